What follows belongs to an exercise in optimizing a design on an open flow for small area, a short achievable clock period and few clock cycles per item; a production flow would make more cautious choices. RTL that was checked went through simulation tests only; none was proved equivalent to the original. Order is by start time. A run may have started before the one above it ended, and the first run may already hold edits. The series may have gaps, and a smaller design here may also do less where the tests do not look. No functional check of the RTL was part of runs 3, 4, 7 to 9 and 11 to 13. Power figures rest on the tool's default switching activity, not on a simulated workload.

<file path="design/flow/design.v">
module w_machine (
    input wire clk,
    input wire load,
    input wire [511:0] block,
    output wire [31:0] w);
reg [511:0] state;
assign w = state[511:480];
wire [31:0] w_im3 = state[95:64];
wire [31:0] w_im8 = state[255:224];
wire [31:0] w_im14 = state[447:416];
wire [31:0] w_im16 = state[511:480];
wire [31:0] w_temp = w_im3 ^ w_im8 ^ w_im14 ^ w_im16;
wire [31:0] w_next = {w_temp[30:0], w_temp[31]};
always @(posedge clk)
begin
    if (load)
        state <= block;
    else begin
        state <= {state[479:0], w_next};
    end
end
endmodule
module sha1_round (
    input wire [159:0] context_in,
    input wire [31:0] w,
    input wire [31:0] k,
    input wire [31:0] f,
    output wire [159:0] context_out,
    output wire [31:0] f_next_20,
    output wire [31:0] f_next_40,
    output wire [31:0] f_next_60,
    output wire [31:0] f_next_80);
wire [31:0] a_in = context_in[159:128];
wire [31:0] b_in = context_in[127:96];
wire [31:0] c_in = context_in[95:64];
wire [31:0] d_in = context_in[63:32];
wire [31:0] e_in = context_in[31:0];
wire [31:0] a_out = {a_in[26:0], a_in[31:27]} + f + e_in + k + w;
wire [31:0] b_out = a_in;
wire [31:0] c_out = {b_in[1:0],b_in[31:2]};
wire [31:0] d_out = c_in;
wire [31:0] e_out = d_in;
assign f_next_20 = ((b_out & c_out) | (~b_out & d_out));
assign f_next_40 = (b_out ^ c_out ^ d_out);
assign f_next_60 = ((b_out & c_out) | (b_out & d_out) | (c_out & d_out));
assign f_next_80 = (b_out ^ c_out ^ d_out);
assign context_out = {a_out, b_out, c_out, d_out, e_out};
endmodule
module sha1_block (
    input wire clk,
    input wire start,
    input wire [159:0] context_in,
    input wire [511:0] block,
    output wire done,
    output wire [159:0] context_out);
reg [6:0] round;
reg [159:0] ctx;
wire [159:0] context_next;
assign done = round == 80;
wire [31:0] h0 = context_in[159:128];
wire [31:0] h1 = context_in[127:96];
wire [31:0] h2 = context_in[95:64];
wire [31:0] h3 = context_in[63:32];
wire [31:0] h4 = context_in[31:0];
wire [31:0] a = ctx[159:128];
wire [31:0] b = ctx[127:96];
wire [31:0] c = ctx[95:64];
wire [31:0] d = ctx[63:32];
wire [31:0] e = ctx[31:0];
wire [31:0] w;
wire [31:0] k = (round <= 19) ? 32'h5A827999 :
                (round <= 39) ? 32'h6ED9EBA1 :
                (round <= 59) ? 32'h8F1BBCDC :
                                32'hCA62C1D6;
reg [31:0] f;
wire [31:0] f_zero = ((h1 & h2) | (~h1 & h3));
wire [31:0] f_next_20;
wire [31:0] f_next_40;
wire [31:0] f_next_60;
wire [31:0] f_next_80;
assign context_out = {h0+a, h1+b, h2+c, h3+d, h4+e};
w_machine w_machine (.clk(clk), .load(start), .block(block), .w(w));
sha1_round sha1_round (
    .context_in(ctx),
    .w(w), .k(k), .f(f),
    .context_out(context_next),
    .f_next_20(f_next_20),
    .f_next_40(f_next_40),
    .f_next_60(f_next_60),
    .f_next_80(f_next_80));
always @(posedge clk)
begin
    if (start) begin
        round <= 0;
        ctx <= context_in;
        f <= f_zero;
    end else begin
        round <= (round + 1) % 128;
        ctx <= context_next;
        if (round+1 <= 19)  
            f <= f_next_20;
        else if (round+1 <= 39)
            f <= f_next_40;
        else if (round+1 <= 59)
            f <= f_next_60;
        else
            f <= f_next_80;
    end
end
endmodule
</file>
<file path="design/flow/run.sh">
#!/bin/bash
# synth_recipe.tcl (not shown) runs the flow's synth.tcl, then flattens the netlist and writes it again
# the make line also repeats each setting of config.mk as NAME=value (left out here)
make -C /OpenROAD-flow-scripts/flow DESIGN_CONFIG=/design/flow/config.mk WORK_HOME=/design/flow/orfs CLKGATE_MAP_FILE= SYNTH_SCRIPT=/design/flow/synth_recipe.tcl finish
</file>
<file path="design/flow/config.mk">
export PLATFORM = sky130hd
export DESIGN_NAME = sha1_block
export DESIGN_NICKNAME = sha1_block
export VERILOG_FILES = /design/flow/design.v
export SDC_FILE = /design/flow/constraint.sdc
export NUM_CORES = 4
export LEC_CHECK = 0
export CAP_MARGIN = 20
export CORE_MARGIN = 2
export CORE_UTILIZATION = 40
export PLACE_DENSITY = 0.6
export SLEW_MARGIN = 20
</file>
<file path="design/flow/constraint.sdc">
create_clock -name core_clock -period 10.0 [get_ports {clk}]
set_input_delay 2.0000 -clock core_clock [delete_from_list [all_inputs] [get_ports {clk}]]
set_output_delay 2.0000 -clock core_clock [all_outputs]
set_load 0.01 [all_outputs]
</file>
==> run_results.csv, run 1 <==
group,metric,value,unit
routing,drt_iter0_drc,1888,
clock_network,cts-buffers-inserted,82,
sta,setup_viol,0,
placement,place_hpwl,107000,um
floorplanning,fp-row-count,111,
cells_and_area,final_common_cell,"clkdlybuf4s50_1",
floorplanning,initial_core_util,0.403,
placement,portBuffers,834,
global_route,grt_pass1_vias,28700,
routing,finalWirelength,129000,um
critical_path,cp_slowest_stage_delay,580,ps
critical_path,worst_ep_required_time,8000,ps
sta,clock.fmax,124,MHz
sta,finalCritPeriodShare,0.805,
critical_path,worstPathCellList,"clkdlybuf4s50_1, ha_1, inv_1, fa_1, nor2b_1, o2111ai_1, a21oi_2, o21ai_0, o21a_1, o21ai_0, a21o_1, a21oi_1, xnor2_1, clkdlybuf4s50_1",
global_route,antenna_found_initial,50,
routing,drtPass1Iterations,5,
cells_and_area,area_growth_syn_to_layout,33.4,%
critical_path,cp_slowest_cell,"clkdlybuf4s50_1",
power_and_ir_drop,power_density,304,nW/um^2
clock_network,cts_root_buf,"clkbuf_16",
sta,tightest_slew,895,ps
power_and_ir_drop,power_leakage,21.1,nW
critical_path,worstSetupStartpointType,"primary input",
sta,slew_violations,0,
critical_path,setup.worst_path.end_class,"output port",
run_status,status,"timing/DRC/antenna clean",
placement,place_ws,1980,ps
synth,ys_seq_area_frac,0.385,
critical_path,crit_type,"primary input to output port",
clock_network,htreeDepth,3,
global_route,grt_util_all_layers,0.267,
clock_network,post_cts_buffers,0,
synth,synth_area_per_cell,10.6,um^2
floorplanning,boundaryPins,835,
synth,synth_area,36900,um^2
sta,layout_setup_ws,1950,ps
routing,routedWlPerCell,23.2,um
clock_network,clk-insertion-delay-late,650,ps
cells_and_area,multi_input_area,21200,um^2
routing,drc_errors,0,
floorplanning,die_x,308,um
critical_path,worstPathArrival,6050,ps
clock_network,cts_buffer_depth,3,
sta,hold_viol,0,
clock_network,cts_tree,"done",
routing,vias,28400,
synth,yosysUniqueCellTypes,64,
flow_run,drv_cap,0,
cells_and_area,num-fill-cells,8261,
hold_path,min_path_type,"flop to flop",
cells_and_area,drive_above_1_share,0.176,
sta,slew_headroom,0.403,
synth,synthCells,3490,
clock_network,post_cts_resized,0,
floorplanning,dieArea,94800,um^2
routing,vias_per_cell,5.10,
global_route,grt_pass1_wl,187000,um
synth,synth_flop_cell,"dfxtp_1",
synth,synthArstFlopShare,0,
global_route,overflow,0,
floorplanning,design.core.area,91500,um^2
sta,setup_tns,0,ps
sta,fin_hold_ws,441,ps
sta,min_period,8050,ps
critical_path,critPathMaxFanout,3,
sta,rsz0062_at_grt,"no",
routing,ant_nets,0,
global_route,grt_max_degree,163,
synth,ys_warn_count,2,
synth,synth_seq_cells,711,
synth,synth_edf_count,0,
cells_and_area,ff_latch_area,14200,um^2
cells_and_area,nets,5296,
cells_and_area,finalNonFillerCells,5567,
sta,skew,39.2,ps
clock_network,clk_pin_slew,60,ps
clock_network,cts_sinks,711,
cells_and_area,utilization,0.538,
floorplanning,die_h,308,um
cells_and_area,mostFrequentLayoutCells,"clkdlybuf4s50_1 (833), dfxtp_1 (711), mux2_2 (581)",
clock_network,cts_hold_buf,0,
power_and_ir_drop,ir_worst_vdd,0.183,mV
placement,gp_congestion,0.935,
placement,place_inst,5406,
## worst max-delay path: cells and delay by family
kind,cells,cell delay [ps]
AOI/OAI and AO/OA,7,1820
buffers and inverters,3,1200
adders and majority gates,2,700
and+or+nand+nor,1,190
xor gates and xnor gates,1,150
## flip-flops by register name, summed over array words and instances, names as in the netlist
signal	flops
w_machine.state	512
ctx	160
f	32
round	7
## through the flow
step | area, um^2 | power (W)
2_1_floorplan | 36900 | 0.00899
3_3_place_gp | 46400 | 0.0119
3_5_place_dp | 46400 | 0.0119
4_1_cts | 49200 | 0.0151
5_1_grt | 49200 | 0.0162
6_report | 49300 | 0.0150
## cells by family after synthesis
kind of cell,count (synthesis),share of synthesized area
AO/OA/AOI/OAI,638,0.109
XOR/XNOR,268,0.0636
adder cells (fa/ha/maj),318,0.133
buffers and inverters,379,0.0399
flip-flops,711,0.385
multiplexers,710,0.212
AND/OR/NAND/NOR,466,0.0568
## final cells by class
type                            instances  share of cell area
Tap cell                             1186              0.0301
Clock buffer                          123              0.0491
Sequential cell                       711               0.289
Multi-Input combinational cell       2400               0.431
Clock inverter                         23             0.00742
Inverter                              262              0.0200
Timing Repair Buffer                  847               0.172
Antenna cell                           15            0.000762
## path summary, 6_finish.rpt
check | startpoint | endpoint | slack (ps) | cells after the start
setup / recovery | context_in[32] | context_out[52] | 1950 | 14
hold reg to reg | w_machine.state[375] | w_machine.state[407] | 440 | 1
hold / removal | w_machine.state[375] | w_machine.state[407] | 440 | 1
setup reg to reg | ctx[157] | ctx[158] | 4520 | 17
## Yosys cell counts, drive strengths merged (14+ instances only)
cell type / number / share of area
nor2: 128 / 0.013
xnor2: 217 / 0.051
a21oi: 211 / 0.030
nand4: 18 / 0.0030
xor2: 51 / 0.012
mux2i: 129 / 0.035
mux2: 581 / 0.18
dfxtp: 711 / 0.39
o21bai: 21 / 0.0047
clkbuf: 102 / 0.010
inv: 262 / 0.027
nor3: 25 / 0.0034
a21o: 85 / 0.017
o21ai: 179 / 0.025
nand2b: 25 / 0.0042
fa: 123 / 0.067
ha: 195 / 0.066
nand3: 41 / 0.0056
nand2: 180 / 0.018
o21a: 29 / 0.0059
a211oi: 22 / 0.0045
and3: 14 / 0.0025
## report_power, final
group          internal [W]  switching, W  total (W)
Combinational       0.00380       0.00436    0.00816
Sequential          0.00331      0.000417    0.00373
Clock               0.00183       0.00126    0.00309
Total               0.00895       0.00604     0.0150
## metal layers
| metal | routed length (um) | share of wire | global-route usage |
|---|---|---|---|
| met1 | 55300 | 0.43 | 0.337 |
| met2 | 60900 | 0.47 | 0.445 |
| met3 | 9810 | 0.076 | 0.0761 |
| met4 | 2930 | 0.023 | 0.0721 |
| met5 | 293 | 0.0023 | 0 |
Testbench counts, summed over its fixed seeds: cycles 31,104, items 384.
==> inputs of run 2 (changes only) <==
==> design/flow/design.v (replaced) <==
module w_machine (
    input wire clk,
    input wire start,
    input wire [5:0] cnt,
    input wire [511:0] block,
    output wire [63:0] w2);
reg [511:0] win;     
wire [31:0] w0  = win[511:480];
wire [31:0] w1  = win[479:448];
wire [31:0] w2_ = win[447:416];
wire [31:0] w3  = win[415:384];
wire [31:0] w8  = win[255:224];
wire [31:0] w9  = win[223:192];
wire [31:0] w13 = win[95:64];
wire [31:0] w14 = win[63:32];
wire [31:0] xa = w13 ^ w8 ^ w2_ ^ w0;
wire [31:0] xb = w14 ^ w9 ^ w3 ^ w1;
wire [63:0] expanded = {xa[30:0], xa[31], xb[30:0], xb[31]};
wire [2:0] sel = start ? 3'd0 : cnt[2:0];
wire from_block = start || (cnt[5:3] == 3'd0);
reg [63:0] blk2;
always @(*) begin
    case (sel)
        3'd0: blk2 = block[511:448];
        3'd1: blk2 = block[447:384];
        3'd2: blk2 = block[383:320];
        3'd3: blk2 = block[319:256];
        3'd4: blk2 = block[255:192];
        3'd5: blk2 = block[191:128];
        3'd6: blk2 = block[127:64];
        default: blk2 = block[63:0];
    endcase
end
assign w2 = from_block ? blk2 : expanded;
always @(posedge clk)
    win <= {win[447:0], w2};
endmodule
module sha1_round (
    input wire [31:0] a,
    input wire [31:0] b,
    input wire [31:0] c,
    input wire [31:0] d,
    input wire [31:0] x,
    input wire [31:0] y,
    input wire f_ch,
    input wire f_maj,
    input wire [31:0] h0,
    output wire [31:0] t1,
    output wire [31:0] t2);
function [31:0] f_sel(input ch, input maj, input [31:0] p, input [31:0] q, input [31:0] r);
    f_sel = ch  ? ((p & q) | (~p & r)) :
            maj ? ((p & q) | (p & r) | (q & r)) :
                  (p ^ q ^ r);
endfunction
wire [31:0] b30 = {b[1:0], b[31:2]};
assign t1 = {a[26:0], a[31:27]} + f_sel(f_ch, f_maj, b, c, d) + x;
wire [31:0] z = f_sel(f_ch, f_maj, a, b30, c) + y + h0;
assign t2 = {t1[26:0], t1[31:27]} + z;
endmodule
module sha1_block (
    input wire clk,
    input wire start,
    input wire [159:0] context_in,
    input wire [511:0] block,
    output wire done,
    output wire [159:0] context_out);
wire [31:0] h0 = context_in[159:128];
wire [31:0] h1 = context_in[127:96];
wire [31:0] h2 = context_in[95:64];
wire [31:0] h3 = context_in[63:32];
wire [31:0] h4 = context_in[31:0];
reg [5:0] cnt;
reg [31:0] a, b, c, d, e;
reg [31:0] x, y;        
reg f_ch, f_maj;        
wire last = (cnt == 6'd40);
assign done = (cnt == 6'd41);
assign context_out = {a, b, c, d, e};
wire [63:0] w2;
w_machine w_machine (
    .clk(clk), .start(start), .cnt(cnt), .block(block), .w2(w2));
wire [1:0] kidx = start ? 2'd0 :
                  (cnt <= 6'd9)  ? 2'd0 :
                  (cnt <= 6'd19) ? 2'd1 :
                  (cnt <= 6'd29) ? 2'd2 : 2'd3;
wire [31:0] k = (kidx == 2'd0) ? 32'h5A827999 :
                (kidx == 2'd1) ? 32'h6ED9EBA1 :
                (kidx == 2'd2) ? 32'h8F1BBCDC : 32'hCA62C1D6;
wire [31:0] t1, t2;
sha1_round sha1_round (
    .a(a), .b(b), .c(c), .d(d), .x(x), .y(y),
    .f_ch(f_ch), .f_maj(f_maj),
    .h0(last ? h0 : 32'd0),
    .t1(t1), .t2(t2));
wire [31:0] hg1 = last ? h1 : 32'd0;
wire [31:0] hg2 = last ? h2 : 32'd0;
wire [31:0] hg3 = last ? h3 : 32'd0;
wire [31:0] hg4 = last ? h4 : 32'd0;
wire [31:0] x_src = start ? h4 : c;
wire [31:0] y_src = start ? h3 : {b[1:0], b[31:2]};
always @(posedge clk) begin
    x <= x_src + k + w2[63:32];
    y <= y_src + k + w2[31:0];
    if (start) begin
        cnt <= 6'd1;
        a <= h0;
        b <= h1;
        c <= h2;
        d <= h3;
        e <= h4;
        f_ch <= 1'b1;
        f_maj <= 1'b0;
    end else begin
        cnt <= cnt + 6'd1;
        a <= t2;
        b <= t1 + hg1;
        c <= {a[1:0], a[31:2]} + hg2;
        d <= {b[1:0], b[31:2]} + hg3;
        e <= c + hg4;
        f_ch <= (cnt <= 6'd9);
        f_maj <= (cnt >= 6'd20) && (cnt <= 6'd29);
    end
end
endmodule
--- a/design/flow/config.mk
+++ b/design/flow/config.mk
@@ -5,8 +5,10 @@
 export SDC_FILE = /design/flow/constraint.sdc
 export NUM_CORES = 4
 export LEC_CHECK = 0
+export ABC_CLOCK_PERIOD_IN_PS = 3000
 export CAP_MARGIN = 20
 export CORE_MARGIN = 2
 export CORE_UTILIZATION = 40
 export PLACE_DENSITY = 0.6
+export SETUP_SLACK_MARGIN = 5
 export SLEW_MARGIN = 20
==> run 2 against run 1 <==
Hold slack worse by 140 ps. Flip-flop and latch count is 33 higher. Core utilization is 4.7 points higher. Non-clock buffer count is 334 higher. Global-route usage is 8.7 points higher. Largest cell class unchanged. Die area is 14% higher. Highest routed layer unchanged. Synthesized cell count is 28% higher. Setup slack better by 640 ps. Register-to-register slack worse by 1900 ps. Clock skew is 0.83 ps higher.
==> run_results.csv, run 2 <==
group,metric,value,unit
cells_and_area,final_common_cell,"clkdlybuf4s50_1",
routing,routedWlPerCell,28.5,um
critical_path,worstSetupStartpointType,"flop",
synth,yosysTopAreaCell,"dfxtp_1",
synth,synth_area_per_cell,9.46,um^2
critical_path,setup.worst_path.end_class,"flop",
routing,drtPass1Iterations,7,
flow_run,drv_cap,0,
hold_path,min_path_type,"flop to flop",
routing,vias,39600,
clock_network,cts_tree,"done",
floorplanning,fp-row-count,119,
sta,min_period,7410,ps
synth,synth_area,42200,um^2
clock_network,cts_hold_buf,0,
sta,slew_violations,0,
clock_network,cts_sinks,744,
synth,synthCells,4459,
cells_and_area,nets,6700,
sta,tightest_slew,1200,ps
global_route,grt_util_all_layers,0.354,
sta,skew,40.0,ps
floorplanning,design.core.area,105000,um^2
cells_and_area,top_register,"w_machine.win",
routing,ant_nets,0,
global_route,grt_pass1_vias,38400,
sta,setup_viol,0,
critical_path,crit_type,"flop to flop",
cells_and_area,area_growth_syn_to_layout,45.7,%
critical_path,cp_slowest_cell,"fa_2",
placement,portBuffers,834,
placement,place_hpwl,150000,um
global_route,overflow,0,
synth,synth_seq_cells,744,
synth,synth_top_area_frac,0.353,
sta,finalCritPeriodShare,0.741,
routing,drc_errors,0,
sta,rsz0062_at_grt,"yes",
global_route,grt_pass1_wl,274000,um
clock_network,cts_root_buf,"clkbuf_16",
cells_and_area,largest_reg_flops,512,
synth,synth_common_cells,"dfxtp_1 (744), inv_1 (334), nand2_1 (331)",
sta,setup_tns,0,ps
floorplanning,die_x,329,um
sta,hold_viol,0,
placement,gp_congestion,0.986,
critical_path,path_delay_family,"compound AO/OA/AOI/OAI gates",
clock_network,cts_buffer_depth,3,
critical_path,worst_ep_required_time,10580,ps
global_route,grt_max_degree,82,
routing,vias_per_cell,5.63,
floorplanning,dieArea,108000,um^2
critical_path,r2r_slack,2590,ps
synth,synthArstFlopShare,0,
floorplanning,initial_core_util,0.402,
placement,place_ws,1500,ps
clock_network,htreeDepth,3,
clock_network,clk_pin_slew,70,ps
sta,clock.fmax,135,MHz
synth,ys_warn_count,3,
floorplanning,die_h,329,um
run_status,status,"timing/DRC/antenna clean",
synth,synth_edf_count,0,
global_route,antenna_found_initial,21,
routing,drt_iter0_drc,3848,
cells_and_area,drive_above_1_share,0.184,
cells_and_area,utilization,0.585,
critical_path,cp_slowest_stage_delay,540,ps
cells_and_area,mostFrequentLayoutCells,"clkdlybuf4s50_1 (812), dfxtp_1 (686), nand2_1 (313)",
synth,synthTopCellsByArea,"dfxtp_1 (35%), fa_1 (10%), ha_1 (7.7%)",
critical_path,critPathMaxFanout,3,
synth,yosysUniqueCellTypes,73,
sta,layout_setup_ws,2590,ps
clock_network,cts-buffers-inserted,82,
synth,ys_seq_area_frac,0.353,
synth,post-synth-top-count-cell,"dfxtp_1",
critical_path,worstPathArrival,7990,ps
critical_path,crit_buf_inv,5,
clock_network,clk-insertion-delay-late,660,ps
sta,slew_headroom,0.201,
floorplanning,boundaryPins,835,
routing,finalWirelength,200000,um
synth,synth_flop_cell,"dfxtp_1",
==> run 2: cell types whose count changed after synthesis, sizes merged, moves of 58 or more <==
cell    previous run  this run
mux2             581        27
nand2            180       331
o21ai            179       320
and3              14       147
xor2              51       153
fa               123       215
inv              262       334
a21o              85       151
ha               195       261
a222oi             0        64
clkbuf           102       166
mux2i            129        71
nor2b             11        69
==> run 2: stage by stage <==
stage | cells | cell area [um^2] | hold slack [ps]
6_report | 7022 | 61500 | 304
5_1_grt | 7015 | 61400 | 301
4_1_cts | 6899 | 59400 | 304
3_5_place_dp | 6545 | 52700 | 312
3_3_place_gp | 6545 | 52700 | 310
2_1_floorplan | 4459 | 43100 | 310
==> run 2: final cells by class <==
| cell class | instances | area (um^2) |
|---|---|---|
| Antenna cell | 16 | 40.0 |
| Clock buffer | 104 | 2250 |
| Clock inverter | 45 | 677 |
| Timing Repair Buffer | 1181 | 12000 |
| Sequential cell | 744 | 15100 |
| Multi-Input combinational cell | 3206 | 28400 |
| Tap cell | 1391 | 1740 |
| Inverter | 334 | 1290 |
| Timing Repair inverter | 1 | 8.76 |
| Fill cell | 9042 | 43500 |
==> run 2: final timing paths <==
| kind | cells after the start | start | to |
|---|---|---|---|
| setup / recovery | 34 | d[1] | a[31] |
| setup reg to reg | 34 | d[1] | a[31] |
| hold reg to reg | 0 | w_machine.win[291] | w_machine.win[355] |
| hold / removal | 0 | w_machine.win[291] | w_machine.win[355] |
==> run 2: worst register-to-register path, delay by kind of cell, from the launching register on <==
kind,cells,cell delay (ps)
compound gates,16,2950
xor+xnor,2,300
fa+ha+maj,7,2670
buf+inv,5,480
flops,1,370
mux,1,140
simple gates,3,450
==> run 2: metal layers <==
metal  routed length, um  vias to the layer above  global-route usage
li1                    -                    18000                   -
met4               11400                       14               0.177
met3               16100                      390              0.0695
met1               80200                    19400               0.445
met2               92600                     1802               0.577
met5                  92                        -                   0
==> run 2: repair_timing <==
item | 4_1_cts | 5_1_grt
pin swaps | 172 | 200
cloned | 18 | 2
buffers inserted | 187 | 105
setup endpoints to repair | 153 | 126
resized for setup | 410 | 265
==> run 2: logic make-up after synthesis <==
logic type                 after synthesis  share of synthesized area
buffers and inverters                  513                     0.0456
AOI/OAI and AO/OA                     1272                      0.202
xor gates and xnor gates               419                     0.0872
DFF                                    744                      0.353
adders and majority gates              482                      0.181
and+or+nand+nor                        931                      0.107
muxes                                   98                     0.0241
Testbench counts for the RTL of run 2, summed over its fixed seeds: cycles 15,744, items 384.
Power of run 2 is left out: the tool's default activity adds up to more than one toggle a clock period on the data nets, which glitch-free logic cannot reach.
==> inputs of run 3 (changes only) <==
--- a/design/flow/design.v
+++ b/design/flow/design.v
@@ -35,6 +35,37 @@
 always @(posedge clk)
     win <= {win[447:0], w2};
 endmodule
+module sha1_add2 (
+    input wire [31:0] x,
+    input wire [31:0] y,
+    output wire [31:0] s);
+reg [31:0] g, p, gn, pn;
+integer i, k;
+always @(*) begin
+    g = x & y;
+    p = x ^ y;
+    for (k = 1; k < 32; k = k * 2) begin
+        gn = g;
+        pn = p;
+        for (i = k; i < 32; i = i + 1) begin
+            gn[i] = g[i] | (p[i] & g[i-k]);
+            pn[i] = p[i] & p[i-k];
+        end
+        g = gn;
+        p = pn;
+    end
+end
+assign s = x ^ y ^ {g[30:0], 1'b0};
+endmodule
+module sha1_add3 (
+    input wire [31:0] x,
+    input wire [31:0] y,
+    input wire [31:0] z,
+    output wire [31:0] s);
+wire [31:0] cs_s = x ^ y ^ z;
+wire [31:0] cs_c = (x & y) | (x & z) | (y & z);
+sha1_add2 add (.x(cs_s), .y({cs_c[30:0], 1'b0}), .s(s));
+endmodule
 module sha1_round (
     input wire [31:0] a,
     input wire [31:0] b,
@@ -53,9 +84,10 @@
                   (p ^ q ^ r);
 endfunction
 wire [31:0] b30 = {b[1:0], b[31:2]};
-assign t1 = {a[26:0], a[31:27]} + f_sel(f_ch, f_maj, b, c, d) + x;
-wire [31:0] z = f_sel(f_ch, f_maj, a, b30, c) + y + h0;
-assign t2 = {t1[26:0], t1[31:27]} + z;
+wire [31:0] z;
+sha1_add3 add_t1 (.x({a[26:0], a[31:27]}), .y(f_sel(f_ch, f_maj, b, c, d)), .z(x), .s(t1));
+sha1_add3 add_z (.x(f_sel(f_ch, f_maj, a, b30, c)), .y(y), .z(h0), .s(z));
+sha1_add2 add_t2 (.x({t1[26:0], t1[31:27]}), .y(z), .s(t2));
 endmodule
 module sha1_block (
     input wire clk,
@@ -75,7 +107,7 @@
 reg f_ch, f_maj;        
 wire last = (cnt == 6'd40);
 assign done = (cnt == 6'd41);
-assign context_out = {a, b, c, d, e};
+assign context_out = {a, b, c, y, x};
 wire [63:0] w2;
 w_machine w_machine (
     .clk(clk), .start(start), .cnt(cnt), .block(block), .w2(w2));
@@ -92,15 +124,20 @@
     .f_ch(f_ch), .f_maj(f_maj),
     .h0(last ? h0 : 32'd0),
     .t1(t1), .t2(t2));
-wire [31:0] hg1 = last ? h1 : 32'd0;
-wire [31:0] hg2 = last ? h2 : 32'd0;
-wire [31:0] hg3 = last ? h3 : 32'd0;
-wire [31:0] hg4 = last ? h4 : 32'd0;
-wire [31:0] x_src = start ? h4 : c;
-wire [31:0] y_src = start ? h3 : {b[1:0], b[31:2]};
+wire [31:0] x_a = start ? h4 : c;
+wire [31:0] y_a = start ? h3 : {b[1:0], b[31:2]};
+wire [31:0] x_b = last ? h4 : k;
+wire [31:0] y_b = last ? h3 : k;
+wire [31:0] x_c = last ? 32'd0 : w2[63:32];
+wire [31:0] y_c = last ? 32'd0 : w2[31:0];
+wire [31:0] x_next, y_next, b_next, c_next;
+sha1_add3 add_x (.x(x_a), .y(x_b), .z(x_c), .s(x_next));
+sha1_add3 add_y (.x(y_a), .y(y_b), .z(y_c), .s(y_next));
+sha1_add2 add_b (.x(t1), .y(last ? h1 : 32'd0), .s(b_next));
+sha1_add2 add_c (.x({a[1:0], a[31:2]}), .y(last ? h2 : 32'd0), .s(c_next));
 always @(posedge clk) begin
-    x <= x_src + k + w2[63:32];
-    y <= y_src + k + w2[31:0];
+    x <= x_next;
+    y <= y_next;
     if (start) begin
         cnt <= 6'd1;
         a <= h0;
@@ -113,10 +150,10 @@
     end else begin
         cnt <= cnt + 6'd1;
         a <= t2;
-        b <= t1 + hg1;
-        c <= {a[1:0], a[31:2]} + hg2;
-        d <= {b[1:0], b[31:2]} + hg3;
-        e <= c + hg4;
+        b <= b_next;
+        c <= c_next;
+        d <= {b[1:0], b[31:2]};
+        e <= c;
         f_ch <= (cnt <= 6'd9);
         f_maj <= (cnt >= 6'd20) && (cnt <= 6'd29);
     end
--- a/design/flow/config.mk
+++ b/design/flow/config.mk
@@ -5,7 +5,6 @@
 export SDC_FILE = /design/flow/constraint.sdc
 export NUM_CORES = 4
 export LEC_CHECK = 0
-export ABC_CLOCK_PERIOD_IN_PS = 3000
 export CAP_MARGIN = 20
 export CORE_MARGIN = 2
 export CORE_UTILIZATION = 40
==> run 3 against run 2 <==
Via count decreased by 7.4%. Highest routed layer unchanged. Still clean. Flip-flop and latch count is 32 lower. Largest cell class unchanged. Synthesized cell count fell by 6.7%.
==> run_results.csv, run 3 <==
group,metric,value,unit
run_status,status,"timing/DRC/antenna clean",
floorplanning,die_h,319,um
synth,ys_warn_count,4,
clock_network,cts_buffer_depth,3,
synth,yosysUniqueCellTypes,94,
synth,post-synth-top-count-cell,"dfxtp_1",
global_route,grt_pass1_vias,35900,
floorplanning,initial_core_util,0.403,
hold_path,min_to,"w_machine.win[248]",
synth,synth-simple-area-share,0.114,
critical_path,r2r_start,"b[1]",
clock_network,htreeDepth,3,
sta,tightest_slew,1220,ps
hold_path,hold_depth,0,
synth,ys_seq_area_frac,0.359,
synth,synth_area_per_cell,9.54,um^2
clock_network,cts_tree,"done",
sta,setup_tns,0,ps
clock_network,cts_sinks,712,
global_route,grt_util_all_layers,0.344,
sta,setup_viol,0,
routing,vias,36600,
floorplanning,dieArea,102000,um^2
cells_and_area,num-fill-cells,8563,
synth,synth_common_cells,"dfxtp_1 (712), nand2_1 (340), o21ai_0 (329)",
synth,synth_edf_count,0,
cells_and_area,mostFrequentLayoutCells,"clkdlybuf4s50_1 (817), dfxtp_1 (664), nand2_1 (329)",
sta,slew_violations,0,
synth,synth_flop_cell,"dfxtp_1",
clock_network,cts_root_buf,"clkbuf_16",
critical_path,cp_slowest_cell,"fa_1",
global_route,grt_pass1_wl,254000,um
clock_network,cts_hold_buf,0,
critical_path,worstSetupStartpointType,"primary input",
global_route,met1_usage,0.435,
global_route,overflow,0,
sta,skew,52.9,ps
critical_path,setup.worst_path.end_class,"flop",
synth,synthTopCellsByArea,"dfxtp_1 (36%), fa_1 (9.8%), ha_1 (7.8%)",
synth,synthArstFlopShare,0,
routing,finalWirelength,183000,um
placement,gp_congestion,0.971,
synth,yosysTopAreaCell,"dfxtp_1",
critical_path,critPathMaxFanout,2,
global_route,grt_use_met2,0.560,
critical_path,rr_worst_depth,30,
sta,min_period,6960,ps
routing,drtPass1Iterations,8,
synth,synth_compound_area_frac,0.186,
critical_path,r2r_slack,3060,ps
routing,routedWlPerCell,27.9,um
placement,portBuffers,834,
global_route,grt_max_degree,84,
global_route,antenna_found_initial,47,
sta,slew_headroom,0.189,
sta,finalCritPeriodShare,0.696,
critical_path,worst_ep_required_time,10530,ps
sta,layout_setup_ws,3040,ps
floorplanning,fp-row-count,115,
synth,synth_area,39700,um^2
critical_path,cp_slowest_stage_delay,480,ps
synth,synth_top_area_frac,0.359,
cells_and_area,top_register,"w_machine.win",
critical_path,rr_endpoint,"a[28]",
critical_path,path_common_cell,"a21oi_2",
routing,ant_nets,0,
synth,synth_seq_cells,712,
hold_path,min_path_type,"flop to flop",
cells_and_area,drive_above_1_share,0.187,
sta,hold_viol,0,
routing,drt_iter0_drc,3556,
global_route,grt-busiest-layer,"met2",
clock_network,clk_pin_slew,60,ps
sta,clock.fmax,144,MHz
floorplanning,boundaryPins,835,
routing,vias_per_cell,5.59,
clock_network,cts-buffers-inserted,79,
routing,drc_errors,0,
sta,rsz0062_at_grt,"yes",
hold_path,worstHoldStart,"w_machine.win[184]",
cells_and_area,final_common_cell,"clkdlybuf4s50_1",
floorplanning,design.core.area,98400,um^2
floorplanning,die_x,319,um
cells_and_area,area_growth_syn_to_layout,44.4,%
critical_path,worstPathArrival,7490,ps
synth,synth_fa_ha_area_frac,0.177,
flow_run,drv_cap,0,
critical_path,crit_type,"primary input to flop",
synth,yosys.area_share.xor_xnor,0.0886,
cells_and_area,nets,6297,
global_route,grt_use_met3,0.0624,
placement,place_ws,1570,ps
synth,synth_top_family_by_area,"compound AO/OA/AOI/OAI gates",
synth,synthCells,4162,
clock_network,clk-insertion-delay-late,650,ps
synth,synth_mux_area_frac,0.0325,
cells_and_area,largest_reg_flops,512,
placement,place_hpwl,141000,um
-- run 3: cell count changes after synthesis, moves of 45 or more --
cell and delta:
a22oi_1 +76, inv_1 -78, mux2_2 +52, and2_1 +45, a21o_1 -46, and3_1 -49
-- run 3: how the worst max path moves through the flow --
stage                     from    end  slack (ps)  depth (start not counted)
2_1_floorplan  context_in[130]  a[30]        2670                         29
3_3_place_gp   context_in[129]  a[30]        1590                         27
3_5_place_dp   context_in[129]  a[30]        1570                         27
4_1_cts                   c[1]  a[28]        2980                         30
5_1_grt                   c[2]  a[24]        2890                         31
6_report       context_in[129]  a[30]        3040                         27
-- run 3: logic make-up after synthesis --
group	count (synthesis)
compound gates	1128
mux	119
buf+inv	440
simple gates	918
fa+ha+maj	446
flops	712
xor+xnor	399
-- run 3: repair_timing --
item | in CTS | in global routing
gates cloned | 12 | 1
setup endpoints to repair | 134 | 110
gates resized for setup | 368 | 242
pin swaps | 227 | 192
setup buffers | 162 | 71
-- run 3: per-layer routing --
layer	part of all wire	vias to the layer above	wire, um
met5	0.00060	-	110
met3	0.075	422	13800
met1	0.40	17800	73900
met2	0.46	1695	83700
li1	-	16700	-
met4	0.062	18	11300
-- run 3: layout make-up --
cell class	count	area [um^2]	area share
Inverter	256	982	0.0171
Clock inverter	43	589	0.0103
Clock buffer	102	2240	0.0392
Multi-Input combinational cell	3014	26400	0.460
Timing Repair Buffer	1118	11100	0.194
Antenna cell	15	37.5	0.000655
Tap cell	1287	1610	0.0281
Sequential cell	712	14400	0.251
Timing Repair inverter	1	8.76	0.000153
-- run 3: through the flow --
stage | cells | hold WS [ps] | instance area (um^2) | utilization
floorplan | 4162 | 310 | 40400 | -
global placement | 6142 | 310 | 49900 | 0.507
detailed placement | 6142 | 312 | 49900 | 0.507
CTS | 6461 | 311 | 55800 | 0.567
finish | 6548 | 315 | 57300 | 0.582
global route | 6547 | 326 | 57300 | 0.582
-- run 3: worst max-delay path: cells and delay by family --
family | cells | cell delay [ps]
xor gates and xnor gates | 1 | 130
adders and majority gates | 4 | 1360
AOI/OAI and AO/OA | 15 | 3060
buffers and inverters | 2 | 250
and+or+nand+nor | 5 | 650
Power of run 3 is left out for the same reason.
==> inputs of run 4 (changes only) <==
--- a/design/flow/config.mk
+++ b/design/flow/config.mk
@@ -9,5 +9,4 @@
 export CORE_MARGIN = 2
 export CORE_UTILIZATION = 40
 export PLACE_DENSITY = 0.6
-export SETUP_SLACK_MARGIN = 5
 export SLEW_MARGIN = 20
==> run 4 against run 3 <==
Die area stayed put. Wire length is 7.2% lower. Via count is 5.1% lower. Critical endpoint unchanged. Core utilization is 5.1 points lower. Critical path depth is 1 lower. Global-route usage is 2.1 points lower. Register-to-register slack worse by 1100 ps. Synthesized area stayed put. First-iteration DRC count is 3.2% lower. Fmax is 14% lower. Final cell count is 3.5% lower. Hold slack worse by 0.61 ps. Critical path type unchanged.
==> run_results.csv, run 4 <==
group,metric,value,unit
hold_path,min_path_type,"flop to flop",
clock_network,post_cts_resized,0,
routing,drc_errors,0,
sta,setup_tns,0,ps
critical_path,worstPathArrival,8640,ps
sta,slew_violations,0,
cells_and_area,num-fill-cells,9021,
synth,synth_top_area_frac,0.359,
floorplanning,design.core.area,98400,um^2
clock_network,cts-buffers-inserted,78,
global_route,overflow,0,
sta,min_period,8090,ps
cells_and_area,finalNonFillerCells,6320,
sta,clock.fmax,124,MHz
synth,synthArstFlopShare,0,
routing,drt_iter0_drc,3442,
routing,finalWirelength,170000,um
clock_network,cts_hold_buf,0,
synth,ys_seq_area_frac,0.359,
cells_and_area,largest_reg_flops,512,
sta,rsz0062_at_grt,"no",
sta,slew_headroom,0.229,
synth,synthCells,4162,
cells_and_area,area_growth_syn_to_layout,31.8,%
synth,ys_warn_count,4,
critical_path,crit_type,"primary input to flop",
floorplanning,boundaryPins,835,
clock_network,clk-insertion-delay-late,660,ps
synth,synth_common_cells,"dfxtp_1 (712), nand2_1 (340), o21ai_0 (329)",
placement,place_inst,6161,
cells_and_area,top_register,"w_machine.win",
critical_path,worstSetupStartpointType,"primary input",
synth,post-synth-top-count-cell,"dfxtp_1",
global_route,grt_pass1_wl,240000,um
critical_path,setup.worst_path.end_class,"flop",
sta,skew,42.0,ps
sta,hold_viol,0,
cells_and_area,nets,6069,
synth,yosysUniqueCellTypes,94,
synth,synth_seq_cells,712,
sta,tightest_slew,1160,ps
placement,gp_congestion,0.965,
flow_run,drv_cap,0,
routing,vias_per_cell,5.50,
clock_network,htreeDepth,3,
clock_network,cts_buffer_depth,3,
clock_network,post_cts_buffers,0,
floorplanning,dieArea,102000,um^2
floorplanning,die_x,319,um
clock_network,cts_root_buf,"clkbuf_16",
routing,routedWlPerCell,26.8,um
sta,setup_viol,0,
routing,drtPass1Iterations,8,
routing,ant_nets,0,
global_route,grt_pass1_vias,34200,
critical_path,worst_ep_required_time,10550,ps
clock_network,cts_sinks,712,
synth,synthTopCellsByArea,"dfxtp_1 (36%), fa_1 (9.8%), ha_1 (7.8%)",
floorplanning,initial_core_util,0.403,
cells_and_area,final_common_cell,"clkdlybuf4s50_1",
synth,synth_edf_count,0,
run_status,status,"timing/DRC/antenna clean",
placement,place_hpwl,139000,um
placement,portBuffers,834,
critical_path,critPathMaxFanout,6,
clock_network,cts_tree,"done",
global_route,grt_max_degree,138,
cells_and_area,drive_above_1_share,0.0641,
floorplanning,fp-row-count,115,
clock_network,clk_pin_slew,60,ps
floorplanning,die_h,319,um
sta,finalCritPeriodShare,0.809,
synth,synth_area_per_cell,9.54,um^2
synth,synth_area,39700,um^2
global_route,antenna_found_initial,39,
cells_and_area,mostFrequentLayoutCells,"clkdlybuf4s50_1 (833), dfxtp_1 (710), nand2_1 (339)",
synth,yosysTopAreaCell,"dfxtp_1",
routing,vias,34800,
global_route,grt_util_all_layers,0.324,
synth,synth_flop_cell,"dfxtp_1",
-- run 4: through the flow --
stage	setup WS (ps)	instance area, um^2	hold slack, ps	utilization
after global routing	1500	52300	321	0.531
after global placement	1400	49400	310	0.502
final	1910	52300	314	0.531
after detailed placement	1400	49400	312	0.502
after CTS	2030	52200	313	0.531
after floorplan	2160	39700	310	-
-- run 4: path summary, 6_finish.rpt --
path | startpoint | slack [ps] | depth (start not counted) | to
min | w_machine.win[278] | 310 | 0 | w_machine.win[342]
min reg2reg | w_machine.win[278] | 310 | 0 | w_machine.win[342]
max | context_in[129] | 1910 | 26 | a[30]
max reg2reg | b[1] | 1960 | 30 | a[30]
-- run 4: worst max-delay path, cell delays in order --
cell             delay [ps]
clkdlybuf4s50_1         620
and3_1                  230
fa_1                    430
ha_1                    230
fa_1                    510
a211oi_1                390
o21bai_1                160
o311a_1                 330
a31oi_1                 380
a21oi_1                 180
xor2_1                  170
ha_1                    400
a21oi_1                 190
nor2b_1                  60
o21ai_0                 160
nand2b_1                100
a21o_1                  190
a21oi_1                 140
nor2b_1                  60
o21ai_0                 120
or2b_2                  320
a221o_1                 360
a221oi_4                320
o31ai_2                 140
a21o_1                  180
a211o_1                 280
-- run 4: area by class of cell --
class	count	area, um^2	area share
inverters	256	961	0.0184
repair buffers	896	8830	0.169
flip-flops and latches	712	14300	0.273
diodes	24	60.1	0.00115
well taps	1287	1610	0.0308
multi-input cells	3010	23800	0.455
clock inverters	28	579	0.0111
clock buffers	107	2200	0.0421
-- run 4: logic make-up after synthesis --
family                     synth area share
xor gates and xnor gates             0.0886
DFF                                   0.359
adders and majority gates             0.177
muxes                                0.0325
AOI/OAI and AO/OA                     0.186
and+or+nand+nor                       0.114
buffers and inverters                0.0436
-- run 4: per-layer routing --
layer	global-route usage	part of all wire
met1	0.414	0.41
met3	0.0530	0.069
met4	0.141	0.043
met2	0.539	0.47
met5	0	0.00047
Power of run 4 is left out for the same reason.
==> inputs of run 5 (changes only) <==
==> design/flow/design.v (replaced) <==
module w_machine (
    input wire clk,
    input wire start,
    input wire [5:0] cnt,
    input wire [511:0] block,
    input wire [31:0] h3,
    input wire [31:0] h4,
    output wire [63:0] w2);
reg [511:0] win;     
wire [31:0] w0  = win[511:480];
wire [31:0] w1  = win[479:448];
wire [31:0] w2_ = win[447:416];
wire [31:0] w3  = win[415:384];
wire [31:0] w8  = win[255:224];
wire [31:0] w9  = win[223:192];
wire [31:0] w13 = win[95:64];
wire [31:0] w14 = win[63:32];
wire [31:0] xa = w13 ^ w8 ^ w2_ ^ w0;
wire [31:0] xb = w14 ^ w9 ^ w3 ^ w1;
wire [63:0] expanded = {xa[30:0], xa[31], xb[30:0], xb[31]};
wire [2:0] sel = start ? 3'd0 : cnt[2:0] + 3'd1;
reg [63:0] blk2;
always @(*) begin
    case (sel)
        3'd0: blk2 = block[511:448];
        3'd1: blk2 = block[447:384];
        3'd2: blk2 = block[383:320];
        3'd3: blk2 = block[319:256];
        3'd4: blk2 = block[255:192];
        3'd5: blk2 = block[191:128];
        3'd6: blk2 = block[127:64];
        default: blk2 = block[63:0];
    endcase
end
wire [63:0] w_in = (start || cnt <= 6'd6) ? blk2 :
                   (cnt == 6'd39) ? {h4, h3} : expanded;
assign w2 = win[63:0];
always @(posedge clk)
    win <= {win[447:0], w_in};
endmodule
module sha1_gp (
    input wire g1, p1, g0, p0,
    output wire g, p);
assign g = g1 | (p1 & g0);
assign p = p1 & p0;
endmodule
module sha1_g (
    input wire g1, p1, g0,
    output wire g);
assign g = g1 | (p1 & g0);
endmodule
module sha1_add2 (
    input wire [31:0] x,
    input wire [31:0] y,
    output wire [31:0] s);
wire [31:0] g [0:5];
wire [31:0] p [0:5];
assign g[0] = x & y;
assign p[0] = x ^ y;
genvar l, i;
generate
    for (l = 0; l < 5; l = l + 1) begin : lvl
        for (i = 0; i < 32; i = i + 1) begin : bt
            if (((i >> l) & 1) == 1) begin : node
                localparam integer J = ((i >> l) << l) - 1;
                if ((i >> (l + 1)) == 0) begin : gonly
                    sha1_g n (.g1(g[l][i]), .p1(p[l][i]), .g0(g[l][J]), .g(g[l+1][i]));
                    assign p[l+1][i] = 1'b0;
                end else begin : gp
                    sha1_gp n (.g1(g[l][i]), .p1(p[l][i]), .g0(g[l][J]), .p0(p[l][J]),
                               .g(g[l+1][i]), .p(p[l+1][i]));
                end
            end else begin : pass
                assign g[l+1][i] = g[l][i];
                assign p[l+1][i] = p[l][i];
            end
        end
    end
endgenerate
assign s = p[0] ^ {g[5][30:0], 1'b0};
endmodule
module sha1_add3 (
    input wire [31:0] x,
    input wire [31:0] y,
    input wire [31:0] z,
    output wire [31:0] s);
wire [31:0] cs_s = x ^ y ^ z;
wire [31:0] cs_c = (x & y) | (x & z) | (y & z);
sha1_add2 add (.x(cs_s), .y({cs_c[30:0], 1'b0}), .s(s));
endmodule
module sha1_add4 (
    input wire [31:0] x,
    input wire [31:0] y,
    input wire [31:0] z,
    input wire [31:0] w,
    output wire [31:0] s);
wire [31:0] cs_s = x ^ y ^ z;
wire [31:0] cs_c = (x & y) | (x & z) | (y & z);
sha1_add3 add (.x(cs_s), .y({cs_c[30:0], 1'b0}), .z(w), .s(s));
endmodule
module sha1_f (
    input wire ch,
    input wire maj,
    input wire [31:0] p,
    input wire [31:0] q,
    input wire [31:0] r,
    output wire [31:0] f);
assign f = ch  ? ((p & q) | (~p & r)) :
           maj ? ((p & q) | (p & r) | (q & r)) :
                 (p ^ q ^ r);
endmodule
module sha1_round (
    input wire [31:0] a,
    input wire [31:0] b,
    input wire [31:0] c,
    input wire [31:0] fr,
    input wire [31:0] x,
    input wire [31:0] y,
    input wire f_ch,
    input wire f_maj,
    output wire [31:0] t1,
    output wire [31:0] t2);
wire [31:0] f2, z;
sha1_add3 add_t1 (.x({a[26:0], a[31:27]}), .y(fr), .z(x), .s(t1));
sha1_f f_2 (.ch(f_ch), .maj(f_maj), .p(a), .q({b[1:0], b[31:2]}), .r(c), .f(f2));
sha1_add2 add_z (.x(f2), .y(y), .s(z));
sha1_add2 add_t2 (.x({t1[26:0], t1[31:27]}), .y(z), .s(t2));
endmodule
module sha1_block (
    input wire clk,
    input wire start,
    input wire [159:0] context_in,
    input wire [511:0] block,
    output wire done,
    output wire [159:0] context_out);
wire [31:0] h0 = context_in[159:128];
wire [31:0] h1 = context_in[127:96];
wire [31:0] h2 = context_in[95:64];
wire [31:0] h3 = context_in[63:32];
wire [31:0] h4 = context_in[31:0];
reg [5:0] cnt;
reg [31:0] a, b, c;
reg [31:0] fr;          
reg [31:0] x, y;        
reg f_ch, f_maj;        
reg [1:0] kidx;         
reg prep;               
reg pre_last;           
reg last;               
assign done = (cnt == 6'd41);
assign context_out = {a, b, c, y, x};
wire [63:0] w2;
w_machine w_machine (
    .clk(clk), .start(start), .cnt(cnt), .block(block), .h3(h3), .h4(h4),
    .w2(w2));
wire [31:0] k = (kidx == 2'd0) ? 32'h5A827999 :
                (kidx == 2'd1) ? 32'h6ED9EBA1 :
                (kidx == 2'd2) ? 32'h8F1BBCDC : 32'hCA62C1D6;
wire [31:0] kg = last ? 32'd0 : k;
wire f_ch_next = (cnt <= 6'd9);
wire f_maj_next = (cnt >= 6'd20) && (cnt <= 6'd29);
wire [31:0] t1, t2;
sha1_round sha1_round (
    .a(a), .b(b), .c(c), .fr(fr), .x(x), .y(y),
    .f_ch(f_ch), .f_maj(f_maj),
    .t1(t1), .t2(t2));
wire [31:0] b30 = {b[1:0], b[31:2]};
wire [31:0] a30 = {a[1:0], a[31:2]};
wire [31:0] fr_next;
sha1_f f_1 (.ch(f_ch_next), .maj(f_maj_next), .p(prep ? h1 : t1), .q(a30), .r(b30),
            .f(fr_next));
wire [31:0] x_next, y_next, b_next, c_next;
sha1_add3 add_x (.x(c), .y(kg), .z(w2[63:32]), .s(x_next));
sha1_add4 add_y (.x(b30), .y(kg), .z(w2[31:0]), .w(pre_last ? h0 : 32'd0),
                 .s(y_next));
sha1_add2 add_b (.x(t1), .y(last ? h1 : 32'd0), .s(b_next));
sha1_add2 add_c (.x(a30), .y(last ? h2 : 32'd0), .s(c_next));
always @(posedge clk) begin
    x <= x_next;
    y <= y_next;
    fr <= fr_next;
    f_ch <= f_ch_next;
    f_maj <= f_maj_next;
    prep <= start;
    pre_last <= !start && (cnt == 6'd38);
    last <= !start && (cnt == 6'd39);
    kidx <= start ? 2'd0 :
            (cnt <= 6'd8)  ? 2'd0 :
            (cnt <= 6'd18) ? 2'd1 :
            (cnt <= 6'd28) ? 2'd2 : 2'd3;
    if (start) begin
        cnt <= 6'd0;
        a <= {h2[29:0], h2[31:30]};
        b <= {h3[29:0], h3[31:30]};
        c <= h4;
    end else begin
        cnt <= cnt + 6'd1;
        a <= prep ? h0 : t2;
        b <= prep ? h1 : b_next;
        c <= c_next;
    end
end
endmodule
--- a/design/flow/config.mk
+++ b/design/flow/config.mk
@@ -10,3 +10,4 @@
 export CORE_UTILIZATION = 40
 export PLACE_DENSITY = 0.6
 export SLEW_MARGIN = 20
+export SYNTH_HIERARCHICAL = 1
==> run 5 against run 4 <==
Synthesized cell count is 6.1% lower. Fmax up 40%. Critical path depth shrank 9. Global-route usage rose by 3.1 points. Flip-flop and latch count grew 5. Via count decreased by 3.8%. Non-clock buffer count fell by 20. Sequential share of layout area down 0.33 points.
==> run_results.csv, run 5 <==
group,metric,value,unit
run_status,status,"timing/DRC/antenna clean",
clock_network,cts_hold_buf,0,
global_route,overflow,0,
cells_and_area,nets,5720,
global_route,grt_pass1_wl,263000,um
floorplanning,dieArea,106000,um^2
clock_network,clk_pin_slew,60,ps
placement,gp_congestion,0.969,
critical_path,worstPathArrival,6290,ps
hold_path,min_path_type,"flop to flop",
synth,post-synth-top-count-cell,"dfxtp_1",
clock_network,clk-insertion-delay-late,690,ps
synth,ys_seq_area_frac,0.346,
floorplanning,initial_core_util,0.402,
synth,synth_common_cells,"dfxtp_1 (717), a21o_1 (525), and2_1 (414)",
cells_and_area,area_growth_syn_to_layout,28.7,%
clock_network,post_cts_resized,0,
synth,yosysUniqueCellTypes,56,
synth,synth_area,41400,um^2
critical_path,worstSetupStartpointType,"flop",
synth,yosysTopAreaCell,"dfxtp_1",
sta,hold_viol,0,
cells_and_area,final_common_cell,"clkdlybuf4s50_1",
cells_and_area,drive_above_1_share,0.0552,
cells_and_area,ff_latch_area,14400,um^2
clock_network,post_cts_buffers,0,
critical_path,worst_ep_required_time,10510,ps
routing,routedWlPerCell,31.6,um
routing,finalWirelength,193000,um
placement,place_inst,5928,
clock_network,cts_tree,"done",
critical_path,r2r_slack,4220,ps
cells_and_area,mostFrequentLayoutCells,"clkdlybuf4s50_1 (833), dfxtp_1 (712), a21o_1 (525)",
routing,drtPass1Iterations,5,
global_route,grt_max_degree,117,
clock_network,cts_root_buf,"clkbuf_16",
cells_and_area,finalNonFillerCells,6121,
placement,portBuffers,834,
critical_path,crit_type,"flop to flop",
synth,synthCells,3907,
cells_and_area,top_register,"w_machine.win",
cells_and_area,utilization,0.517,
global_route,antenna_found_initial,93,
synth,synth_edf_count,0,
floorplanning,boundaryPins,835,
sta,finalCritPeriodShare,0.578,
sta,setup_tns,0,ps
floorplanning,design.core.area,103000,um^2
placement,place_hpwl,161000,um
critical_path,critPathMaxFanout,16,
floorplanning,die_x,326,um
routing,ant_nets,0,
routing,drc_errors,0,
global_route,grt_util_all_layers,0.354,
sta,skew,65.3,ps
sta,clock.fmax,173,MHz
cells_and_area,multi_input_area,25600,um^2
synth,synth_area_per_cell,10.6,um^2
synth,ys_warn_count,9,
sta,min_period,5780,ps
sta,slew_violations,0,
synth,synth_flop_cell,"dfxtp_1",
synth,synth_seq_cells,717,
synth,synthArstFlopShare,0,
clock_network,htreeDepth,3,
floorplanning,fp-row-count,118,
clock_network,cts-buffers-inserted,78,
routing,vias,33400,
clock_network,cts_sinks,717,
sta,tightest_slew,1080,ps
sta,rsz0062_at_grt,"no",
clock_network,cts_buffer_depth,3,
synth,synth_top_area_frac,0.346,
floorplanning,die_h,326,um
sta,slew_headroom,0.281,
cells_and_area,largest_reg_flops,512,
critical_path,setup.worst_path.end_class,"flop",
flow_run,drv_cap,0,
synth,synthTopCellsByArea,"dfxtp_1 (35%), a21o_1 (9.5%), fa_1 (9.1%)",
routing,vias_per_cell,5.46,
cells_and_area,num-fill-cells,9546,
routing,drt_iter0_drc,2621,
global_route,grt_pass1_vias,33500,
sta,setup_viol,0,
## run 5: changes by cell type in the layout (fill, tap and decap cells not counted), sizes merged, moves of 63 or more
cell | previous run | this run
a21oi | 241 | 50
a21o | 108 | 525
xor2 | 133 | 261
a222oi | 64 | 1
and3 | 106 | 2
nand2 | 340 | 196
nor2 | 131 | 15
inv | 259 | 18
and2 | 62 | 414
a221oi | 5 | 82
mux2i | 40 | 320
xnor2 | 265 | 146
a22oi | 129 | 32
o21ai | 341 | 141
## run 5: kinds of logic after synthesis
kind of cell / Yosys count / share of synthesized area
flops: 717 / 0.346
fa+ha+maj: 419 / 0.161
simple gates: 776 / 0.104
other cells: 5 / 0.000453
mux: 384 / 0.0947
buf+inv: 250 / 0.0374
compound gates: 938 / 0.164
xor+xnor: 418 / 0.0925
## run 5: worst paths after layout
kind | startpoint | to | cells after the start
worst max-delay path | a[29] | a[31] | 17
worst min register to register | w_machine.win[336] | w_machine.win[400] | 0
worst min-delay path | w_machine.win[336] | w_machine.win[400] | 0
worst max register to register | a[29] | a[31] | 17
## run 5: per-module statistics from Yosys (local to each module, per instance), excerpt
module / area [um^2] / times used / cells inside / flip-flops and latches
sha1_add3: 648 / 3 / 33 / 0
sha1_add4: 648 / 1 / 33 / 0
sha1_f: 1700 / 2 / 136 / 0
sha1_g: 7.51 / 210 / 1 / 0
sha1_gp: 13.8 / 315 / 2 / 0
w_machine: 17400 / 1 / 1555 / 512
## run 5: layout make-up
type / count / share of cell area
diodes: 51 / 0.00239
clock buffers: 107 / 0.0409
clock inverters: 35 / 0.0103
inverters: 14 / 0.00103
multi-input cells: 2941 / 0.481
flip-flops and latches: 717 / 0.269
well taps: 1380 / 0.0324
repair buffers: 876 / 0.163
## run 5: worst max-delay path, stage by stage, from the launching register on
cell	delay [ps]
dfxtp_1	610
fa_1	500
ha_1	340
and2_1	140
a21o_1	230
a21o_1	340
a21o_1	550
a21o_1	210
xor2_1	300
ha_1	260
a21o_1	180
a21o_1	230
a21o_1	390
a21o_1	710
a21o_1	200
xor3_1	210
mux2i_1	120
o21ai_0	80
## run 5: stage by stage
step | instance area (um^2) | setup WS [ps] | hold slack (ps)
2_1_floorplan | 41400 | 5460 | 310
3_3_place_gp | 50500 | 4380 | 310
3_5_place_dp | 50500 | 4250 | 312
4_1_cts | 53200 | 4230 | 305
5_1_grt | 53300 | 3890 | 314
6_report | 53300 | 4220 | 302
## run 5: metal layers
| layer | up-vias | wire length, um | global-route usage |
|---|---|---|---|
| li1 | 15300 | - | - |
| met1 | 16500 | 74900 | 0.410 |
| met2 | 1313 | 94600 | 0.604 |
| met3 | 388 | 11100 | 0.0625 |
| met4 | 16 | 12600 | 0.228 |
| met5 | - | 106 | 0 |
Testbench counts for the RTL of run 5, summed over its fixed seeds: cycles 16,128, items 384.
Power of run 5 is left out for the same reason.
==> inputs of run 6 (changes only) <==
--- a/design/flow/config.mk
+++ b/design/flow/config.mk
@@ -9,5 +9,6 @@
 export CORE_MARGIN = 2
 export CORE_UTILIZATION = 40
 export PLACE_DENSITY = 0.6
+export SETUP_SLACK_MARGIN = 5
 export SLEW_MARGIN = 20
 export SYNTH_HIERARCHICAL = 1
==> run 6 against run 5 <==
Global-route usage is essentially flat. Critical path type unchanged. Final cell count grew 0.29%. Critical path depth shrank 1. Synthesized cell count is the same. Core utilization grew 0.36 points. Non-clock buffer count grew 16. First-iteration DRC count shrank 2.9%. Largest cell class unchanged.
==> run_results.csv, run 6 <==
group,metric,value,unit
critical_path,r2r_slack,5150,ps
clock_network,cts_tree,"done",
synth,synth_flop_cell,"dfxtp_1",
critical_path,rr_worst_depth,16,
critical_path,rr_endpoint,"b[31]",
sta,setup_viol,0,
clock_network,htreeDepth,3,
synth,synth_top_area_frac,0.346,
routing,vias_per_cell,5.47,
synth,post-synth-top-count-cell,"dfxtp_1",
synth,synth_area_per_cell,10.6,um^2
cells_and_area,drive_above_1_share,0.0722,
global_route,grt_util_all_layers,0.354,
synth,yosysUniqueCellTypes,56,
run_status,status,"timing/DRC/antenna clean",
synth,synth_common_cells,"dfxtp_1 (717), a21o_1 (525), and2_1 (414)",
critical_path,path_common_cell,"a21o_1",
critical_path,worst_ep_required_time,10510,ps
clock_network,cts_sinks,717,
critical_path,worstPathArrival,5360,ps
sta,finalCritPeriodShare,0.485,
floorplanning,initial_core_util,0.402,
sta,hold_viol,0,
cells_and_area,nets,5736,
sta,setup_tns,0,ps
hold_path,hold_depth,0,
sta,clock.fmax,206,MHz
clock_network,cts_root_buf,"clkbuf_16",
sta,rsz0062_at_grt,"no",
routing,drt_iter0_drc,2546,
cells_and_area,final_common_cell,"clkdlybuf4s50_1",
hold_path,min_path_type,"flop to flop",
cells_and_area,area_growth_syn_to_layout,29.5,%
synth,synth_area,41400,um^2
clock_network,clk_pin_slew,70,ps
critical_path,crit_buf_inv,0,
critical_path,worstPathCellList,"fa_1, ha_1, a21o_1, a21o_1, a21o_2, a21o_1, xor2_1, ha_1, and2_1, and2_1, and2_1, a21o_2, a21o_1, xor3_1, mux2i_1, o21ai_0",
routing,ant_nets,0,
sta,slew_headroom,0.296,
synth,synth_seq_cells,717,
floorplanning,die_x,326,um
global_route,grt_pass1_vias,33500,
global_route,antenna_found_initial,94,
floorplanning,dieArea,106000,um^2
cells_and_area,largest_reg_flops,512,
hold_path,worstHoldStart,"w_machine.win[336]",
routing,finalWirelength,194000,um
critical_path,setup.worst_path.end_class,"flop",
floorplanning,die_h,326,um
critical_path,cp_slowest_cell,"xor2_1",
clock_network,cts-buffers-inserted,78,
critical_path,crit_type,"flop to flop",
routing,vias,33600,
cells_and_area,top_register,"w_machine.win",
critical_path,worstSetupStartpointType,"flop",
critical_path,cp_slowest_stage_delay,520,ps
placement,gp_congestion,0.969,
routing,drtPass1Iterations,7,
sta,tightest_slew,1060,ps
cells_and_area,utilization,0.520,
synth,synthTopCellsByArea,"dfxtp_1 (35%), a21o_1 (9.5%), fa_1 (9.1%)",
clock_network,clk-insertion-delay-late,700,ps
placement,place_hpwl,161000,um
synth,synthArstFlopShare,0,
hold_path,min_to,"w_machine.win[400]",
critical_path,path_delay_family,"compound AO/OA/AOI/OAI gates",
global_route,grt_pass1_wl,263000,um
sta,slew_violations,0,
critical_path,critPathMaxFanout,16,
synth,yosysTopAreaCell,"dfxtp_1",
synth,ys_warn_count,9,
floorplanning,boundaryPins,835,
floorplanning,fp-row-count,118,
floorplanning,design.core.area,103000,um^2
synth,synthCells,3907,
placement,portBuffers,834,
global_route,grt_max_degree,117,
sta,skew,67.8,ps
critical_path,r2r_start,"a[27]",
routing,drc_errors,0,
sta,min_period,4850,ps
cells_and_area,mostFrequentLayoutCells,"clkdlybuf4s50_1 (833), dfxtp_1 (667), a21o_1 (515)",
global_route,overflow,0,
synth,ys_seq_area_frac,0.346,
synth,synth_edf_count,0,
routing,routedWlPerCell,31.6,um
flow_run,drv_cap,0,
clock_network,cts_buffer_depth,3,
## run 6: Yosys stat by module (local to each module, per instance), excerpt
module	cells inside	cell area, um^2
sha1_gp	2	13.8
w_machine	1555	17400
sha1_add4	33	648
sha1_f	136	1700
sha1_block	667	7390
sha1_g	1	7.51
sha1_add2	63	682
sha1_add3	33	648
## run 6: how the worst max path moves through the flow
stage                from    end  cells past startpoint
global placement    a[29]  a[31]                     17
finish              a[27]  b[31]                     16
floorplan           a[30]  a[31]                     17
CTS                  b[7]  a[31]                     19
global route        a[11]  a[31]                     17
detailed placement  a[29]  a[31]                     17
## run 6: repair_timing
action / in CTS / in global routing
buffers inserted: 0 / 15
pin swaps: 0 / 1
endpoints found under the hold margin: 0 / 0
hold buffers: 0 / 0
gates cloned: 0 / 1
gates resized for setup: 40 / 48
setup endpoints to repair: 55 / 24
## run 6: cell families after synthesis
group | Yosys count | share of synthesized area
compound gates | 938 | 0.164
simple gates | 776 | 0.104
flops | 717 | 0.346
fa+ha+maj | 419 | 0.161
xor+xnor | 418 | 0.0925
mux | 384 | 0.0947
buf+inv | 250 | 0.0374
other cells | 5 | 0.000453
## run 6: final cells by class
cell class                      instances  area [um^2]
Antenna cell                           53          133
Clock buffer                          107         2180
Clock inverter                         35          547
Fill cell                            9516        49500
Inverter                               14         55.1
Multi-Input combinational cell       2941        25700
Sequential cell                       717        14400
Tap cell                             1380         1730
Timing Repair Buffer                  892         8850
## run 6: metal layers
layer	track usage	vias up	part of all wire
met3	0.0623	394	0.057
met2	0.604	1333	0.49
met1	0.410	16500	0.39
met4	0.228	12	0.066
met5	0	-	0.00043
li1	-	15300	-
## run 6: per-stage QoR
stage | instances | setup WS [ps] | hold WS, ps | area (um^2)
detailed placement | 5928 | 4250 | 312 | 50500
CTS | 6070 | 5000 | 305 | 53300
floorplan | 3908 | 5460 | 310 | 41400
global placement | 5928 | 4380 | 310 | 50500
global route | 6129 | 5000 | 314 | 53700
finish | 6139 | 5150 | 302 | 53700
## run 6: worst register-to-register path: cells and delay by family (launching register included)
kind	cells	cell delay, ps
AO/OA/AOI/OAI	7	1660
XOR/XNOR	2	700
adder cells (fa/ha/maj)	3	1070
flip-flops	1	480
multiplexers	1	240
AND/OR/NAND/NOR	3	510
Power of run 6 is left out for the same reason.
==> inputs of run 7 (changes only) <==
--- a/design/flow/design.v
+++ b/design/flow/design.v
@@ -7,6 +7,8 @@
     input wire [31:0] h4,
     output wire [63:0] w2);
 reg [511:0] win;     
+reg [7:1] sel_blk;
+reg sel_h, sel_exp;
 wire [31:0] w0  = win[511:480];
 wire [31:0] w1  = win[479:448];
 wire [31:0] w2_ = win[447:416];
@@ -18,25 +20,23 @@
 wire [31:0] xa = w13 ^ w8 ^ w2_ ^ w0;
 wire [31:0] xb = w14 ^ w9 ^ w3 ^ w1;
 wire [63:0] expanded = {xa[30:0], xa[31], xb[30:0], xb[31]};
-wire [2:0] sel = start ? 3'd0 : cnt[2:0] + 3'd1;
-reg [63:0] blk2;
+reg [63:0] picked;
+integer p;
 always @(*) begin
-    case (sel)
-        3'd0: blk2 = block[511:448];
-        3'd1: blk2 = block[447:384];
-        3'd2: blk2 = block[383:320];
-        3'd3: blk2 = block[319:256];
-        3'd4: blk2 = block[255:192];
-        3'd5: blk2 = block[191:128];
-        3'd6: blk2 = block[127:64];
-        default: blk2 = block[63:0];
-    endcase
+    picked = ({64{sel_h}} & {h4, h3}) | ({64{sel_exp}} & expanded);
+    for (p = 1; p < 8; p = p + 1)
+        picked = picked | ({64{sel_blk[p]}} & block[511 - 64*p -: 64]);
 end
-wire [63:0] w_in = (start || cnt <= 6'd6) ? blk2 :
-                   (cnt == 6'd39) ? {h4, h3} : expanded;
+wire [63:0] w_in = start ? block[511:448] : picked;
 assign w2 = win[63:0];
-always @(posedge clk)
+wire [5:0] n = start ? 6'd0 : cnt + 6'd1;
+always @(posedge clk) begin
     win <= {win[447:0], w_in};
+    for (p = 1; p < 8; p = p + 1)
+        sel_blk[p] <= (n + 6'd1 == p);
+    sel_h <= (n == 6'd39);
+    sel_exp <= (n >= 6'd7) && (n != 6'd39);
+end
 endmodule
 module sha1_gp (
     input wire g1, p1, g0, p0,
==> design/flow/flow/run.sh (new file) <==
#!/bin/bash
# Layout flow: the standard layout (standard.sh), unchanged except that
# the port buffers that global placement inserts are the smallest buffer
# cell, sky130_fd_sc_hd__buf_1, instead of the default pick.  Every input and
# output port still gets its own buffer; resizing may upsize them later.
set -euo pipefail
export BUFFER_PORTS_ARGS="-buffer_cell sky130_fd_sc_hd__buf_1"
bash standard.sh finish > standard_flow.log 2>&1
==> design/flow/standard.sh (new file) <==
#!/bin/bash
# synth_recipe.tcl (not shown) runs the flow's synth.tcl, then flattens the netlist and writes it again
# the make line also repeats each setting of config.mk as NAME=value (left out here)
make -C /OpenROAD-flow-scripts/flow DESIGN_CONFIG=/design/flow/config.mk WORK_HOME=/design/flow/orfs CLKGATE_MAP_FILE= SYNTH_SCRIPT=/design/flow/synth_recipe.tcl "${@:-finish}"
removed: design/flow/run.sh
==> run 7 against run 6 <==
Synthesized cell count down 4.6%. First-iteration DRC count up 19%. Design area down 12%. Clock-buffer cell count down 3. Via count down 2.4%. Critical path depth up 1. Clock skew down 45 ps. Synthesized area down 2.0%. Fmax about the same. Flip-flop and latch count up 9. Highest routed layer unchanged.
==> run_results.csv, run 7 <==
group,metric,value,unit
clock_network,clk_pin_slew,60,ps
synth,synthArstFlopShare,0,
clock_network,cts_root_buf,"clkbuf_16",
synth,synthCells,3729,
synth,synth_common_cells,"dfxtp_1 (726), a21o_1 (527), and2_1 (413)",
flow_run,drv_cap,0,
critical_path,startpoint,"a[30]",
routing,routedWlPerCell,29.4,um
critical_path,worst_ep_required_time,10500,ps
synth,yosysUniqueCellTypes,50,
sta,skew,22.6,ps
routing,finalWirelength,174000,um
cells_and_area,nets,5564,
sta,min_period,4850,ps
floorplanning,die_x,323,um
sta,slew_violations,0,
routing,drt_iter0_drc,3026,
cells_and_area,final_cell_area,47500,um^2
cells_and_area,largest_reg_flops,512,
routing,drtPass1Iterations,9,
critical_path,rr_worst_depth,17,
floorplanning,design.core.area,100000,um^2
critical_path,r2r_start,"a[30]",
run_status,status,"timing/DRC/antenna clean",
sta,layout_setup_ws,5150,ps
global_route,grt_pass1_wl,235000,um
synth,yosysTopAreaCell,"dfxtp_1",
floorplanning,die_h,323,um
sta,tightest_slew,1180,ps
global_route,overflow,0,
cells_and_area,utilization,0.473,
sta,finalCritPeriodShare,0.485,
hold_path,min_path_type,"flop to flop",
routing,drc_errors,0,
routing,vias_per_cell,5.54,
sta,hold_viol,0,
synth,synthTopCellsByArea,"dfxtp_1 (36%), a21o_1 (9.7%), fa_1 (9.3%)",
critical_path,setup.worst_path.end_class,"flop",
sta,clock.fmax,206,MHz
critical_path,crit_type,"flop to flop",
synth,synth_flop_cell,"dfxtp_1",
placement,place_ws,4180,ps
clock_network,cts_tree,"done",
critical_path,endpoint,"a[31]",
global_route,grt_util_all_layers,0.322,
clock_network,cts-buffers-inserted,81,
routing,ant_nets,0,
synth,ys_warn_count,9,
routing,vias,32800,
sta,setup_tns,0,ps
critical_path,cp_slowest_cell,"dfxtp_4",
sta,rsz0062_at_grt,"yes",
critical_path,worstPathArrival,5350,ps
synth,post-synth-top-count-cell,"dfxtp_1",
sta,slew_headroom,0.214,
clock_network,cts_buffer_depth,3,
global_route,grt_pass1_vias,31600,
cells_and_area,drive_above_1_share,0.0731,
clock_network,post_cts_resized,22,
floorplanning,boundaryPins,835,
cells_and_area,final_common_cell,"buf_1",
clock_network,clk-insertion-delay-late,660,ps
critical_path,cp_slowest_stage_delay,440,ps
clock_network,htreeDepth,3,
floorplanning,dieArea,104000,um^2
clock_network,post_cts_buffers,0,
cells_and_area,top_register,"w_machine.win",
placement,gp_congestion,0.978,
critical_path,rr_endpoint,"a[31]",
placement,placed_cell_area,44300,um^2
critical_path,critPathMaxFanout,16,
global_route,antenna_found_initial,44,
placement,portBuffers,834,
placement,place_hpwl,142000,um
critical_path,worstPathCellList,"fa_1, ha_1, and2_1, a21o_1, a21o_2, a21o_4, a21o_1, xor3_1, ha_1, and2_1, and2_1, a21o_2, a21o_4, a21o_1, xor3_1, mux2i_1, o21ai_0",
critical_path,worstSetupStartpointType,"flop",
synth,synth_area,40600,um^2
sta,setup_viol,0,
cells_and_area,mostFrequentLayoutCells,"buf_1 (833), dfxtp_1 (670), a21o_1 (518)",
synth,synth_top_area_frac,0.358,
critical_path,r2r_slack,5150,ps
synth,synth_area_per_cell,10.9,um^2
clock_network,cts_sinks,726,
floorplanning,fp-row-count,116,
global_route,grt_max_degree,171,
synth,synth_seq_cells,726,
synth,synth_edf_count,0,
floorplanning,initial_core_util,0.405,
clock_network,cts_hold_buf,0,
synth,ys_seq_area_frac,0.358,
cells_and_area,area_growth_syn_to_layout,16.9,%
run 7: changes by cell type in the layout (fill, tap and decap cells not counted), moves of 64 or more:
| cell | delta |
|---|---|
| nand2_1 | -96 |
| a21oi_1 | +87 |
| mux2i_1 | -64 |
| buf_1 | +833 |
| o21ai_0 | -73 |
| clkdlybuf4s50_1 | -833 |
run 7: routing by layer:
metal	global-route usage	share of wire	vias up
met3	0.0696	0.082	380
met5	0	0.00093	-
met1	0.405	0.40	16100
met4	0.176	0.061	26
met2	0.515	0.45	1614
li1	-	-	14700
run 7: per-stage QoR:
step	cells	hold slack (ps)
floorplan	3730	310
global placement	5746	310
detailed placement	5746	312
CTS	5896	317
global route	5908	321
finish	5912	317
run 7: logic make-up (layout without fill, tap and decap cells):
logic type / after synthesis / after routing / share of synthesized area
AOI/OAI and AO/OA: 959 / 959 / 0.172
buffers and inverters: 256 / 1066 / 0.0412
xor gates and xnor gates: 421 / 421 / 0.0951
muxes: 320 / 320 / 0.0809
other: 5 / 21 / 0.000462
and+or+nand+nor: 624 / 624 / 0.0892
adders and majority gates: 418 / 418 / 0.164
DFF: 726 / 726 / 0.358
run 7: layout make-up:
cell class	instances	area, um^2
fillers	9571	52800
multi-input cells	2748	24500
flip-flops and latches	726	14600
repair buffers	872	3450
clock buffers	104	2270
well taps	1357	1700
clock inverters	46	658
inverters	44	168
diodes	15	37.5
run 7: worst min path at each step:
stage,startpoint,endpoint,slack [ps],cells past startpoint
after floorplan,w_machine.win[96],w_machine.win[160],310,0
after global placement,w_machine.win[99],w_machine.win[163],310,0
after detailed placement,w_machine.win[106],w_machine.win[170],310,0
after CTS,w_machine.win[177],w_machine.win[241],320,0
after global routing,w_machine.win[374],w_machine.win[438],320,0
final,w_machine.win[306],w_machine.win[370],320,0
run 7: per-module statistics from Yosys (local to each module, per instance), excerpt:
module	cell area, um^2	times used	flip-flops and latches
sha1_f	1700	2	0
sha1_block	7390	1	205
sha1_add2	682	7	0
sha1_g	7.51	210	0
w_machine	16500	1	521
sha1_add4	648	1	0
sha1_gp	13.8	315	0
sha1_add3	648	3	0
run 7: worst max-delay path: cells and delay by family, from the launching register on:
| kind | cells | cell delay [ps] |
|---|---|---|
| AOI/OAI and AO/OA | 8 | 1960 |
| xor gates and xnor gates | 2 | 530 |
| adders and majority gates | 3 | 1090 |
| DFF | 1 | 440 |
| muxes | 1 | 130 |
| and+or+nand+nor | 3 | 490 |
Power of run 7 is left out for the same reason.
==> inputs of run 8 (changes only) <==
--- a/design/flow/config.mk
+++ b/design/flow/config.mk
@@ -8,6 +8,7 @@
 export CAP_MARGIN = 20
 export CORE_MARGIN = 2
 export CORE_UTILIZATION = 40
+export CTS_BUF_LIST = sky130_fd_sc_hd__clkbuf_4 sky130_fd_sc_hd__clkbuf_8
 export PLACE_DENSITY = 0.6
 export SETUP_SLACK_MARGIN = 5
 export SLEW_MARGIN = 20
==> run 8 against run 7 <==
Clock skew grew 29 ps. Global-route usage is essentially flat. Via count grew 0.14%. Fmax shrank 0.11%. Highest routed layer unchanged.
==> run_results.csv, run 8 <==
group,metric,value,unit
synth,synth_top_area_frac,0.358,
sta,skew,51.7,ps
clock_network,cts_buffer_depth,3,
synth,synthCells,3729,
cells_and_area,final_common_cell,"buf_1",
sta,setup_tns,0,ps
synth,ys_seq_area_frac,0.358,
cells_and_area,num-fill-cells,9632,
critical_path,worstSetupStartpointType,"flop",
clock_network,cts_tree,"done",
flow_run,drv_cap,0,
routing,vias_per_cell,5.49,
synth,synthArstFlopShare,0,
hold_path,min_path_type,"flop to flop",
routing,ant_nets,0,
sta,hold_viol,0,
clock_network,htreeDepth,3,
sta,fin_hold_ws,307,ps
placement,gp_congestion,0.978,
run_status,status,"timing/DRC/antenna clean",
global_route,grt_max_degree,171,
placement,place_hpwl,142000,um
global_route,grt_pass1_vias,31800,
critical_path,worst_ep_required_time,10610,ps
synth,yosysTopAreaCell,"dfxtp_1",
routing,vias,32800,
synth,synth_area_per_cell,10.9,um^2
cells_and_area,mostFrequentLayoutCells,"buf_1 (833), dfxtp_1 (666), a21o_1 (518)",
routing,wl_met2,79000,um
sta,setup_viol,0,
sta,slew_headroom,0.201,
routing,topRoutingLayerUsed,"met5",
synth,synthTopCellsByArea,"dfxtp_1 (36%), a21o_1 (9.7%), fa_1 (9.3%)",
clock_network,cts_sinks,726,
routing,drc_errors,0,
sta,slew_violations,0,
clock_network,cts-buffers-inserted,120,
cells_and_area,largest_reg_flops,512,
clock_network,cts_root_buf,"clkbuf_8",
cells_and_area,top_register,"w_machine.win",
global_route,overflow,0,
cells_and_area,area_growth_syn_to_layout,16.4,%
global_route,antenna_found_initial,45,
floorplanning,die_x,323,um
routing,dr_wl_met3,14800,um
routing,drtPass1Iterations,9,
cells_and_area,utilization,0.471,
routing,m1WireLength,69600,um
sta,tightest_slew,1200,ps
cells_and_area,drive_above_1_share,0.0890,
cells_and_area,nets,5603,
clock_network,clk_pin_slew,60,ps
synth,post-synth-top-count-cell,"dfxtp_1",
floorplanning,design.core.area,100000,um^2
floorplanning,dieArea,104000,um^2
synth,synth_edf_count,0,
routing,routedWlPerCell,29.1,um
sta,rsz0062_at_grt,"yes",
critical_path,setup.worst_path.end_class,"flop",
synth,synth_common_cells,"dfxtp_1 (726), a21o_1 (527), and2_1 (413)",
critical_path,worstPathArrival,5460,ps
routing,drt_iter0_drc,2951,
routing,finalWirelength,174000,um
synth,synth_seq_cells,726,
floorplanning,boundaryPins,835,
floorplanning,fp-row-count,116,
floorplanning,initial_core_util,0.405,
global_route,grt_util_all_layers,0.323,
clock_network,clk-insertion-delay-late,800,ps
sta,min_period,4850,ps
synth,yosysUniqueCellTypes,50,
critical_path,critPathMaxFanout,16,
global_route,grt_pass1_wl,236000,um
synth,synth_flop_cell,"dfxtp_1",
floorplanning,die_h,323,um
placement,portBuffers,834,
critical_path,crit_type,"flop to flop",
clock_network,cts_hold_buf,0,
sta,finalCritPeriodShare,0.485,
synth,ys_warn_count,9,
synth,synth_area,40600,um^2
sta,clock.fmax,206,MHz
[run 8: changes by cell type in the layout (fill, tap and decap cells not counted), moves of 2 or more]
| cell | change |
|---|---|
| clkbuf_1 | -8 |
| clkinv_2 | -2 |
| clkbuf_16 | -82 |
| bufinv_16 | -7 |
| inv_16 | -2 |
| dfxtp_1 | -4 |
| dfxtp_2 | +4 |
| clkinvlp_4 | -6 |
| clkinv_4 | -4 |
| clkbuf_4 | +34 |
| inv_12 | +2 |
| clkbuf_8 | +143 |
[run 8: layout make-up]
class	instances	area [um^2]	area share
clock inverters	25	330	0.00699
repair buffers	872	3440	0.0728
well taps	1357	1700	0.0359
flip-flops and latches	726	14600	0.310
multi-input cells	2748	24500	0.519
clock buffers	191	2420	0.0511
diodes	16	40.0	0.000847
inverters	44	168	0.00355
[run 8: worst max-delay path, cell delays in order, from the launching register on]
cell and delay (ps):
dfxtp_1 300, buf_4 190, fa_1 380, ha_1 350, and2_1 160, a21o_1 240
a21o_2 300, a21o_4 310, a21o_1 190, xor3_1 350, ha_1 320, and2_1 180
and2_1 140, a21o_2 300, a21o_4 320, a21o_1 190, xor3_1 170, mux2i_1 140
o21ai_0 90
[run 8: per-module statistics from Yosys (local to each module, per instance), excerpt]
module      copies in the design  cells inside  flip-flops and latches  area [um^2]
sha1_add2                      7            63                       0          682
sha1_f                         2           136                       0         1700
sha1_block                     1           667                     205         7390
w_machine                      1          1377                     521        16500
sha1_add3                      3            33                       0          648
sha1_gp                      315             2                       0         13.8
sha1_add4                      1            33                       0          648
[run 8: metal layers]
metal | global-route usage | vias to the layer above
li1 | - | 14700
met5 | 0 | -
met2 | 0.517 | 1663
met3 | 0.0772 | 380
met4 | 0.170 | 26
met1 | 0.402 | 16000
[run 8: final timing paths]
check / end / start / slack, ps / depth (start not counted)
max: a[31] / a[28] / 5150 / 18
max reg2reg: a[31] / a[28] / 5150 / 18
min reg2reg: w_machine.win[352] / w_machine.win[288] / 310 / 0
min: w_machine.win[352] / w_machine.win[288] / 310 / 0
[run 8: cell families (layout without fill, tap and decap cells)]
logic type,count (synthesis),after routing,synth area share
fa+ha+maj,418,418,0.164
xor+xnor,421,421,0.0951
compound gates,959,959,0.172
flops,726,726,0.358
buf+inv,256,1132,0.0412
mux,320,320,0.0809
other cells,5,22,0.000462
simple gates,624,624,0.0892
[run 8: metrics by stage]
step,instances,cell area (um^2),setup slack [ps]
2_1_floorplan,3730,40600,5460
3_3_place_gp,5746,44300,4330
3_5_place_dp,5746,44300,4180
4_1_cts,5962,47100,4970
5_1_grt,5976,47300,4950
6_report,5979,47300,5150
[run 8: timing repair]
item / 4_1_cts / 5_1_grt
buffers inserted: 0 / 0
gates resized for setup: 21 / 58
setup endpoints to repair: 55 / 48
Power of run 8 is left out for the same reason.
==> inputs of run 9 (changes only) <==
==> design/flow/config.mk (replaced) <==
export PLATFORM = sky130hd
export DESIGN_NAME = sha1_block
export DESIGN_NICKNAME = sha1_block
export VERILOG_FILES = /design/flow/design.v
export SDC_FILE = /design/flow/constraint.sdc
export NUM_CORES = 4
export LEC_CHECK = 0
export CAP_MARGIN = 20
export CORE_MARGIN = 2
export CORE_UTILIZATION = 60
export PLACE_DENSITY = 0.75
export SETUP_SLACK_MARGIN = 5
export SLEW_MARGIN = 20
export SYNTH_HIERARCHICAL = 1
==> run 9 against run 8 <==
Core utilization rose by 22 points. Global-route usage is 14 points higher. Fmax is 0.25% higher. Design area is 1.4% lower. Highest routed layer unchanged.
==> run_results.csv, run 9 <==
group,metric,value,unit
synth,synthArstFlopShare,0,
sta,tightest_slew,1030,ps
floorplanning,die_x,264,um
routing,finalWirelength,165000,um
synth,synth_flop_cell,"dfxtp_1",
critical_path,worst_ep_required_time,10490,ps
synth,synthTopCellsByArea,"dfxtp_1 (36%), a21o_1 (9.7%), fa_1 (9.3%)",
routing,ant_nets,0,
synth,synthCells,3729,
routing,drc_errors,0,
sta,rsz0062_at_grt,"no",
synth,synth_fa_ha_area_frac,0.164,
clock_network,cts_sinks,726,
synth,synth_top_area_frac,0.358,
cells_and_area,nets,5570,
placement,gp_congestion,1.07,
routing,drtPass1Iterations,7,
sta,slew_headroom,0.310,
floorplanning,initial_core_util,0.606,
clock_network,clk-insertion-delay-late,640,ps
critical_path,critPathMaxFanout,15,
sta,min_period,4840,ps
critical_path,worstSetupStartpointType,"flop",
cells_and_area,largest_reg_flops,512,
floorplanning,die_h,264,um
sta,hold_viol,0,
clock_network,cts_root_buf,"clkbuf_16",
global_route,grt_util_all_layers,0.459,
sta,setup_tns,0,ps
cells_and_area,mostFrequentLayoutCells,"buf_1 (833), dfxtp_1 (665), a21o_1 (519)",
critical_path,setup.worst_path.end_class,"flop",
synth,ys_seq_area_frac,0.358,
clock_network,clk_pin_slew,60,ps
routing,routedWlPerCell,30.4,um
floorplanning,design.core.area,67000,um^2
routing,vias_per_cell,6.21,
global_route,overflow,0,
synth,synth_top_family_by_area,"compound AO/OA/AOI/OAI gates",
sta,finalCritPeriodShare,0.484,
synth,yosysUniqueCellTypes,50,
clock_network,cts-buffers-inserted,74,
cells_and_area,area_growth_syn_to_layout,14.8,%
global_route,antenna_found_initial,36,
sta,skew,30.7,ps
sta,clock.fmax,207,MHz
run_status,status,"timing/DRC/antenna clean",
floorplanning,dieArea,69800,um^2
critical_path,crit_type,"flop to flop",
global_route,grt_pass1_wl,228000,um
hold_path,min_path_type,"flop to flop",
sta,setup_viol,0,
synth,ys_warn_count,9,
clock_network,cts_buffer_depth,3,
placement,portBuffers,834,
clock_network,htreeDepth,3,
placement,place_hpwl,130000,um
flow_run,drv_cap,0,
synth,yosysTopAreaCell,"dfxtp_1",
cells_and_area,top_register,"w_machine.win",
global_route,grt_pass1_vias,32400,
synth,post-synth-top-count-cell,"dfxtp_1",
clock_network,cts_tree,"done",
synth,synth_common_cells,"dfxtp_1 (726), a21o_1 (527), and2_1 (413)",
cells_and_area,drive_above_1_share,0.0725,
cells_and_area,final_common_cell,"buf_1",
synth,synth-simple-area-share,0.0892,
synth,synth_area,40600,um^2
critical_path,worstPathArrival,5330,ps
routing,drt_iter0_drc,4359,
synth,synth_area_per_cell,10.9,um^2
sta,slew_violations,0,
global_route,grt_max_degree,121,
synth,synth_mux_area_frac,0.0809,
synth,synth_compound_area_frac,0.172,
synth,synth_seq_cells,726,
floorplanning,boundaryPins,835,
floorplanning,fp-row-count,95,
routing,vias,33700,
synth,synth_edf_count,0,
synth,yosys.area_share.xor_xnor,0.0951,
==> run 9: cell counts after synthesis <==
Identical to the previous run, type by type.
==> run 9: timing repair <==
item / CTS / global route
endpoints found under the setup margin: 42 / 49
resized for setup: 16 / 66
hold buffers: 0 / 0
buffers inserted: 0 / 2
pin swaps: 0 / 1
cloned: 0 / 0
==> run 9: cell families (layout without fill, tap and decap cells) <==
group	Yosys count	in the layout
xor+xnor	421	421
fa+ha+maj	418	418
simple gates	624	624
mux	320	320
compound gates	959	959
buf+inv	256	1061
flops	726	726
other cells	5	25
==> run 9: layout make-up <==
class	instances	area [um^2]
flip-flops and latches	726	14600
repair buffers	885	3530
inverters	44	168
diodes	19	47.5
clock inverters	35	514
clock buffers	97	2070
multi-input cells	2748	24600
fillers	5304	20400
well taps	873	1090
==> run 9: layer usage <==
| metal | part of all wire | up-vias | global-route usage |
|---|---|---|---|
| met3 | 0.11 | 614 | 0.140 |
| met1 | 0.35 | 16100 | 0.538 |
| met2 | 0.43 | 2238 | 0.687 |
| li1 | - | 14700 | - |
| met5 | 0.0015 | - | 0 |
| met4 | 0.10 | 38 | 0.392 |
==> run 9: per-module statistics from Yosys, one instance, submodules excluded, excerpt <==
module      times used  cells inside  flip-flops and latches
w_machine            1          1377                     521
sha1_add2            7            63                       0
sha1_gp            315             2                       0
sha1_add3            3            33                       0
sha1_block           1           667                     205
sha1_g             210             1                       0
sha1_f               2           136                       0
sha1_add4            1            33                       0
==> run 9: worst max-delay path, stage by stage (launching register included) <==
cell and delay [ps]:
dfxtp_1 490, fa_1 470, mux2i_1 160, mux2i_1 110, ha_1 360, and2_1 180
and2_1 170, a21o_4 270, a21o_4 310, buf_4 170, a21o_1 170, xor2_1 250
ha_1 320, and2_1 190, and2_1 170, and2_1 180, and2_1 160, a21o_1 180
xor3_1 170, mux2i_1 120, o21ai_0 80
==> run 9: path summary, 6_finish.rpt <==
kind | startpoint | endpoint | slack [ps] | depth (start not counted)
worst max-delay path | c[7] | a[31] | 5160 | 20
worst min-delay path | w_machine.win[303] | w_machine.win[367] | 320 | 0
worst max register to register | c[7] | a[31] | 5160 | 20
worst min register to register | w_machine.win[303] | w_machine.win[367] | 320 | 0
==> run 9: per-stage QoR <==
stage | setup slack (ps) | cells | hold slack [ps] | area (um^2) | utilization
after floorplan | 5460 | 3730 | 310 | 40600 | -
after global placement | 4480 | 5268 | 310 | 43700 | 0.652
after detailed placement | 4330 | 5270 | 312 | 43700 | 0.652
after CTS | 5000 | 5402 | 315 | 46400 | 0.692
after global routing | 4990 | 5416 | 318 | 46600 | 0.695
final | 5160 | 5427 | 315 | 46600 | 0.695
Power of run 9 is left out for the same reason.
==> inputs of run 10 (changes only) <==
--- a/design/flow/design.v
+++ b/design/flow/design.v
@@ -79,6 +79,50 @@
 endgenerate
 assign s = p[0] ^ {g[5][30:0], 1'b0};
 endmodule
+module sha1_add2s (
+    input wire [31:0] x,
+    input wire [31:0] y,
+    output wire [31:0] s);
+wire [31:0] ug [0:5];
+wire [31:0] up [0:5];
+assign ug[0] = x & y;
+assign up[0] = x ^ y;
+genvar l, i;
+generate
+    for (l = 0; l < 5; l = l + 1) begin : upl
+        for (i = 0; i < 32; i = i + 1) begin : bt
+            if ((i % (2 << l)) == (2 << l) - 1) begin : node
+                if (i == (2 << l) - 1) begin : gonly
+                    sha1_g n (.g1(ug[l][i]), .p1(up[l][i]), .g0(ug[l][i - (1 << l)]),
+                              .g(ug[l+1][i]));
+                    assign up[l+1][i] = 1'b0;
+                end else begin : gp
+                    sha1_gp n (.g1(ug[l][i]), .p1(up[l][i]), .g0(ug[l][i - (1 << l)]),
+                               .p0(up[l][i - (1 << l)]), .g(ug[l+1][i]), .p(up[l+1][i]));
+                end
+            end else begin : pass
+                assign ug[l+1][i] = ug[l][i];
+                assign up[l+1][i] = up[l][i];
+            end
+        end
+    end
+endgenerate
+wire [31:0] cg [0:4];
+assign cg[4] = ug[5];
+generate
+    for (l = 3; l >= 0; l = l - 1) begin : dnl
+        for (i = 0; i < 32; i = i + 1) begin : bt
+            if (i >= (2 << l) && (i % (2 << l)) == (1 << l) - 1) begin : node
+                sha1_g n (.g1(cg[l+1][i]), .p1(up[l+1][i]), .g0(cg[l+1][i - (1 << l)]),
+                          .g(cg[l][i]));
+            end else begin : pass
+                assign cg[l][i] = cg[l+1][i];
+            end
+        end
+    end
+endgenerate
+assign s = up[0] ^ {cg[0][30:0], 1'b0};
+endmodule
 module sha1_add3 (
     input wire [31:0] x,
     input wire [31:0] y,
@@ -97,6 +141,15 @@
 wire [31:0] cs_s = x ^ y ^ z;
 wire [31:0] cs_c = (x & y) | (x & z) | (y & z);
 sha1_add3 add (.x(cs_s), .y({cs_c[30:0], 1'b0}), .z(w), .s(s));
+endmodule
+module sha1_add3s (
+    input wire [31:0] x,
+    input wire [31:0] y,
+    input wire [31:0] z,
+    output wire [31:0] s);
+wire [31:0] cs_s = x ^ y ^ z;
+wire [31:0] cs_c = (x & y) | (x & z) | (y & z);
+sha1_add2s add (.x(cs_s), .y({cs_c[30:0], 1'b0}), .s(s));
 endmodule
 module sha1_f (
     input wire ch,
@@ -170,7 +223,7 @@
 sha1_f f_1 (.ch(f_ch_next), .maj(f_maj_next), .p(prep ? h1 : t1), .q(a30), .r(b30),
             .f(fr_next));
 wire [31:0] x_next, y_next, b_next, c_next;
-sha1_add3 add_x (.x(c), .y(kg), .z(w2[63:32]), .s(x_next));
+sha1_add3s add_x (.x(c), .y(kg), .z(w2[63:32]), .s(x_next));
 sha1_add4 add_y (.x(b30), .y(kg), .z(w2[31:0]), .w(pre_last ? h0 : 32'd0),
                  .s(y_next));
 sha1_add2 add_b (.x(t1), .y(last ? h1 : 32'd0), .s(b_next));
--- a/design/flow/config.mk
+++ b/design/flow/config.mk
@@ -7,8 +7,10 @@
 export LEC_CHECK = 0
 export CAP_MARGIN = 20
 export CORE_MARGIN = 2
-export CORE_UTILIZATION = 60
-export PLACE_DENSITY = 0.75
+export CORE_UTILIZATION = 40
+export CTS_CLUSTER_DIAMETER = 100
+export CTS_CLUSTER_SIZE = 20
+export PLACE_DENSITY = 0.6
 export SETUP_SLACK_MARGIN = 5
 export SLEW_MARGIN = 20
 export SYNTH_HIERARCHICAL = 1
==> run 10 against run 9 <==
First-iteration DRC count down 22%. Hold slack worse by 4.1 ps. Clock-buffer cell count down 47. Final cell count up 5.5%. Via count down 3.8%. Register-to-register slack worse by 50 ps. Synthesized area down 0.84%. Wire length up 10%. Critical path depth down 3. Design area down 2.5%.
==> run_results.csv, run 10 <==
group,metric,value,unit
synth,ys_warn_count,10,
flow_run,drv_cap,0,
cells_and_area,top_register,"w_machine.win",
synth,synth_top_area_frac,0.361,
clock_network,clk-insertion-delay-late,640,ps
sta,hold_viol,0,
synth,ys_seq_area_frac,0.361,
cells_and_area,final_cell_area,45500,um^2
synth,synthArstFlopShare,0,
synth,synthTopCellsByArea,"dfxtp_1 (36%), a21o_1 (9.4%), fa_1 (9.3%)",
placement,place_hpwl,151000,um
sta,slew_headroom,0.288,
cells_and_area,num-fill-cells,9774,
run_status,status,"timing/DRC/antenna clean",
global_route,grt_pass1_wl,245000,um
synth,synth_mux_area_frac,0.0815,
clock_network,cts_sinks,726,
sta,skew,47.3,ps
sta,setup_tns,0,ps
cells_and_area,area_growth_syn_to_layout,12.9,%
routing,drt_iter0_drc,3392,
global_route,overflow,0,
synth,synth_edf_count,0,
synth,synth_top_family_by_area,"compound AO/OA/AOI/OAI gates",
cells_and_area,drive_above_1_share,0.0562,
hold_path,min_path_type,"flop to flop",
critical_path,path_common_cell,"a21o_1",
sta,slew_violations,0,
critical_path,worstPathArrival,5370,ps
floorplanning,boundaryPins,835,
cells_and_area,finalNonFillerCells,5727,
routing,drc_errors,0,
floorplanning,dieArea,103000,um^2
global_route,grt_pass1_vias,31100,
cells_and_area,nets,5487,
routing,vias_per_cell,5.66,
critical_path,cp_slowest_stage_delay,460,ps
placement,place_inst,5644,
synth,post-synth-top-count-cell,"dfxtp_1",
synth,synth_compound_area_frac,0.169,
placement,placed_cell_area,43900,um^2
routing,drtPass1Iterations,8,
global_route,grt_max_degree,85,
sta,rsz0062_at_grt,"yes",
synth,synth_seq_cells,726,
clock_network,cts_hold_buf,0,
clock_network,clk_pin_slew,90,ps
floorplanning,fp-row-count,116,
sta,finalCritPeriodShare,0.489,
sta,clock.fmax,204,MHz
clock_network,cts_buffer_depth,3,
routing,finalWirelength,182000,um
synth,synth_fa_ha_area_frac,0.165,
critical_path,crit_type,"flop to flop",
critical_path,critPathMaxFanout,16,
synth,yosysTopAreaCell,"dfxtp_1",
routing,ant_nets,0,
critical_path,cp_slowest_cell,"dfxtp_4",
cells_and_area,mostFrequentLayoutCells,"buf_1 (833), dfxtp_1 (676), a21o_1 (494)",
placement,gp_congestion,0.964,
clock_network,cts_root_buf,"clkbuf_16",
cells_and_area,final_common_cell,"buf_1",
floorplanning,die_h,321,um
synth,synthCells,3682,
synth,synth_area_per_cell,10.9,um^2
sta,setup_viol,0,
global_route,antenna_found_initial,54,
clock_network,htreeDepth,2,
clock_network,cts-buffers-inserted,46,
global_route,grt_util_all_layers,0.341,
synth,synth_area,40300,um^2
critical_path,setup.worst_path.end_class,"flop",
cells_and_area,utilization,0.455,
sta,tightest_slew,1070,ps
routing,vias,32400,
placement,portBuffers,834,
synth,synth-simple-area-share,0.0866,
clock_network,cts_tree,"done",
critical_path,worstSetupStartpointType,"flop",
synth,synth_common_cells,"dfxtp_1 (726), a21o_1 (504), and2_1 (390)",
floorplanning,die_x,321,um
routing,routedWlPerCell,31.7,um
cells_and_area,largest_reg_flops,512,
critical_path,worstPathCellList,"fa_1, ha_1, and2_1, a21o_1, a21o_2, a21o_4, a21o_1, xor2_1, ha_1, and2_1, a21o_1, a21o_1, a21o_1, a21o_1, xor3_1, mux2i_1, o21ai_0",
floorplanning,design.core.area,100000,um^2
floorplanning,initial_core_util,0.403,
synth,synth_flop_cell,"dfxtp_1",
sta,min_period,4890,ps
synth,yosysUniqueCellTypes,51,
critical_path,worst_ep_required_time,10480,ps
synth,yosys.area_share.xor_xnor,0.0959,
[run 10: cell count changes in the layout (fill, tap and decap cells not counted), sizes merged, moves of 2 or more]
cell,before,now
a21o,527,504
nor2,15,17
a21oi,137,139
clkbuf,100,51
bufinv,10,1
nor4,7,5
buf,882,876
and2,413,390
clkinv,16,2
clkinvlp,2,0
[run 10: cell type report]
class	count	area, um^2	area share
timing repair buffer	877	3470	0.0763
inverter	41	154	0.00338
clock inverter	12	163	0.00358
tap	1298	1620	0.0357
sequential	726	14600	0.322
antenna	19	47.5	0.00105
multi-input combinational	2704	24200	0.532
clock buffer	50	1180	0.0259
[run 10: path summary, 6_finish.rpt]
path                            cells after the start  slack (ps)          startpoint                 end
worst max-delay path                               17        5110               a[30]               b[31]
worst min-delay path                                0         310  w_machine.win[100]  w_machine.win[164]
worst max register to register                     17        5110               a[30]               b[31]
worst min register to register                      0         310  w_machine.win[100]  w_machine.win[164]
[run 10: critical path, delay by kind of cell, from the launching register on]
family / cells / cell delay (ps)
DFF: 1 / 460
and+or+nand+nor: 2 / 360
muxes: 1 / 140
xor gates and xnor gates: 2 / 580
adders and majority gates: 3 / 1140
AOI/OAI and AO/OA: 9 / 2050
[run 10: timing repair]
action | 4_1_cts | 5_1_grt
cloned | 0 | 0
pin swaps | 0 | 1
endpoints found under the setup margin | 56 | 34
resized for setup | 31 | 35
setup buffers | 0 | 2
[run 10: per-module statistics from Yosys (local to each module, per instance), excerpt]
| module | copies in the design | flops+latches | cells inside |
|---|---|---|---|
| w_machine | 1 | 521 | 1377 |
| sha1_add2s | 1 | 0 | 63 |
| sha1_g | 210 | 0 | 1 |
| sha1_gp | 292 | 0 | 2 |
| sha1_add3s | 1 | 0 | 33 |
| sha1_add4 | 1 | 0 | 33 |
| sha1_add3 | 2 | 0 | 33 |
| sha1_block | 1 | 205 | 666 |
| sha1_f | 2 | 0 | 136 |
| sha1_add2 | 6 | 0 | 63 |
[run 10: logic make-up after synthesis]
kind of cell / count (synthesis)
buf+inv: 253
flops: 726
simple gates: 601
mux: 320
fa+ha+maj: 417
other cells: 5
compound gates: 939
xor+xnor: 421
[run 10: per-stage QoR]
stage / setup WS, ps / hold slack (ps)
floorplan: 5460 / 310
global placement: 4330 / 310
detailed placement: 4190 / 312
CTS: 5000 / 318
global route: 4960 / 331
finish: 5110 / 311
[run 10: routing by layer]
metal	global-route usage	share of wire	routed length, um	vias up
met5	0	0.00096	175	-
met3	0.0713	0.085	15500	360
met2	0.542	0.45	81700	1606
li1	-	-	-	14400
met4	0.180	0.062	11300	30
met1	0.434	0.40	73200	16100
Testbench counts for the RTL of run 10, summed over its fixed seeds: cycles 16,128, items 384.
Power of run 10 is left out for the same reason.
==> inputs of run 11 (changes only) <==
--- a/design/flow/design.v
+++ b/design/flow/design.v
@@ -27,15 +27,14 @@
     for (p = 1; p < 8; p = p + 1)
         picked = picked | ({64{sel_blk[p]}} & block[511 - 64*p -: 64]);
 end
-wire [63:0] w_in = start ? block[511:448] : picked;
-assign w2 = win[63:0];
-wire [5:0] n = start ? 6'd0 : cnt + 6'd1;
+assign w2 = start ? block[511:448] : picked;
+wire [5:0] n = start ? 6'd1 : cnt + 6'd1;
 always @(posedge clk) begin
-    win <= {win[447:0], w_in};
+    win <= {win[447:0], w2};
     for (p = 1; p < 8; p = p + 1)
-        sel_blk[p] <= (n + 6'd1 == p);
-    sel_h <= (n == 6'd39);
-    sel_exp <= (n >= 6'd7) && (n != 6'd39);
+        sel_blk[p] <= (n == p);
+    sel_h <= (n == 6'd40);
+    sel_exp <= (n >= 6'd8) && (n != 6'd40);
 end
 endmodule
 module sha1_gp (
@@ -197,7 +196,6 @@
 reg [31:0] x, y;        
 reg f_ch, f_maj;        
 reg [1:0] kidx;         
-reg prep;               
 reg pre_last;           
 reg last;               
 assign done = (cnt == 6'd41);
@@ -209,9 +207,9 @@
 wire [31:0] k = (kidx == 2'd0) ? 32'h5A827999 :
                 (kidx == 2'd1) ? 32'h6ED9EBA1 :
                 (kidx == 2'd2) ? 32'h8F1BBCDC : 32'hCA62C1D6;
-wire [31:0] kg = last ? 32'd0 : k;
-wire f_ch_next = (cnt <= 6'd9);
-wire f_maj_next = (cnt >= 6'd20) && (cnt <= 6'd29);
+wire [31:0] kg = start ? 32'h5A827999 : last ? 32'd0 : k;
+wire f_ch_next = start || (cnt <= 6'd9);
+wire f_maj_next = !start && (cnt >= 6'd20) && (cnt <= 6'd29);
 wire [31:0] t1, t2;
 sha1_round sha1_round (
     .a(a), .b(b), .c(c), .fr(fr), .x(x), .y(y),
@@ -219,12 +217,14 @@
     .t1(t1), .t2(t2));
 wire [31:0] b30 = {b[1:0], b[31:2]};
 wire [31:0] a30 = {a[1:0], a[31:2]};
+wire [31:0] nb = start ? h1 : t1;
+wire [31:0] nc = start ? h2 : a30;
+wire [31:0] nd = start ? h3 : b30;
 wire [31:0] fr_next;
-sha1_f f_1 (.ch(f_ch_next), .maj(f_maj_next), .p(prep ? h1 : t1), .q(a30), .r(b30),
-            .f(fr_next));
+sha1_f f_1 (.ch(f_ch_next), .maj(f_maj_next), .p(nb), .q(nc), .r(nd), .f(fr_next));
 wire [31:0] x_next, y_next, b_next, c_next;
-sha1_add3s add_x (.x(c), .y(kg), .z(w2[63:32]), .s(x_next));
-sha1_add4 add_y (.x(b30), .y(kg), .z(w2[31:0]), .w(pre_last ? h0 : 32'd0),
+sha1_add3s add_x (.x(start ? h4 : c), .y(kg), .z(w2[63:32]), .s(x_next));
+sha1_add4 add_y (.x(nd), .y(kg), .z(w2[31:0]), .w(pre_last ? h0 : 32'd0),
                  .s(y_next));
 sha1_add2 add_b (.x(t1), .y(last ? h1 : 32'd0), .s(b_next));
 sha1_add2 add_c (.x(a30), .y(last ? h2 : 32'd0), .s(c_next));
@@ -234,7 +234,6 @@
     fr <= fr_next;
     f_ch <= f_ch_next;
     f_maj <= f_maj_next;
-    prep <= start;
     pre_last <= !start && (cnt == 6'd38);
     last <= !start && (cnt == 6'd39);
     kidx <= start ? 2'd0 :
@@ -242,14 +241,14 @@
             (cnt <= 6'd18) ? 2'd1 :
             (cnt <= 6'd28) ? 2'd2 : 2'd3;
     if (start) begin
-        cnt <= 6'd0;
-        a <= {h2[29:0], h2[31:30]};
-        b <= {h3[29:0], h3[31:30]};
-        c <= h4;
+        cnt <= 6'd1;
+        a <= h0;
+        b <= h1;
+        c <= h2;
     end else begin
         cnt <= cnt + 6'd1;
-        a <= prep ? h0 : t2;
-        b <= prep ? h1 : b_next;
+        a <= t2;
+        b <= b_next;
         c <= c_next;
     end
 end
==> run 11 against run 10 <==
Setup slack got worse by 370 ps. Hold slack got worse by 11 ps. Register-to-register slack got worse by 50 ps. Non-clock buffer count increased by 84. Fmax decreased by 7.0%. Clock-buffer cell count decreased by 3. Design area increased by 6.9%. First-iteration DRC count decreased by 4.6%. Clock skew decreased by 0.70 ps. Critical path depth decreased by 1. Largest cell class unchanged.
==> run_results.csv, run 11 <==
group,metric,value,unit
critical_path,crit_type,"primary input to flop",
routing,drt_iter0_drc,3236,
sta,clock.fmax,190,MHz
routing,vias_per_cell,5.58,
synth,synth_common_cells,"dfxtp_1 (725), a21o_1 (505), and2_1 (395)",
sta,setup_tns,0,ps
sta,tightest_slew,1050,ps
critical_path,path_delay_family,"compound AO/OA/AOI/OAI gates",
hold_path,min_path_type,"flop to flop",
critical_path,cp_slowest_stage_delay,540,ps
synth,synth_top_family_by_area,"compound AO/OA/AOI/OAI gates",
cells_and_area,mostFrequentLayoutCells,"buf_1 (815), dfxtp_1 (675), a21o_1 (485)",
synth,synth_top_area_frac,0.360,
cells_and_area,multi_input_area,25700,um^2
clock_network,cts_hold_buf,0,
cells_and_area,drive_above_1_share,0.117,
routing,finalWirelength,176000,um
cells_and_area,top_register,"w_machine.win",
cells_and_area,ff_latch_area,14600,um^2
clock_network,cts_buffer_depth,3,
synth,synth-simple-area-share,0.0890,
synth,synthArstFlopShare,0,
floorplanning,fp-row-count,116,
sta,hold_viol,0,
placement,portBuffers,834,
critical_path,cp_slowest_cell,"fa_1",
cells_and_area,final_common_cell,"buf_1",
cells_and_area,final_cell_area,48600,um^2
synth,post-synth-top-count-cell,"dfxtp_1",
critical_path,critPathMaxFanout,2,
global_route,grt_max_degree,75,
critical_path,setup.worst_path.end_class,"flop",
synth,ys_seq_area_frac,0.360,
placement,place_ws,3240,ps
sta,rsz0062_at_grt,"yes",
synth,synth_mux_area_frac,0.0746,
cells_and_area,area_growth_syn_to_layout,20.8,%
routing,ant_nets,0,
clock_network,cts_sinks,725,
routing,routedWlPerCell,29.5,um
synth,synth_area_per_cell,10.7,um^2
synth,ys_warn_count,10,
cells_and_area,largest_reg_flops,512,
routing,drc_errors,0,
placement,gp_congestion,0.977,
synth,synthCells,3769,
floorplanning,die_x,321,um
critical_path,crit_buf_inv,1,
floorplanning,die_h,321,um
synth,synth_area,40300,um^2
cells_and_area,num-fill-cells,9439,
synth,synth_edf_count,0,
sta,layout_setup_ws,4740,ps
placement,place_hpwl,137000,um
critical_path,worstPathArrival,5770,ps
synth,synthTopCellsByArea,"dfxtp_1 (36%), a21o_1 (9.4%), fa_1 (9.3%)",
synth,synth_fa_ha_area_frac,0.165,
global_route,grt_pass1_wl,237000,um
critical_path,worstSetupStartpointType,"primary input",
sta,skew,46.6,ps
clock_network,cts_tree,"done",
clock_network,clk-insertion-delay-late,640,ps
run_status,status,"timing/DRC/antenna clean",
routing,vias,33200,
sta,slew_violations,0,
floorplanning,design.core.area,100000,um^2
critical_path,path_common_cell,"a21o_1",
synth,yosys.area_share.xor_xnor,0.0952,
floorplanning,boundaryPins,835,
routing,drtPass1Iterations,7,
global_route,overflow,0,
global_route,antenna_found_initial,56,
synth,synth_seq_cells,725,
synth,yosysTopAreaCell,"dfxtp_1",
flow_run,drv_cap,0,
floorplanning,initial_core_util,0.403,
clock_network,clk_pin_slew,80,ps
sta,setup_viol,0,
synth,yosysUniqueCellTypes,54,
cells_and_area,nets,5721,
critical_path,worstPathCellList,"buf_2, a222oi_1, nand4_1, a21oi_2, a21oi_2, fa_1, ha_4, and2_4, a21o_1, a21o_4, a21o_4, a21o_4, a21o_1, a21o_1, a21o_1, xor3_1",
global_route,grt_util_all_layers,0.324,
synth,synth_compound_area_frac,0.179,
synth,synth_flop_cell,"dfxtp_1",
sta,slew_headroom,0.297,
critical_path,worst_ep_required_time,10510,ps
floorplanning,dieArea,103000,um^2
clock_network,htreeDepth,2,
sta,finalCritPeriodShare,0.526,
placement,placed_cell_area,44700,um^2
global_route,grt_pass1_vias,31800,
clock_network,cts-buffers-inserted,45,
sta,min_period,5260,ps
clock_network,cts_root_buf,"clkbuf_16",
## run 11: cell type report
| type | instances | area share |
|---|---|---|
| inverters | 156 | 0.0120 |
| diodes | 17 | 0.000875 |
| repair buffers | 961 | 0.0968 |
| well taps | 1298 | 0.0334 |
| multi-input cells | 2740 | 0.529 |
| flip-flops and latches | 725 | 0.301 |
| clock buffers | 47 | 0.0233 |
| clock inverters | 12 | 0.00432 |
## run 11: cells by family after synthesis
kind of cell             count (synthesis)
XOR/XNOR                               418
AND/OR/NAND/NOR                        612
other                                    5
flip-flops                             725
AO/OA/AOI/OAI                          997
adder cells (fa/ha/maj)                418
buffers and inverters                  306
multiplexers                           288
## run 11: per-stage QoR
step           utilization  hold slack, ps  std cells
4_1_cts              0.474             308       5889
5_1_grt              0.486             317       5949
2_1_floorplan            -             310       3770
3_3_place_gp         0.447             310       5776
6_report             0.486             301       5956
3_5_place_dp         0.447             312       5777
## run 11: worst paths after layout
| path | from | end | slack, ps | depth (start not counted) |
|---|---|---|---|---|
| worst max-delay path | context_in[2] | x[31] | 4740 | 16 |
| worst min-delay path | w_machine.win[150] | w_machine.win[214] | 300 | 0 |
| worst max register to register | a[1] | a[30] | 5060 | 20 |
| worst min register to register | w_machine.win[150] | w_machine.win[214] | 300 | 0 |
## run 11: Yosys stat by module (local to each module, per instance), a selection
module,copies in the design,flops+latches
w_machine,1,521
sha1_g,210,0
sha1_block,1,204
sha1_add3s,1,0
sha1_f,2,0
sha1_add2s,1,0
sha1_add2,6,0
sha1_add4,1,0
sha1_gp,292,0
sha1_add3,2,0
## run 11: repair_timing
action	in CTS	in global routing
buffers inserted	39	46
gates resized for setup	135	157
endpoints found under the setup margin	96	66
pin swaps	63	81
gates cloned	14	4
hold endpoints to repair	0	0
## run 11: metal layers
| layer | share of wire | GRT usage | routed length [um] |
|---|---|---|---|
| met1 | 0.44 | 0.455 | 77700 |
| met3 | 0.082 | 0.0626 | 14400 |
| met5 | 0.0013 | 0 | 235 |
| met4 | 0.036 | 0.102 | 6380 |
| met2 | 0.44 | 0.502 | 77200 |
Power of run 11 is left out for the same reason.
==> inputs of run 12 (changes only) <==
--- a/design/flow/design.v
+++ b/design/flow/design.v
@@ -27,14 +27,15 @@
     for (p = 1; p < 8; p = p + 1)
         picked = picked | ({64{sel_blk[p]}} & block[511 - 64*p -: 64]);
 end
-assign w2 = start ? block[511:448] : picked;
-wire [5:0] n = start ? 6'd1 : cnt + 6'd1;
+wire [63:0] w_in = start ? block[511:448] : picked;
+assign w2 = win[63:0];
+wire [5:0] n = start ? 6'd0 : cnt + 6'd1;
 always @(posedge clk) begin
-    win <= {win[447:0], w2};
+    win <= {win[447:0], w_in};
     for (p = 1; p < 8; p = p + 1)
-        sel_blk[p] <= (n == p);
-    sel_h <= (n == 6'd40);
-    sel_exp <= (n >= 6'd8) && (n != 6'd40);
+        sel_blk[p] <= (n + 6'd1 == p);
+    sel_h <= (n == 6'd39);
+    sel_exp <= (n >= 6'd7) && (n != 6'd39);
 end
 endmodule
 module sha1_gp (
@@ -196,6 +197,7 @@
 reg [31:0] x, y;        
 reg f_ch, f_maj;        
 reg [1:0] kidx;         
+reg prep;               
 reg pre_last;           
 reg last;               
 assign done = (cnt == 6'd41);
@@ -207,9 +209,9 @@
 wire [31:0] k = (kidx == 2'd0) ? 32'h5A827999 :
                 (kidx == 2'd1) ? 32'h6ED9EBA1 :
                 (kidx == 2'd2) ? 32'h8F1BBCDC : 32'hCA62C1D6;
-wire [31:0] kg = start ? 32'h5A827999 : last ? 32'd0 : k;
-wire f_ch_next = start || (cnt <= 6'd9);
-wire f_maj_next = !start && (cnt >= 6'd20) && (cnt <= 6'd29);
+wire [31:0] kg = last ? 32'd0 : k;
+wire f_ch_next = (cnt <= 6'd9);
+wire f_maj_next = (cnt >= 6'd20) && (cnt <= 6'd29);
 wire [31:0] t1, t2;
 sha1_round sha1_round (
     .a(a), .b(b), .c(c), .fr(fr), .x(x), .y(y),
@@ -217,23 +219,22 @@
     .t1(t1), .t2(t2));
 wire [31:0] b30 = {b[1:0], b[31:2]};
 wire [31:0] a30 = {a[1:0], a[31:2]};
-wire [31:0] nb = start ? h1 : t1;
-wire [31:0] nc = start ? h2 : a30;
-wire [31:0] nd = start ? h3 : b30;
 wire [31:0] fr_next;
-sha1_f f_1 (.ch(f_ch_next), .maj(f_maj_next), .p(nb), .q(nc), .r(nd), .f(fr_next));
+sha1_f f_1 (.ch(f_ch_next), .maj(f_maj_next), .p(prep ? h1 : t1), .q(a30), .r(b30),
+            .f(fr_next));
 wire [31:0] x_next, y_next, b_next, c_next;
-sha1_add3s add_x (.x(start ? h4 : c), .y(kg), .z(w2[63:32]), .s(x_next));
-sha1_add4 add_y (.x(nd), .y(kg), .z(w2[31:0]), .w(pre_last ? h0 : 32'd0),
+sha1_add3s add_x (.x(c), .y(kg), .z(w2[63:32]), .s(x_next));
+sha1_add4 add_y (.x(b30), .y(kg), .z(w2[31:0]), .w(pre_last ? h0 : 32'd0),
                  .s(y_next));
 sha1_add2 add_b (.x(t1), .y(last ? h1 : 32'd0), .s(b_next));
-sha1_add2 add_c (.x(a30), .y(last ? h2 : 32'd0), .s(c_next));
+sha1_add2s add_c (.x(a30), .y(last ? h2 : 32'd0), .s(c_next));
 always @(posedge clk) begin
     x <= x_next;
     y <= y_next;
     fr <= fr_next;
     f_ch <= f_ch_next;
     f_maj <= f_maj_next;
+    prep <= start;
     pre_last <= !start && (cnt == 6'd38);
     last <= !start && (cnt == 6'd39);
     kidx <= start ? 2'd0 :
@@ -241,14 +242,14 @@
             (cnt <= 6'd18) ? 2'd1 :
             (cnt <= 6'd28) ? 2'd2 : 2'd3;
     if (start) begin
-        cnt <= 6'd1;
-        a <= h0;
-        b <= h1;
-        c <= h2;
+        cnt <= 6'd0;
+        a <= {h2[29:0], h2[31:30]};
+        b <= {h3[29:0], h3[31:30]};
+        c <= h4;
     end else begin
         cnt <= cnt + 6'd1;
-        a <= t2;
-        b <= b_next;
+        a <= prep ? h0 : t2;
+        b <= prep ? h1 : b_next;
         c <= c_next;
     end
 end
==> run 12 against run 11 <==
Global-route usage rose by 1.4 points. Sequential share of layout area rose by 2.2 points. Fmax rose by 6.5%. Wire length rose by 1.8%. Final cell count fell by 4.8%. Die area fell by 0.78%. Synthesized cell count fell by 3.5%. Clock-buffer cell count rose by 4. Hold slack improved by 6.8 ps. Setup slack improved by 320 ps. Via count fell by 4.5%.
==> run_results.csv, run 12 <==
group,metric,value,unit
run_status,status,"timing/DRC/antenna clean",
cells_and_area,top_register,"w_machine.win",
sta,slew_headroom,0.227,
routing,finalWirelength,179000,um
cells_and_area,num-fill-cells,9536,
routing,vias,31700,
clock_network,cts_hold_buf,0,
floorplanning,die_x,320,um
critical_path,worst_ep_required_time,10480,ps
hold_path,min_path_type,"flop to flop",
cells_and_area,area_growth_syn_to_layout,13.5,%
global_route,antenna_found_initial,58,
sta,slew_violations,0,
cells_and_area,nets,5439,
critical_path,rr_endpoint,"a[31]",
global_route,overflow,0,
floorplanning,dieArea,102000,um^2
synth,synth_top_area_frac,0.364,
floorplanning,initial_core_util,0.405,
sta,clock.fmax,202,MHz
cells_and_area,drive_above_1_share,0.0600,
floorplanning,boundaryPins,835,
clock_network,cts_sinks,726,
placement,portBuffers,834,
cells_and_area,mostFrequentLayoutCells,"buf_1 (833), dfxtp_1 (669), a21o_1 (472)",
routing,vias_per_cell,5.60,
routing,topRoutingLayerUsed,"met5",
critical_path,rr_worst_depth,19,
global_route,grt_util_all_layers,0.338,
hold_path,min_to,"w_machine.win[242]",
routing,routedWlPerCell,31.6,um
synth,synth_common_cells,"dfxtp_1 (726), a21o_1 (481), and2_1 (367)",
critical_path,worstSetupStartpointType,"flop",
synth,yosysUniqueCellTypes,51,
placement,gp_congestion,0.993,
placement,place_ws,4270,ps
critical_path,r2r_slack,5060,ps
routing,dr_wl_met3,15100,um
cells_and_area,largest_reg_flops,512,
critical_path,startpoint,"c[0]",
cells_and_area,final_common_cell,"buf_1",
routing,drt_iter0_drc,3324,
hold_path,hold_depth,0,
sta,layout_setup_ws,5060,ps
clock_network,cts_root_buf,"clkbuf_16",
sta,setup_viol,0,
sta,hold_viol,0,
flow_run,drv_cap,0,
synth,post-synth-top-count-cell,"dfxtp_1",
global_route,grt_pass1_vias,31000,
floorplanning,fp-row-count,115,
synth,synth_area_per_cell,11.0,um^2
sta,tightest_slew,1160,ps
critical_path,crit_type,"flop to flop",
critical_path,setup.worst_path.end_class,"flop",
critical_path,worstPathArrival,5420,ps
clock_network,clk-insertion-delay-late,640,ps
floorplanning,die_h,320,um
routing,ant_nets,0,
sta,rsz0062_at_grt,"yes",
sta,skew,30.8,ps
critical_path,r2r_start,"c[0]",
routing,m1WireLength,71700,um
placement,place_hpwl,148000,um
sta,min_period,4940,ps
synth,synth_seq_cells,726,
clock_network,cts_tree,"done",
clock_network,htreeDepth,2,
sta,fin_hold_ws,308,ps
routing,drc_errors,0,
critical_path,critPathMaxFanout,11,
clock_network,cts_buffer_depth,3,
synth,synthArstFlopShare,0,
routing,drtPass1Iterations,9,
synth,ys_seq_area_frac,0.364,
floorplanning,design.core.area,98700,um^2
sta,finalCritPeriodShare,0.494,
sta,setup_tns,0,ps
global_route,grt_max_degree,158,
clock_network,clk_pin_slew,90,ps
routing,wl_met2,80200,um
synth,synth_area,39900,um^2
synth,yosysTopAreaCell,"dfxtp_1",
synth,synth_flop_cell,"dfxtp_1",
global_route,grt_pass1_wl,242000,um
synth,ys_warn_count,10,
synth,synthTopCellsByArea,"dfxtp_1 (36%), fa_1 (9.4%), a21o_1 (9.0%)",
clock_network,cts-buffers-inserted,47,
synth,synth_edf_count,0,
hold_path,worstHoldStart,"w_machine.win[178]",
synth,synthCells,3636,
==> run 12: cell count changes in the layout (fill, tap and decap cells not counted), sizes merged, moves of 10 or more <==
cell	change
inv	-114
buf	-74
o21ai	-68
mux2i	+64
mux2	-32
and2	-28
a21oi	+27
a22oi	+26
a21o	-24
a221oi	-14
a41oi	-14
a22o	-13
nand2	-12
nand4	+10
==> run 12: final cells by class <==
type | instances | area [um^2] | share of cell area
Clock inverter | 15 | 220 | 0.00486
Clock buffer | 51 | 1230 | 0.0272
Antenna cell | 17 | 42.5 | 0.000939
Sequential cell | 726 | 14600 | 0.323
Tap cell | 1287 | 1610 | 0.0355
Inverter | 41 | 154 | 0.00340
Multi-Input combinational cell | 2659 | 24000 | 0.529
Timing Repair Buffer | 873 | 3460 | 0.0764
==> run 12: Yosys stat by module (local to each module, per instance), a selection <==
| module | cells inside | area, um^2 | flip-flops and latches | copies in the design |
|---|---|---|---|---|
| sha1_gp | 2 | 13.8 | 0 | 269 |
| sha1_block | 666 | 7370 | 205 | 1 |
| w_machine | 1377 | 16500 | 521 | 1 |
| sha1_f | 136 | 1700 | 0 | 2 |
| sha1_add2 | 63 | 682 | 0 | 5 |
| sha1_add3 | 33 | 648 | 0 | 2 |
| sha1_g | 1 | 7.51 | 0 | 210 |
| sha1_add4 | 33 | 648 | 0 | 1 |
| sha1_add2s | 63 | 682 | 0 | 2 |
| sha1_add3s | 33 | 648 | 0 | 1 |
==> run 12: metrics by stage <==
stage	util	instance area [um^2]	instances
2_1_floorplan	-	40000	3637
3_3_place_gp	0.441	43600	5583
3_5_place_dp	0.441	43600	5583
4_1_cts	0.457	45100	5649
5_1_grt	0.459	45300	5663
6_report	0.459	45300	5669
==> run 12: cells by family (layout without fill, tap and decap cells) <==
kind of cell               after synthesis  in the layout  share of synthesized area
AOI/OAI and AO/OA                      916            917                      0.166
xor gates and xnor gates               421            421                     0.0966
adders and majority gates              417            417                      0.166
buffers and inverters                  253            980                     0.0411
DFF                                    726            726                      0.364
muxes                                  320            320                     0.0822
other                                    5             23                   0.000470
and+or+nand+nor                        578            578                     0.0837
==> run 12: worst max path at each step <==
| stage | slack, ps | end | cells past startpoint |
|---|---|---|---|
| 2_1_floorplan | 5460 | a[31] | 17 |
| 3_3_place_gp | 4390 | a[31] | 17 |
| 3_5_place_dp | 4270 | a[31] | 17 |
| 4_1_cts | 5010 | b[31] | 16 |
| 5_1_grt | 4970 | b[31] | 18 |
| 6_report | 5060 | a[31] | 19 |
==> run 12: critical path: stages, from the launching register on <==
cell and delay [ps]:
dfxtp_1 520, fa_1 480, mux2i_1 160, mux2i_1 100, ha_1 240, a21o_1 210
a21o_1 240, a21o_4 290, a21o_4 310, a21o_1 190, xor2_1 140, ha_1 330
a21o_1 220, a21o_1 270, a21o_4 290, a21o_1 190, a21o_1 170, xor3_1 220
mux2i_1 140, o21ai_0 80
==> run 12: metal layers <==
metal  GRT usage  vias up
li1            -    14200
met1       0.422    15500
met2       0.540     1583
met3      0.0762      386
met4       0.186       36
met5           0        -
==> run 12: what timing repair did <==
action | CTS | global route
pin swaps | 0 | 2
endpoints found under the hold margin | 0 | 0
setup buffers | 0 | 1
cloned | 0 | 1
gates resized for setup | 43 | 40
endpoints found under the setup margin | 48 | 32
Power of run 12 is left out for the same reason.
==> inputs of run 13 (changes only) <==
--- a/design/flow/design.v
+++ b/design/flow/design.v
@@ -20,14 +20,17 @@
 wire [31:0] xa = w13 ^ w8 ^ w2_ ^ w0;
 wire [31:0] xb = w14 ^ w9 ^ w3 ^ w1;
 wire [63:0] expanded = {xa[30:0], xa[31], xb[30:0], xb[31]};
-reg [63:0] picked;
+wire [7:1] use_blk = sel_blk & {7{!start}};
+wire use_h = sel_h && !start;
+wire use_exp = sel_exp && !start;
+reg [63:0] w_in;
 integer p;
 always @(*) begin
-    picked = ({64{sel_h}} & {h4, h3}) | ({64{sel_exp}} & expanded);
+    w_in = ({64{start}} & block[511:448]) | ({64{use_h}} & {h4, h3}) |
+           ({64{use_exp}} & expanded);
     for (p = 1; p < 8; p = p + 1)
-        picked = picked | ({64{sel_blk[p]}} & block[511 - 64*p -: 64]);
+        w_in = w_in | ({64{use_blk[p]}} & block[511 - 64*p -: 64]);
 end
-wire [63:0] w_in = start ? block[511:448] : picked;
 assign w2 = win[63:0];
 wire [5:0] n = start ? 6'd0 : cnt + 6'd1;
 always @(posedge clk) begin
@@ -227,7 +230,7 @@
 sha1_add4 add_y (.x(b30), .y(kg), .z(w2[31:0]), .w(pre_last ? h0 : 32'd0),
                  .s(y_next));
 sha1_add2 add_b (.x(t1), .y(last ? h1 : 32'd0), .s(b_next));
-sha1_add2s add_c (.x(a30), .y(last ? h2 : 32'd0), .s(c_next));
+sha1_add2 add_c (.x(a30), .y(last ? h2 : 32'd0), .s(c_next));
 always @(posedge clk) begin
     x <= x_next;
     y <= y_next;
--- a/design/flow/config.mk
+++ b/design/flow/config.mk
@@ -9,7 +9,7 @@
 export CORE_MARGIN = 2
 export CORE_UTILIZATION = 40
 export CTS_CLUSTER_DIAMETER = 100
-export CTS_CLUSTER_SIZE = 20
+export CTS_CLUSTER_SIZE = 24
 export PLACE_DENSITY = 0.6
 export SETUP_SLACK_MARGIN = 5
 export SLEW_MARGIN = 20
==> run 13 against run 12 <==
Still clean. Fmax is 0.11% lower. First-iteration DRC count is 16% lower. Sequential share of layout area is 0.13 points lower. Clock skew is 3.2 ps higher. Design area is 0.41% higher. Highest routed layer unchanged.
==> run_results.csv, run 13 <==
group,metric,value,unit
sta,clock.fmax,202,MHz
floorplanning,die_h,321,um
synth,yosysUniqueCellTypes,52,
floorplanning,boundaryPins,835,
sta,layout_setup_ws,5060,ps
routing,drtPass1Iterations,7,
placement,place_inst,5598,
global_route,grt_pass1_wl,231000,um
synth,synth_area_per_cell,11.0,um^2
sta,setup_viol,0,
sta,setup_tns,0,ps
cells_and_area,nets,5439,
critical_path,worstPathArrival,5460,ps
synth,post-synth-top-count-cell,"dfxtp_1",
floorplanning,fp-row-count,116,
cells_and_area,largest_reg_flops,512,
sta,skew,34.0,ps
clock_network,clk_pin_slew,100,ps
global_route,grt_util_all_layers,0.318,
synth,synthTopCellsByArea,"dfxtp_1 (36%), a21o_1 (9.4%), fa_1 (9.4%)",
critical_path,critPathMaxFanout,16,
placement,place_hpwl,140000,um
cells_and_area,final_common_cell,"buf_1",
cells_and_area,utilization,0.456,
clock_network,cts_tree,"done",
placement,place_ws,4270,ps
clock_network,cts-buffers-inserted,43,
clock_network,cts_root_buf,"clkbuf_16",
sta,min_period,4940,ps
cells_and_area,mostFrequentLayoutCells,"buf_1 (833), dfxtp_1 (671), a21o_1 (497)",
routing,drt_iter0_drc,2778,
placement,gp_congestion,0.967,
placement,portBuffers,834,
floorplanning,die_x,321,um
synth,synth_flop_cell,"dfxtp_1",
critical_path,setup.worst_path.end_class,"flop",
routing,vias_per_cell,5.59,
synth,synth_edf_count,0,
sta,finalCritPeriodShare,0.494,
synth,synth_common_cells,"dfxtp_1 (726), a21o_1 (504), and2_1 (390)",
cells_and_area,num-fill-cells,9792,
sta,slew_violations,0,
synth,synthCells,3645,
floorplanning,initial_core_util,0.402,
floorplanning,dieArea,103000,um^2
hold_path,min_path_type,"flop to flop",
synth,synth_area,40200,um^2
cells_and_area,finalNonFillerCells,5690,
cells_and_area,top_register,"w_machine.win",
routing,finalWirelength,169000,um
synth,synth_top_area_frac,0.362,
synth,ys_warn_count,10,
clock_network,htreeDepth,2,
synth,yosysTopAreaCell,"dfxtp_1",
global_route,antenna_found_initial,46,
floorplanning,design.core.area,99900,um^2
sta,tightest_slew,1100,ps
clock_network,cts_buffer_depth,3,
routing,vias,31800,
run_status,status,"timing/DRC/antenna clean",
synth,ys_seq_area_frac,0.362,
critical_path,crit_type,"flop to flop",
synth,synthArstFlopShare,0,
critical_path,worst_ep_required_time,10520,ps
critical_path,worstSetupStartpointType,"flop",
routing,drc_errors,0,
global_route,grt_max_degree,148,
clock_network,cts_hold_buf,0,
flow_run,drv_cap,0,
sta,hold_viol,0,
cells_and_area,drive_above_1_share,0.0554,
sta,slew_headroom,0.263,
synth,synth_seq_cells,726,
clock_network,cts_sinks,726,
clock_network,clk-insertion-delay-late,630,ps
global_route,grt_pass1_vias,30800,
global_route,overflow,0,
sta,rsz0062_at_grt,"no",
cells_and_area,area_growth_syn_to_layout,13.3,%
routing,ant_nets,0,
routing,routedWlPerCell,29.7,um
==> run 13: critical path, stage by stage, from the launching register on <==
cell and delay, ps:
dfxtp_1 400, inv_1 170, ha_1 240, nor2b_1 830, or2_2 470, fa_1 480, fa_1 380, ha_1 210
a21o_1 190, a21o_1 250, a21o_2 320, a21o_1 220, buf_4 220, a21o_1 230, xor3_1 190
==> run 13: metrics by stage <==
step                hold slack, ps  cell area [um^2]
finish                         316             45500
global route                   329             45500
CTS                            311             45300
detailed placement             312             43900
global placement               310             43800
floorplan                      310             40200
==> run 13: area by class of cell <==
type,instances,area [um^2],area share
inverter,7,26.3,0.000577
clock buffer,46,1130,0.0248
sequential,726,14600,0.322
timing repair buffer,866,3400,0.0747
tap,1298,1620,0.0357
clock inverter,16,239,0.00525
multi-input combinational,2704,24400,0.536
antenna,27,67.6,0.00148
==> run 13: layer usage <==
metal  track usage  wire [um]
met1         0.431      74500
met5             0        153
met4         0.128       7800
met2         0.494      74100
met3        0.0681      12700
==> run 13: path summary, 6_finish.rpt <==
| check | from | to | slack, ps | cells past startpoint |
|---|---|---|---|---|
| max | kidx[0] | y[31] | 5060 | 14 |
| min reg2reg | w_machine.win[277] | w_machine.win[341] | 320 | 0 |
| min | w_machine.win[277] | w_machine.win[341] | 320 | 0 |
| max reg2reg | kidx[0] | y[31] | 5060 | 14 |
==> run 13: kinds of logic (layout without fill, tap and decap cells) <==
family | Yosys count | after routing | synth area share
XOR/XNOR | 421 | 421 | 0.0961
flip-flops | 726 | 726 | 0.362
AO/OA/AOI/OAI | 904 | 904 | 0.170
adder cells (fa/ha/maj) | 417 | 417 | 0.165
other | 5 | 33 | 0.000467
AND/OR/NAND/NOR | 636 | 636 | 0.0899
buffers and inverters | 216 | 935 | 0.0347
multiplexers | 320 | 320 | 0.0817
==> run 13: repair_timing <==
action	4_1_cts	5_1_grt
endpoints found under the setup margin	42	32
cloned	0	0
buffers inserted	1	2
gates resized for setup	24	50
==> run 13: per-module statistics from Yosys, one instance, submodules excluded, a selection <==
| module | cells | area, um^2 | flip-flops and latches |
|---|---|---|---|
| sha1_f | 136 | 1700 | 0 |
| sha1_gp | 2 | 13.8 | 0 |
| sha1_add4 | 33 | 648 | 0 |
| sha1_add2 | 63 | 682 | 0 |
| sha1_add2s | 63 | 682 | 0 |
| w_machine | 1340 | 16400 | 521 |
| sha1_add3s | 33 | 648 | 0 |
| sha1_g | 1 | 7.51 | 0 |
Power of run 13 is left out for the same reason.
==> inputs of run 14 (changes only) <==
--- a/design/flow/design.v
+++ b/design/flow/design.v
@@ -20,17 +20,14 @@
 wire [31:0] xa = w13 ^ w8 ^ w2_ ^ w0;
 wire [31:0] xb = w14 ^ w9 ^ w3 ^ w1;
 wire [63:0] expanded = {xa[30:0], xa[31], xb[30:0], xb[31]};
-wire [7:1] use_blk = sel_blk & {7{!start}};
-wire use_h = sel_h && !start;
-wire use_exp = sel_exp && !start;
-reg [63:0] w_in;
+reg [63:0] picked;
 integer p;
 always @(*) begin
-    w_in = ({64{start}} & block[511:448]) | ({64{use_h}} & {h4, h3}) |
-           ({64{use_exp}} & expanded);
+    picked = ({64{sel_h}} & {h4, h3}) | ({64{sel_exp}} & expanded);
     for (p = 1; p < 8; p = p + 1)
-        w_in = w_in | ({64{use_blk[p]}} & block[511 - 64*p -: 64]);
+        picked = picked | ({64{sel_blk[p]}} & block[511 - 64*p -: 64]);
 end
+wire [63:0] w_in = start ? block[511:448] : picked;
 assign w2 = win[63:0];
 wire [5:0] n = start ? 6'd0 : cnt + 6'd1;
 always @(posedge clk) begin
==> run 14 against run 13 <==
Fmax grew 2.0%. Hold slack lost 16 ps. Non-clock buffer count grew 11. Clock skew grew 28 ps. Flip-flop and latch count is the same. Synthesized cell count grew 1.0%. Via count grew 2.2%. Synthesized area grew 0.24%. Highest routed layer unchanged.
==> run_results.csv, run 14 <==
group,metric,value,unit
run_status,status,"timing/DRC/antenna clean",
cells_and_area,top_register,"w_machine.win",
sta,clock.fmax,206,MHz
sta,min_period,4850,ps
placement,gp_congestion,0.964,
critical_path,worstPathCellList,"fa_1, mux2i_1, mux2i_1, ha_1, and2_1, a21o_1, a21o_4, a21o_4, a21o_1, xor2_1, ha_1, a21o_1, a21o_1, a21o_2, a21o_1, a21o_1, xor3_1, mux2i_1, o21ai_0",
global_route,grt_pass1_wl,245000,um
synth,synthArstFlopShare,0,
synth,ys_warn_count,10,
critical_path,cp_slowest_stage_delay,500,ps
cells_and_area,area_growth_syn_to_layout,12.7,%
sta,slew_violations,0,
floorplanning,initial_core_util,0.403,
synth,synth_area,40300,um^2
hold_path,hold_depth,0,
critical_path,setup.worst_path.end_class,"flop",
clock_network,cts_root_buf,"clkbuf_16",
sta,hold_viol,0,
clock_network,clk-insertion-delay-late,650,ps
clock_network,clk_pin_slew,110,ps
cells_and_area,multi_input_area,24200,um^2
clock_network,cts_buffer_depth,3,
critical_path,worstPathArrival,5350,ps
global_route,grt_pass1_vias,31200,
cells_and_area,nets,5481,
clock_network,cts_hold_buf,0,
synth,synthTopCellsByArea,"dfxtp_1 (36%), a21o_1 (9.4%), fa_1 (9.3%)",
critical_path,critPathMaxFanout,9,
routing,vias,32500,
critical_path,rr_worst_depth,19,
floorplanning,dieArea,103000,um^2
global_route,grt_util_all_layers,0.341,
cells_and_area,ff_latch_area,14600,um^2
clock_network,cts_sinks,726,
floorplanning,design.core.area,100000,um^2
cells_and_area,utilization,0.454,
routing,vias_per_cell,5.67,
floorplanning,boundaryPins,835,
clock_network,htreeDepth,2,
placement,portBuffers,834,
routing,drt_iter0_drc,3453,
synth,post-synth-top-count-cell,"dfxtp_1",
routing,drtPass1Iterations,9,
cells_and_area,drive_above_1_share,0.0550,
critical_path,cp_slowest_cell,"dfxtp_1",
synth,synth_flop_cell,"dfxtp_1",
cells_and_area,final_common_cell,"buf_1",
routing,routedWlPerCell,31.8,um
sta,fin_hold_ws,299,ps
cells_and_area,mostFrequentLayoutCells,"buf_1 (833), dfxtp_1 (677), a21o_1 (494)",
floorplanning,die_h,321,um
critical_path,crit_type,"flop to flop",
routing,drc_errors,0,
synth,ys_seq_area_frac,0.361,
synth,synth_area_per_cell,10.9,um^2
synth,yosysUniqueCellTypes,51,
synth,synthCells,3682,
critical_path,worst_ep_required_time,10500,ps
synth,yosysTopAreaCell,"dfxtp_1",
flow_run,drv_cap,0,
sta,finalCritPeriodShare,0.485,
hold_path,min_path_type,"flop to flop",
clock_network,cts_tree,"done",
sta,slew_headroom,0.284,
routing,finalWirelength,182000,um
critical_path,crit_buf_inv,0,
critical_path,path_common_cell,"a21o_1",
global_route,antenna_found_initial,57,
synth,synth_common_cells,"dfxtp_1 (726), a21o_1 (504), and2_1 (390)",
floorplanning,fp-row-count,116,
floorplanning,die_x,321,um
cells_and_area,num-fill-cells,9797,
clock_network,cts-buffers-inserted,40,
placement,place_hpwl,151000,um
sta,setup_viol,0,
routing,ant_nets,0,
sta,rsz0062_at_grt,"yes",
critical_path,worstSetupStartpointType,"flop",
sta,setup_tns,0,ps
synth,synth_top_area_frac,0.361,
cells_and_area,largest_reg_flops,512,
critical_path,path_delay_family,"compound AO/OA/AOI/OAI gates",
global_route,overflow,0,
sta,tightest_slew,1070,ps
critical_path,cp.depth,19,
global_route,grt_max_degree,85,
sta,skew,62.2,ps
synth,synth_seq_cells,726,
synth,synth_edf_count,0,
run 14: timing repair:
item | 4_1_cts | 5_1_grt
endpoints found under the setup margin | 58 | 34
buffers inserted | 0 | 2
resized for setup | 30 | 36
pin swaps | 0 | 1
run 14: path summary, 6_finish.rpt:
kind                       from                 end  slack [ps]
max                        c[3]               a[31]        5150
min          w_machine.win[285]  w_machine.win[349]         300
max reg2reg                c[3]               a[31]        5150
min reg2reg  w_machine.win[285]  w_machine.win[349]         300
run 14: Yosys stat by module, one instance, submodules excluded, excerpt:
module	cells	flops+latches
w_machine	1377	521
sha1_block	666	205
sha1_f	136	0
sha1_add2	63	0
sha1_add2s	63	0
sha1_add3	33	0
sha1_add3s	33	0
sha1_add4	33	0
sha1_gp	2	0
sha1_g	1	0
run 14: final cells by class:
type | instances | share of cell area
repair buffers | 877 | 0.0764
clock inverters | 11 | 0.00359
clock buffers | 44 | 0.0229
multi-input cells | 2704 | 0.534
flip-flops and latches | 726 | 0.323
diodes | 24 | 0.00132
well taps | 1298 | 0.0358
inverters | 41 | 0.00339
run 14: per-layer routing:
metal	share of wire	track usage
met1	0.41	0.433
met4	0.061	0.185
met2	0.45	0.541
met5	0.00092	0
met3	0.080	0.0721
run 14: stage by stage:
| step | worst slack, ps | instance area [um^2] | instances |
|---|---|---|---|
| 6_report | 5150 | 45400 | 5725 |
| 3_5_place_dp | 4190 | 43900 | 5644 |
| 4_1_cts | 5000 | 45200 | 5699 |
| 5_1_grt | 4980 | 45300 | 5714 |
| 3_3_place_gp | 4330 | 43900 | 5644 |
| 2_1_floorplan | 5460 | 40300 | 3683 |
run 14: logic make-up (layout without fill, tap and decap cells):
kind of cell    Yosys count  in the layout  synth area share
fa+ha+maj               417            417             0.165
xor+xnor                421            421            0.0959
buf+inv                 253            973            0.0408
mux                     320            320            0.0815
compound gates          939            939             0.169
simple gates            601            601            0.0866
other cells               5             30          0.000466
flops                   726            726             0.361
Testbench counts for the RTL of run 14, summed over its fixed seeds: cycles 16,128, items 384.
Power of run 14 is left out for the same reason.

-- separate check: timing with driven ports --
No port has a modelled driver above. Below, the same layouts with a new extraction and two added sets of constraints. Step 1 assumes that a clkbuf_16 drives the clock port and a buf_2 every other input. Step 2 adds t to the input delays and takes it off the output delays; t is the mean of the earliest and latest rising clock arrival at the registers after step 1. Input paths then give back, and output paths get back, about the clock's delay inside the block. Slacks: ideal / step 1 / step 2; pairs: ideal / step 1.
| run | t, ns | setup slack, ns | hold slack, ns | worst setup path at the end | worst register clock-pin slew, ns |
|---|---|---|---|---|---|
| run 1 | 0.706 | 1.951 / 1.922 / 1.922 | 0.441 / 0.441 / 0.441 | input to output | 0.06 / 0.06 |
| run 2 | 0.712 | 2.594 / 2.594 / 2.594 | 0.304 / 0.304 / 0.304 | register to register | 0.07 / 0.07 |
| run 3 | 0.698 | 3.038 / 3.062 / 2.375 | 0.315 / 0.315 / 0.315 | input to register | 0.07 / 0.07 |
| run 4 | 0.709 | 1.911 / 1.954 / 1.246 | 0.314 / 0.314 / 0.314 | input to register | 0.07 / 0.07 |
| run 5 | 0.738 | 4.220 / 4.220 / 4.220 | 0.302 / 0.302 / 0.302 | register to register | 0.07 / 0.07 |
| run 6 | 0.736 | 5.152 / 5.136 / 4.705 | 0.302 / 0.302 / 0.302 | input to register | 0.07 / 0.07 |
| run 7 | 0.718 | 5.152 / 5.152 / 4.911 | 0.317 / 0.317 / 0.317 | input to register | 0.07 / 0.07 |
| run 8 | 0.846 | 5.147 / 5.147 / 4.901 | 0.307 / 0.307 / 0.307 | input to register | 0.07 / 0.07 |
| run 9 | 0.689 | 5.159 / 5.159 / 4.741 | 0.315 / 0.315 / 0.315 | input to register | 0.07 / 0.07 |
| run 10 | 0.690 | 5.106 / 5.106 / 5.022 | 0.311 / 0.311 / 0.311 | input to register | 0.10 / 0.10 |
| run 11 | 0.686 | 4.738 / 4.539 / 3.853 | 0.301 / 0.301 / 0.301 | input to register | 0.10 / 0.10 |
| run 12 | 0.693 | 5.061 / 5.061 / 4.710 | 0.308 / 0.308 / 0.308 | input to register | 0.10 / 0.10 |
| run 13 | 0.681 | 5.056 / 5.056 / 4.955 | 0.316 / 0.316 / 0.316 | input to register | 0.10 / 0.10 |
| run 14 | 0.701 | 5.152 / 5.152 / 5.020 | 0.299 / 0.299 / 0.299 | input to register | 0.11 / 0.11 |
After both steps every run listed still meets setup and hold. The setup slack of run 11, which loses most, moves by -0.199 ns with the drivers and by -0.885 ns with both steps.
